Context: an optimization exercise on an open-source flow, tuned for small area, a short achievable clock period and few clock cycles. The choices shown serve that exercise and are no tape-out recipe.
Function was checked by simulation only, so behaviour that the tests miss may differ from the original.
Runs are listed by start time; runs that overlapped did not see each other's results, and the first one shown may already differ from the original design.
Not every run is shown, and edits may drop behaviour that the tests do not exercise.

**design/flow/config.mk**
```make
export PLATFORM = sky130hd
export DESIGN_NAME = decoder_unit
export DESIGN_NICKNAME = decoder_unit
export VERILOG_FILES = /design/flow/design.v
export SDC_FILE = /design/flow/constraint.sdc
export NUM_CORES = 4
export LEC_CHECK = 0
export CAP_MARGIN = 20
export CORE_MARGIN = 2
export CORE_UTILIZATION = 40
export SLEW_MARGIN = 20
```
**design/flow/constraint.sdc**
```tcl
create_clock -name core_clock -period 100.0 [get_ports {clk}]
set_input_delay 20.0000 -clock core_clock [delete_from_list [all_inputs] [get_ports {clk}]]
set_output_delay 20.0000 -clock core_clock [all_outputs]
set_load 0.01 [all_outputs]
```
**design/flow/design.v**
```verilog
module decoder (
	input wire [31:0] out,
	output wire [6:0] d0, d1, d2, d3, d4, d5, d6, d7,
	input wire reset
);
reg [31:0] b0, b1, b2, b3, b4, b5, b6, b7;
reg [6:0] r0, r1, r2, r3, r4, r5, r6, r7;
assign d0 = r0;
assign d1 = r1;
assign d2 = r2;
assign d3 = r3;
assign d4 = r4;
assign d5 = r5;
assign d6 = r6;
assign d7 = r7;
always @ (out or reset) begin
	b0 = reset ? {32{1'b1}} : (out) % 10;
	b1 = reset ? {32{1'b1}} : (out/10) % 10;
	b2 = reset ? {32{1'b1}} : (out/100) % 10;
	b3 = reset ? {32{1'b1}} : (out/1000) % 10;
	b4 = reset ? {32{1'b1}} : (out/10000) % 10;
	b5 = reset ? {32{1'b1}} : (out/100000) % 10;
	b6 = reset ? {32{1'b1}} : (out/1000000) % 10;
	b7 = reset ? {32{1'b1}} : (out/10000000) % 10;	
   case (b0[3:0])
		4'b0000: r0 = 7'b0000001;
		4'b0001: r0 = 7'b1001111;
		4'b0010: r0 = 7'b0010010;
		4'b0011: r0 = 7'b0000110;
		4'b0100: r0 = 7'b1001100;
		4'b0101: r0 = 7'b0100100;
		4'b0110: r0 = 7'b0100000;
		4'b0111: r0 = 7'b0001111;
		4'b1000: r0 = 7'b0000000;
		4'b1001: r0 = 7'b0000100;
		default: r0 = 7'b1111111;
	endcase
   case (b1[3:0])
		4'b0000: r1 = 7'b0000001;
		4'b0001: r1 = 7'b1001111;
		4'b0010: r1 = 7'b0010010;
		4'b0011: r1 = 7'b0000110;
		4'b0100: r1 = 7'b1001100;
		4'b0101: r1 = 7'b0100100;
		4'b0110: r1 = 7'b0100000;
		4'b0111: r1 = 7'b0001111;
		4'b1000: r1 = 7'b0000000;
		4'b1001: r1 = 7'b0000100;
		default: r1 = 7'b1111111;
	endcase
   case (b2[3:0])
		4'b0000: r2 = 7'b0000001;
		4'b0001: r2 = 7'b1001111;
		4'b0010: r2 = 7'b0010010;
		4'b0011: r2 = 7'b0000110;
		4'b0100: r2 = 7'b1001100;
		4'b0101: r2 = 7'b0100100;
		4'b0110: r2 = 7'b0100000;
		4'b0111: r2 = 7'b0001111;
		4'b1000: r2 = 7'b0000000;
		4'b1001: r2 = 7'b0000100;
		default: r2 = 7'b1111111;
	endcase
   case (b3[3:0])
		4'b0000: r3 = 7'b0000001;
		4'b0001: r3 = 7'b1001111;
		4'b0010: r3 = 7'b0010010;
		4'b0011: r3 = 7'b0000110;
		4'b0100: r3 = 7'b1001100;
		4'b0101: r3 = 7'b0100100;
		4'b0110: r3 = 7'b0100000;
		4'b0111: r3 = 7'b0001111;
		4'b1000: r3 = 7'b0000000;
		4'b1001: r3 = 7'b0000100;
		default: r3 = 7'b1111111;
	endcase
   case (b4[3:0])
		4'b0000: r4 = 7'b0000001;
		4'b0001: r4 = 7'b1001111;
		4'b0010: r4 = 7'b0010010;
		4'b0011: r4 = 7'b0000110;
		4'b0100: r4 = 7'b1001100;
		4'b0101: r4 = 7'b0100100;
		4'b0110: r4 = 7'b0100000;
		4'b0111: r4 = 7'b0001111;
		4'b1000: r4 = 7'b0000000;
		4'b1001: r4 = 7'b0000100;
		default: r4 = 7'b1111111;
	endcase
   case (b5[3:0])
		4'b0000: r5 = 7'b0000001;
		4'b0001: r5 = 7'b1001111;
		4'b0010: r5 = 7'b0010010;
		4'b0011: r5 = 7'b0000110;
		4'b0100: r5 = 7'b1001100;
		4'b0101: r5 = 7'b0100100;
		4'b0110: r5 = 7'b0100000;
		4'b0111: r5 = 7'b0001111;
		4'b1000: r5 = 7'b0000000;
		4'b1001: r5 = 7'b0000100;
		default: r5 = 7'b1111111;
	endcase
   case (b6[3:0])
		4'b0000: r6 = 7'b0000001;
		4'b0001: r6 = 7'b1001111;
		4'b0010: r6 = 7'b0010010;
		4'b0011: r6 = 7'b0000110;
		4'b0100: r6 = 7'b1001100;
		4'b0101: r6 = 7'b0100100;
		4'b0110: r6 = 7'b0100000;
		4'b0111: r6 = 7'b0001111;
		4'b1000: r6 = 7'b0000000;
		4'b1001: r6 = 7'b0000100;
		default: r6 = 7'b1111111;
	endcase
   case (b7[3:0])
		4'b0000: r7 = 7'b0000001;
		4'b0001: r7 = 7'b1001111;
		4'b0010: r7 = 7'b0010010;
		4'b0011: r7 = 7'b0000110;
		4'b0100: r7 = 7'b1001100;
		4'b0101: r7 = 7'b0100100;
		4'b0110: r7 = 7'b0100000;
		4'b0111: r7 = 7'b0001111;
		4'b1000: r7 = 7'b0000000;
		4'b1001: r7 = 7'b0000100;
		default: r7 = 7'b1111111;
	endcase
end
endmodule
module decoder_unit (
	input  wire        clk,
	input  wire        rst,
	input  wire        start,
	input  wire [31:0] value,
	input  wire        blank,
	output wire        done,
	output wire [6:0]  d0, d1, d2, d3, d4, d5, d6, d7
);
wire [6:0] s0, s1, s2, s3, s4, s5, s6, s7;
reg  [55:0] regSegments;
reg         regDone;
assign done = regDone;
assign {d7, d6, d5, d4, d3, d2, d1, d0} = regSegments;
decoder u_decoder (
	.out(value),
	.d0(s0), .d1(s1), .d2(s2), .d3(s3),
	.d4(s4), .d5(s5), .d6(s6), .d7(s7),
	.reset(blank)
);
always @(posedge clk) begin
	if (rst) regDone <= 1'b0;
	else     regDone <= start;
	if (start) regSegments <= {s7, s6, s5, s4, s3, s2, s1, s0};
end
endmodule
```
**design/flow/run.sh**
```bash
#!/bin/bash
# synth_recipe.tcl (not shown) runs the flow's synth.tcl, then flattens the netlist and writes it again
# the make line also repeats each setting of config.mk as NAME=value (left out here)
make -C /OpenROAD-flow-scripts/flow DESIGN_CONFIG=/design/flow/config.mk WORK_HOME=/design/flow/orfs CLKGATE_MAP_FILE= SYNTH_SCRIPT=/design/flow/synth_recipe.tcl finish
```
==> summary.txt, run 1 <==
Run status
  • Status: no timing/DRC/antenna violations

Timing
  • Fmax: around 0.014 GHz
  • Hold_ws: ~20 ns
  • Worst Tran Pin Value: 1.09 ns
  • Max_slew headroom: 25.2%
  • Tmin final: about 74 ns
  • Tcrit/Tclk final: approximately three quarters
  • Final Hold Vio Count: 0
  • Final setup vio count: 0
  • RSZ-0062 raised after global routing: false
  • TNS Setup: 0 ns
  • Slew Viols, Final: 0

Setup path
  • Data arrival, critical path: 73.63 ns
  • CP Capture Type: flip-flop
  • Start point of the critical path: value[31]
  • Critical Path RT: 100.06 ns
  • Max incr delay on CP: approximately 0.9 ns
  • CP startpoint kind: input port
  • CP Max Fanout: 40
  • Slowest library cell on the worst path: and3_1
  • Worst setup endpoint: regSegments[29]
  • Kind of critical path: in2reg

Logic synthesis
  • Area contributors post-synth: xnor2_1 10%, nor2_1 6.1%, nand2_1 5.8%, a21oi_1 5.6%, o21ai_0 4.8%
  • Number of synthesized flops with an enable pin: 56
  • Synth Instances: 8767
  • Leading area contributor after synthesis: xnor2_1
  • Fraction of registers with async set/reset: 0%
  • Post-synth top cells: 917 x nor2_1, 873 x nand2_1, 663 x xnor2_1, 633 x a21oi_1, 546 x o21ai_0
  • Cell variety after synth: about 160
  • Mapped cell area: 56500 um2
  • Top cell type's share of synthesized area: about 10%
  • Most common cell in the netlist: nor2_1
  • Sequential share of the synthesized area: 3.01%
  • Syn_nets: 8875
  • Synth Flop Type: edfxtp_1
  • YS warnings: 2
  • Flop and latch count out of synthesis: 57
  • Syn Area/Cell: 6.45 um2

Floorplanning
  • DIE AREA: approximately 140000 um2
  • IO Count: 93
  • Core area: around 140000 um2
  • Rows: approximately 140
  • Die height: 380 um
  • DIE WIDTH: 380 um
  • Initial Util: 40.4%

Global route
  • Largest net degree at the start of global routing: 63
  • Initial antenna violation count: 2
  • Vias in the first global route: ~59000
  • GRT Util Overall: roughly a quarter
  • First-pass GRT wire length: 323 mm
  • Aggregate global routing overflow: 0

Hold path
  • Hold Path Class: in2reg

Placement
  • Placed cell area: 58600 um2
  • DPL Wire Length: 157 mm
  • Gp weighted congestion: 0.994
  • IO buf count: between 90 and 100

CTS
  • Hold-fix buffers at CTS: 0
  • Post-CTS Repair Setup Buffers: 0
  • Clk buf depth: 2
  • Num CTS Buffers: 9
  • Post-CTS sizing: 0
  • TritonCTS Sinks: 57
  • H-tree Lvls: 3
  • Reg clk slew, reported paths: around 0.05 ns
  • Clock tree from TritonCTS: yes
  • Root buffer cell: clkbuf_16

Cells and area
  • Nets: around 8600
  • Layout cells sized above 1: 6.75%
  • Filler cells: around 15000
  • Design Area, Final: between 50000 and 60000 um2
  • Area grow syn2layout: 4.33%
  • Number of diodes: 0

Drt
  • Met2 wire len: about 88 mm
  • Via density per instance: 6.48
  • Detailed Route WL: 202 mm
  • Via count: 67229
  • Initial DRT Pass Iterations: 7
  • Met3 wire len: about 14 mm
  • Final antenna-violating net count: 0
  • M1 wire length: 95.3 mm
  • Routed len/inst: between 15 and 20 um
  • Remaining DRCs: 0
  • DRT iter0 DRCs: 7288
  • Top sig layer: met5

Flow run
  • Number of max-cap violations: 0
layout by cell type (no fill, tap or decap), drive strengths merged, types with 46 or more instances in the layout:
cell and count:
nor2 927, nand2 875, xnor2 668, a21oi 646, o21ai 645, nor3 383
nand3 303, inv 249, xor2 214, mux2i 183, a31oi 167, buf 149
nand4 136, and2 132, o211ai 128, a211oi 122, and3 121, or2 120
or3 119, nor4 113, nand2b 98, maj3 96, a21o 95, o31ai 94
o21a 91, clkdlybuf4s50 74, nor2b 73, ha 72, mux2 72, o22ai 70
a2111oi 65, o2111ai 57, edfxtp 56, a221oi 56, a311oi 55, a22oi 50
or4 46
area by class of cell:
cell class                      instances  area (um2)  share of cell area [%]
Multi-Input combinational cell       7931       51800                    87.9
Clock buffer                           10         229                   0.388
Clock inverter                          6        58.8                  0.0997
Timing Repair Buffer                  224        1820                    3.09
Inverter                              267        1000                    1.70
Tap cell                             1876        2350                    3.98
Sequential cell                        57        1700                    2.89
critical path: cells and delay by family:
kind / cells / cell delay [ns]
multiplexers: 6 / 1.96
XOR/XNOR: 9 / 4.75
AND/OR/NAND/NOR: 43 / 20.09
AO/OA/AOI/OAI: 56 / 22.63
buffers and inverters: 12 / 3.72
adder cells (fa/ha/maj): 1 / 0.22
how the worst min path moves through the flow:
stage,startpoint,endpoint,slack [ns],cells after the start
after floorplan,rst,regDone,20.07,1
after global placement,rst,regDone,20.54,2
after detailed placement,rst,regDone,20.55,2
after CTS,rst,regDone,20.20,2
after global routing,rst,regDone,20.22,2
final,rst,regDone,20.20,2
metal layers:
metal	vias up	GRT usage (%)
li1	32677	-
met1	31514	38.0
met2	2724	40.9
met3	310	2.04
met4	4	6.67
met5	-	0
metrics by stage:
step | utilization, % | instances | setup WS [ns]
after floorplan | - | 8767 | 43.04
after global routing | 42.1 | 10371 | 22.01
after global placement | 41.9 | 10353 | 28.43
after detailed placement | 41.9 | 10353 | 26.91
final | 42.1 | 10371 | 26.43
after CTS | 42.1 | 10369 | 27.20
kinds of logic (layout without fill, tap and decap cells):
kind of cell,count (synthesis),in the layout,synth area share (%)
AND/OR/NAND/NOR,3657,3657,32.6
AO/OA/AOI/OAI,2964,2964,36.8
XOR/XNOR,883,883,13.9
buffers and inverters,779,507,5.54
multiplexers,259,259,4.85
adder cells (fa/ha/maj),168,168,3.30
flip-flops,57,57,3.01
sequential cells by signal, summed over array words and instances, names as in the netlist:
signal / count
regSegments: 56
regDone: 1
Testbench counts, summed over its fixed seeds: cycles 32,008.
Power of run 1 is not shown: default switching activity piles up to over one toggle a cycle in this logic, so the estimate is an artifact.
--- run 2: outline of the changes from run 1 ---
design/flow/design.v: 156 -> 3028 lines; modules unchanged: 0
  conv_front: new, 1008 lines, not shown
  g_a21o_1: new, 3 lines
  g_a31o_1: new, 3 lines
  g_a31oi_1: new, 3 lines
  g_and2_1: new, 3 lines
  g_inv_1: new, 3 lines
  g_nand2_1: new, 3 lines
  g_nand2b_1: new, 3 lines
  g_nand3_1: new, 3 lines
  g_nand4_1: new, 3 lines
  g_nor2_1: new, 3 lines
  g_o211a_1: new, 3 lines
  g_o21a_1: new, 3 lines
  g_o21ai_1: new, 3 lines
  g_o21bai_1: new, 3 lines
  g_o22ai_1: new, 3 lines
  g_or2_1: new, 3 lines
  g_or3_1: new, 3 lines
  g_xnor2_1: new, 3 lines
  g_xor2_1: new, 3 lines
  conv_back: new, 1916 lines, shown in part
  g_a21oi_2: new, 3 lines
  g_a22o_1: new, 3 lines
  g_a32o_1: new, 3 lines
  g_a41o_1: new, 3 lines
  g_and3_1: new, 3 lines
  g_mux2i_1: new, 3 lines
  g_nand3b_1: new, 3 lines
  decoder_unit: edited, 26 -> 26 lines
  removed: decoder
==> module g_a21o_1 as of run 2 <==
module g_a21o_1 (input wire A1, A2, B1, output wire X);
assign X = (A1&A2) | (B1);
endmodule
==> module g_a31o_1 as of run 2 <==
module g_a31o_1 (input wire A1, A2, A3, B1, output wire X);
assign X = (A1&A2&A3) | (B1);
endmodule
==> module g_a31oi_1 as of run 2 <==
module g_a31oi_1 (input wire A1, A2, A3, B1, output wire Y);
assign Y = (~A1&~B1) | (~A2&~B1) | (~A3&~B1);
endmodule
==> module g_and2_1 as of run 2 <==
module g_and2_1 (input wire A, B, output wire X);
assign X = (A&B);
endmodule
==> module g_inv_1 as of run 2 <==
module g_inv_1 (input wire A, output wire Y);
assign Y = (~A);
endmodule
==> module g_nand2_1 as of run 2 <==
module g_nand2_1 (input wire A, B, output wire Y);
assign Y = (~A) | (~B);
endmodule
==> module g_nand2b_1 as of run 2 <==
module g_nand2b_1 (input wire A_N, B, output wire Y);
assign Y = (A_N) | (~B);
endmodule
==> module g_nand3_1 as of run 2 <==
module g_nand3_1 (input wire A, B, C, output wire Y);
assign Y = (~A) | (~B) | (~C);
endmodule
==> module g_nand4_1 as of run 2 <==
module g_nand4_1 (input wire A, B, C, D, output wire Y);
assign Y = (~A) | (~B) | (~C) | (~D);
endmodule
==> module g_nor2_1 as of run 2 <==
module g_nor2_1 (input wire A, B, output wire Y);
assign Y = (~A&~B);
endmodule
==> module g_o211a_1 as of run 2 <==
module g_o211a_1 (input wire A1, A2, B1, C1, output wire X);
assign X = (A1&B1&C1) | (A2&B1&C1);
endmodule
==> module g_o21a_1 as of run 2 <==
module g_o21a_1 (input wire A1, A2, B1, output wire X);
assign X = (A1&B1) | (A2&B1);
endmodule
==> module g_o21ai_1 as of run 2 <==
module g_o21ai_1 (input wire A1, A2, B1, output wire Y);
assign Y = (~A1&~A2) | (~B1);
endmodule
==> module g_o21bai_1 as of run 2 <==
module g_o21bai_1 (input wire A1, A2, B1_N, output wire Y);
assign Y = (~A1&~A2) | (B1_N);
endmodule
==> module g_o22ai_1 as of run 2 <==
module g_o22ai_1 (input wire A1, A2, B1, B2, output wire Y);
assign Y = (~B1&~B2) | (~A1&~A2);
endmodule
==> module g_or2_1 as of run 2 <==
module g_or2_1 (input wire A, B, output wire X);
assign X = (A) | (B);
endmodule
==> module g_or3_1 as of run 2 <==
module g_or3_1 (input wire A, B, C, output wire X);
assign X = (A) | (B) | (C);
endmodule
==> module g_xnor2_1 as of run 2 <==
module g_xnor2_1 (input wire A, B, output wire Y);
assign Y = (~A&~B) | (A&B);
endmodule
==> module g_xor2_1 as of run 2 <==
module g_xor2_1 (input wire A, B, output wire X);
assign X = (A&~B) | (~A&B);
endmodule
==> module conv_back as of run 2, first 155 of 1916 lines <==
module conv_back (input wire [23:0] st, input wire [12:0] v, input wire blank, output wire [55:0] seg);
wire n96;
wire n97;
wire n98;
wire n99;
wire n100;
wire n101;
wire n102;
wire n103;
wire n104;
wire n105;
wire n106;
wire n107;
wire n108;
wire n109;
wire n110;
wire n111;
wire n112;
wire n113;
wire n114;
wire n115;
wire n116;
wire n117;
wire n118;
wire n119;
wire n120;
wire n121;
wire n122;
wire n123;
wire n124;
wire n125;
wire n126;
wire n127;
wire n128;
wire n129;
wire n130;
wire n131;
wire n132;
wire n133;
wire n134;
wire n135;
wire n136;
wire n137;
wire n138;
wire n139;
wire n140;
wire n141;
wire n142;
wire n143;
wire n144;
wire n145;
wire n146;
wire n147;
wire n148;
wire n149;
wire n150;
wire n151;
wire n152;
wire n153;
wire n154;
wire n155;
wire n156;
wire n157;
wire n158;
wire n159;
wire n160;
wire n161;
wire n162;
wire n163;
wire n164;
wire n165;
wire n166;
wire n167;
wire n168;
wire n169;
wire n170;
wire n171;
wire n172;
wire n173;
wire n174;
wire n175;
wire n176;
wire n177;
wire n178;
wire n179;
wire n180;
wire n181;
wire n182;
wire n183;
wire n184;
wire n185;
wire n186;
wire n187;
wire n188;
wire n189;
wire n190;
wire n191;
wire n192;
wire n193;
wire n194;
wire n195;
wire n196;
wire n197;
wire n198;
wire n199;
wire n200;
wire n201;
wire n202;
wire n203;
wire n204;
wire n205;
wire n206;
wire n207;
wire n208;
wire n209;
wire n210;
wire n211;
wire n212;
wire n213;
wire n214;
wire n215;
wire n216;
wire n217;
wire n218;
wire n219;
wire n220;
wire n221;
wire n222;
wire n223;
wire n224;
wire n225;
wire n226;
wire n227;
wire n228;
wire n229;
wire n230;
wire n231;
wire n232;
wire n233;
wire n234;
wire n235;
wire n236;
wire n237;
wire n238;
wire n239;
wire n240;
wire n241;
wire n242;
wire n243;
wire n244;
wire n245;
wire n246;
wire n247;
wire n248;
wire n249;
==> module g_a21oi_2 as of run 2 <==
module g_a21oi_2 (input wire A1, A2, B1, output wire Y);
assign Y = (~A1&~B1) | (~A2&~B1);
endmodule
==> module g_a22o_1 as of run 2 <==
module g_a22o_1 (input wire A1, A2, B1, B2, output wire X);
assign X = (B1&B2) | (A1&A2);
endmodule
==> module g_a32o_1 as of run 2 <==
module g_a32o_1 (input wire A1, A2, A3, B1, B2, output wire X);
assign X = (A1&A2&A3) | (B1&B2);
endmodule
==> module g_a41o_1 as of run 2 <==
module g_a41o_1 (input wire A1, A2, A3, A4, B1, output wire X);
assign X = (A1&A2&A3&A4) | (B1);
endmodule
==> module g_and3_1 as of run 2 <==
module g_and3_1 (input wire A, B, C, output wire X);
assign X = (A&B&C);
endmodule
==> module g_mux2i_1 as of run 2 <==
module g_mux2i_1 (input wire A0, A1, S, output wire Y);
assign Y = (~A0&~S) | (~A1&S);
endmodule
==> module g_nand3b_1 as of run 2 <==
module g_nand3b_1 (input wire A_N, B, C, output wire Y);
assign Y = (A_N) | (~B) | (~C);
endmodule
==> module decoder_unit as of run 2 <==
module decoder_unit (
	input  wire        clk,
	input  wire        rst,
	input  wire        start,
	input  wire [31:0] value,
	input  wire        blank,
	output wire        done,
	output wire [6:0]  d0, d1, d2, d3, d4, d5, d6, d7
);
reg         regDone;
reg  [23:0]  st_q;
reg  [12:0] v_q;
reg         blank_q;
wire [23:0]  st;
wire [55:0] seg;
assign done = regDone;
assign {d7, d6, d5, d4, d3, d2, d1, d0} = seg;
conv_front u_front (.v(value), .st(st));
always @(posedge clk) begin
	regDone <= start & ~rst;
	st_q    <= st;
	v_q     <= value[12:0];
	blank_q <= blank;
end
conv_back u_back (.st(st_q), .v(v_q), .blank(blank_q), .seg(seg));
endmodule
--- a/design/flow/config.mk
+++ b/design/flow/config.mk
@@ -10,2 +10,3 @@
 export CORE_UTILIZATION = 40
 export SLEW_MARGIN = 20
+export SYNTH_HIERARCHICAL = 1
==> run 2 against run 1 <==
Critical path type is now reg2out. Fmax rose to 2.8 times the previous value. Global-route usage down 10 points. Via count down 87%. Still clean on timing, DRC and antenna.
==> summary.txt, run 2 <==
Run status
  • Status: no timing/DRC/antenna violations

Logic synthesis
  • Syn_nets: between 1500 and 2000
  • Most common cell in the netlist: nand2_1
  • Post-synth top cells: 496 x nand2_1, 251 x nor2_1, 246 x o21ai_1, 240 x inv_1, 64 x nand3_1
  • Fraction of registers with async set/reset: 0%
  • Leading area contributor after synthesis: nand2_1
  • Synth Instances: 1540
  • Area contributors post-synth: nand2_1 25%, o21ai_1 16%, nor2_1 13%, inv_1 12%, dfxtp_1 10%
  • Flop and latch count out of synthesis: 39
  • Mapped cell area: 7520 um2
  • Number of synthesized flops with an enable pin: 0
  • Cell variety after synth: 28
  • Synth Flop Type: dfxtp_1
  • Sequential share of the synthesized area: 10.4%
  • Top cell type's share of synthesized area: 24.8%
  • Syn Area/Cell: 4.88 um2
  • YS warnings: 7

CTS
  • Clock tree from TritonCTS: yes
  • TritonCTS Sinks: 39
  • Post-CTS sizing: 0
  • Reg clk slew, reported paths: 0.06 ns
  • H-tree Lvls: 2
  • Hold-fix buffers at CTS: 0
  • Num CTS Buffers: 5
  • Clk buf depth: 2
  • Root buffer cell: clkbuf_16
  • Post-CTS Repair Setup Buffers: 0

Floorplanning
  • Initial Util: 40.5%
  • Die height: 141 um
  • DIE WIDTH: 141 um
  • DIE AREA: between 15000 and 20000 um2
  • Core area: 18600 um2
  • Rows: 50
  • IO Count: slightly above 90

Placement
  • DPL Wire Length: between 10 and 15 mm
  • Gp weighted congestion: 0.800
  • DP Worst Slack: around 74 ns
  • IO buf count: 92

Global route
  • Initial antenna violation count: 0
  • First-pass GRT wire length: 28.3 mm
  • Largest net degree at the start of global routing: 25
  • Aggregate global routing overflow: 0
  • Vias in the first global route: 7561
  • GRT Util Overall: 15.6%

Hold path
  • Worst Hold Endpoint: v_q[9]
  • Hold Startpoint: value[9]
  • Hold Path Class: in2reg
  • Hold Path Cell Cnt: 1

Cells and area
  • Number of diodes: 0
  • Layout cells sized above 1: 0.609%
  • Final Core Density: 47.8%
  • Area grow syn2layout: 18.1%
  • Number of flip-flops in the largest register: 24
  • Commonest non-fill, non-tap cell in the layout: nand2_1
  • Most frequent cells in the layout: 496 x nand2_1, 251 x nor2_1, 246 x o21ai_1, 240 x inv_1, 92 x clkdlybuf4s50_1
  • Nets: 1676
  • Reg with most FFs: st_q
  • Biggest regs: st_q x24, v_q x13

Timing
  • Max_slew headroom: 73.2%
  • Tmin final: between 20 and 30 ns
  • TNS Setup: 0 ns
  • RSZ-0062 raised after global routing: false
  • Final setup vio count: 0
  • Final WS setup: 73.68 ns
  • Fmax: about 0.038 GHz
  • Worst Tran Pin Value: roughly 0.40 ns
  • Final Hold Vio Count: 0
  • Tcrit/Tclk final: 26.3%
  • Slew Viols, Final: 0

Drt
  • Remaining DRCs: 0
  • Initial DRT Pass Iterations: 5
  • Routed len/inst: 8.17 um
  • Via density per instance: roughly 4.8
  • Detailed Route WL: 15.3 mm
  • Final antenna-violating net count: 0
  • DRT iter0 DRCs: 273
  • Via count: 8985

Setup path
  • CP startpoint kind: flip-flop
  • Kind of critical path: reg2out
  • Data arrival, critical path: 6.32 ns
  • Max incr delay on CP: 0.49 ns
  • Slowest library cell on the worst path: clkdlybuf4s50_1
  • CP Capture Type: primary output
  • CP Max Fanout: 4
  • Critical Path RT: around 80 ns
  • Start point of the critical path: st_q[0]

Flow run
  • Number of max-cap violations: 0
[run 2: cell types whose count changed in the layout (fill, tap and decap cells not counted), moves of 145 or more]
cell,change
a31oi_1,-145
mux2i_1,-181
nor3_1,-368
xor2_1,-205
nand2_1,-377
nor2_1,-664
o21ai_0,-542
nand3_1,-237
o21ai_1,+149
a21oi_1,-630
xnor2_1,-659
[run 2: critical path: cells and delay by family, from the launching register on]
kind	cells	cell delay, ns
AOI/OAI and AO/OA	14	2.10
buffers and inverters	7	0.90
DFF	1	0.33
and+or+nand+nor	20	2.68
[run 2: logic make-up after synthesis]
kind of cell,share of synthesized area [%]
xor gates and xnor gates,1.16
DFF,10.4
buffers and inverters,12.0
and+or+nand+nor,48.2
AOI/OAI and AO/OA,28.1
muxes,0.133
[run 2: metrics by stage]
step           hold slack (ns)  std cells  instance area [um2]
2_1_floorplan            20.03       1540                 7520
3_3_place_gp             20.45       1867                 8740
3_5_place_dp             20.45       1867                 8740
4_1_cts                  20.14       1875                 8880
5_1_grt                  20.14       1875                 8880
6_report                 20.15       1875                 8880
[run 2: worst max path at each step]
stage | end | slack (ns) | depth (start not counted)
after floorplan | st_q[14] | 74.74 | 49
after global placement | st_q[14] | 73.84 | 48
after detailed placement | st_q[14] | 73.63 | 50
after CTS | d7[1] | 73.67 | 50
after global routing | d7[1] | 72.87 | 51
final | d5[2] | 73.68 | 41
[run 2: metal layers]
| layer | track usage, % | routed length (um) | up-vias |
|---|---|---|---|
| li1 | - | - | 5198 |
| met1 | 19.3 | 7900 | 3680 |
| met5 | 0 | 0 | - |
| met3 | 1.70 | 415 | 7 |
| met4 | 2.63 | 108 | 0 |
| met2 | 29.3 | 6900 | 100 |
[run 2: per-module statistics from Yosys, one instance, submodules excluded, a selection]
module | area, um2 | cells inside | times used | flops+latches
decoder_unit | 795 | 40 | 1 | 39
g_a22o_1 | 8.76 | 1 | 1 | 0
g_a31o_1 | 8.76 | 1 | 30 | 0
g_a31oi_1 | 6.26 | 1 | 18 | 0
g_and3_1 | 6.26 | 1 | 1 | 0
g_mux2i_1 | 10.0 | 1 | 1 | 0
g_nand2_1 | 3.75 | 1 | 496 | 0
g_nand2b_1 | 6.26 | 1 | 32 | 0
g_nand4_1 | 6.26 | 1 | 21 | 0
g_o211a_1 | 10.0 | 1 | 1 | 0
g_o21a_1 | 7.51 | 1 | 19 | 0
g_o22ai_1 | 6.26 | 1 | 7 | 0
[run 2: final cells by class]
type                       instances  area [um2]
timing repair buffer              93         928
fill                            2078        9700
sequential                        39         781
clock inverter                     2        12.5
clock buffer                       6         129
tap                              234         293
multi-input combinational       1261        5840
inverter                         240         901
Testbench counts for the RTL of run 2, summed over its fixed seeds: cycles 32,008.
Power of run 2 is left out for the same reason.
==> run 3, diff against run 2 <==
==> design/flow/flow/run.sh (new file) <==
#!/bin/bash
# Layout flow: the standard ORFS flow, with the port buffers that
# buffer_ports inserts made sky130_fd_sc_hd__buf_1 instead of the default.
export BUFFER_PORTS_ARGS="-buffer_cell sky130_fd_sc_hd__buf_1"
bash standard.sh finish > standard.log 2>&1
==> design/flow/standard.sh (new file) <==
#!/bin/bash
# synth_recipe.tcl (not shown) runs the flow's synth.tcl, then flattens the netlist and writes it again
# the make line also repeats each setting of config.mk as NAME=value (left out here)
make -C /OpenROAD-flow-scripts/flow DESIGN_CONFIG=/design/flow/config.mk WORK_HOME=/design/flow/orfs CLKGATE_MAP_FILE= SYNTH_SCRIPT=/design/flow/synth_recipe.tcl "${@:-finish}"
--- a/design/flow/config.mk
+++ b/design/flow/config.mk
@@ -9,4 +9,5 @@
 export CORE_MARGIN = 2
 export CORE_UTILIZATION = 40
+export CTS_BUF_LIST = sky130_fd_sc_hd__clkbuf_8
 export SLEW_MARGIN = 20
 export SYNTH_HIERARCHICAL = 1
removed: design/flow/run.sh
==> run 3 against run 2 <==
Largest cell class unchanged. Utilization is 3.4 points lower. First-iteration DRC count is 21% lower. Die area stayed put. Sequential share of layout area is 0.67 points higher. Highest routed layer unchanged. Worst hold slack worse by 0.37 ns. Critical endpoint is now d7[1]. Synthesized area stayed put. Routed wire length is 5.0% lower. Critical path depth is 9 higher. Setup slack better by 0.37 ns. Via count is 0.88% lower. Final cell count hardly changed. Final area is 7.1% lower.
==> summary.txt, run 3 <==
Run status
  • Status: no timing/DRC/antenna violations

Logic synthesis
  • Post-synth top cells: 496 x nand2_1, 251 x nor2_1, 246 x o21ai_1, 240 x inv_1, 64 x nand3_1
  • Sequential share of the synthesized area: between 10% and 20%
  • Number of synthesized flops with an enable pin: 0
  • Syn Area/Cell: just under 5 um2
  • Most common cell in the netlist: nand2_1
  • Fraction of registers with async set/reset: 0%
  • YS warnings: 7
  • Synth Instances: 1540
  • Leading area contributor after synthesis: nand2_1
  • Area contributors post-synth: nand2_1 25%, o21ai_1 16%, nor2_1 13%, inv_1 12%, dfxtp_1 10%
  • Cell variety after synth: 28
  • Syn_nets: 1576
  • Flop and latch count out of synthesis: 39
  • Mapped cell area: about 7500 um2
  • Top cell type's share of synthesized area: 24.8%
  • Synth Flop Type: dfxtp_1

Drt
  • Via density per instance: between 4 and 5
  • Via count: 8906
  • Remaining DRCs: 0
  • Initial DRT Pass Iterations: 4
  • Detailed Route WL: 14.5 mm
  • Routed len/inst: 7.76 um
  • DRT iter0 DRCs: 216
  • Final antenna-violating net count: 0

CTS
  • Post-CTS sizing: 0
  • H-tree Lvls: 2
  • Clk buf depth: 2
  • Post-CTS Repair Setup Buffers: 0
  • Clock tree from TritonCTS: yes
  • Hold-fix buffers at CTS: 0
  • TritonCTS Sinks: 39
  • Reg clk slew, reported paths: 0.09 ns
  • Num CTS Buffers: 5
  • Root buffer cell: clkbuf_8

Setup path
  • Crit path max-delay family: simple AND/OR/NAND/NOR gates
  • Critical Path RT: ~80 ns
  • Slowest library cell on the worst path: dfxtp_1
  • Max incr delay on CP: between 0.3 and 0.4 ns
  • Critical path depth: 50
  • CP startpoint kind: flip-flop
  • CP Max Fanout: 4
  • CP most frequent cell: inv_1
  • Kind of critical path: reg2out
  • Start point of the critical path: st_q[0]
  • Buf/Inv on CP: 14
  • Data arrival, critical path: 5.95 ns
  • CP Capture Type: primary output
  • Worst setup endpoint: d7[1]

Floorplanning
  • IO Count: 93
  • Core area: 18600 um2
  • Die height: roughly 140 um
  • DIE WIDTH: between 100 and 150 um
  • DIE AREA: 19900 um2
  • Rows: 50
  • Initial Util: between 40% and 50%

Placement
  • Gp weighted congestion: 0.808
  • IO buf count: between 90 and 100
  • DPL Wire Length: roughly 13 mm

Global route
  • First-pass GRT wire length: 27.1 mm
  • GRT Util Overall: 14.8%
  • Vias in the first global route: 7452
  • Initial antenna violation count: 0
  • Largest net degree at the start of global routing: 33
  • Aggregate global routing overflow: 0

Timing
  • Tmin final: 25.95 ns
  • RSZ-0062 raised after global routing: false
  • Slew Viols, Final: 0
  • Fmax: 0.0385 GHz
  • Max_slew headroom: 48.8%
  • Final setup vio count: 0
  • Final Hold Vio Count: 0
  • TNS Setup: 0 ns
  • Worst Tran Pin Value: 0.767 ns
  • Tcrit/Tclk final: 25.9%

Cells and area
  • Most frequent cells in the layout: 496 x nand2_1, 251 x nor2_1, 246 x o21ai_1, 240 x inv_1, 92 x buf_1
  • Number of diodes: 0
  • Nets: 1675
  • Biggest regs: st_q x24, v_q x13
  • Layout cells sized above 1: 0.610%
  • Area grow syn2layout: 9.72%
  • Number of flip-flops in the largest register: 24
  • Reg with most FFs: st_q
  • Commonest non-fill, non-tap cell in the layout: nand2_1

Hold path
  • Hold Path Class: in2reg

Flow run
  • Number of max-cap violations: 0
## run 3: cell type report
| type | instances | area, um2 |
|---|---|---|
| clock buffer | 5 | 68.8 |
| clock inverter | 3 | 23.8 |
| fill | 2106 | 10300 |
| inverter | 240 | 901 |
| multi-input combinational | 1261 | 5840 |
| sequential | 39 | 781 |
| tap | 234 | 293 |
| timing repair buffer | 92 | 345 |
## run 3: worst min-delay path by stage
stage / from / end / slack [ns] / depth (start not counted)
after global routing: value[11] / v_q[11] / 19.76 / 1
after floorplan: blank / blank_q / 20.03 / 0
after detailed placement: value[5] / v_q[5] / 20.10 / 1
after global placement: value[3] / v_q[3] / 20.09 / 1
after CTS: value[5] / v_q[5] / 19.76 / 1
final: value[8] / v_q[8] / 19.78 / 1
## run 3: kinds of logic (layout without fill, tap and decap cells)
kind of cell / Yosys count / in the layout / synth area share, %
buffers and inverters: 240 / 340 / 12.0
DFF: 39 / 39 / 10.4
xor gates and xnor gates: 10 / 10 / 1.16
AOI/OAI and AO/OA: 360 / 360 / 28.1
and+or+nand+nor: 890 / 890 / 48.2
muxes: 1 / 1 / 0.133
## run 3: per-layer routing
metal  vias to the layer above  part of all wire [%]  GRT usage, %
li1                       5181                     -             -
met1                      3625                    51          18.0
met2                        93                    46          28.3
met3                         7                   2.2          1.32
met4                         0                  0.77          2.53
met5                         -                     0             0
## run 3: metrics by stage
step           utilization [%]  setup slack, ns  cells  hold slack, ns  cell area (um2)
4_1_cts                   44.4            73.98   1874           19.76             8250
3_3_place_gp              43.9            74.22   1866           20.09             8160
6_report                  44.4            74.05   1874           19.78             8250
5_1_grt                   44.4            73.14   1874           19.76             8250
3_5_place_dp              43.9            73.95   1866           20.10             8160
2_1_floorplan                -            74.74   1540           20.03             7520
## run 3: per-module statistics from Yosys (local to each module, per instance), excerpt
module | cells | area [um2]
g_a21oi_2 | 1 | 8.76
decoder_unit | 40 | 795
g_nand2_1 | 1 | 3.75
g_nand3_1 | 1 | 5.00
g_nor2_1 | 1 | 3.75
g_a31o_1 | 1 | 8.76
g_a32o_1 | 1 | 10.0
g_xnor2_1 | 1 | 8.76
g_a21o_1 | 1 | 7.51
Power of run 3 is left out for the same reason.
--- run 4: outline of the changes from run 3 ---
design/flow/design.v: 3028 -> 2437 lines; modules unchanged: 21
  conv_front: edited, 1008 -> 788 lines, not shown
  g_a32oi_1: new, 3 lines
  g_and4_1: new, 3 lines
  g_nor3_2: new, 3 lines
  g_o31a_1: new, 3 lines
  conv_back: edited, 1916 -> 1542 lines, shown in part
  g_a222oi_1: new, 3 lines
  g_and3b_1: new, 3 lines
  g_o32a_1: new, 3 lines
  removed: g_nand4_1, g_o211a_1, g_a22o_1, g_a32o_1, g_a41o_1, g_mux2i_1
==> module g_a32oi_1 as of run 4 <==
module g_a32oi_1 (input wire A1, A2, A3, B1, B2, output wire Y);
assign Y = (~A1&~B1) | (~A1&~B2) | (~A2&~B1) | (~A3&~B1) | (~A2&~B2) | (~A3&~B2);
endmodule
==> module g_and4_1 as of run 4 <==
module g_and4_1 (input wire A, B, C, D, output wire X);
assign X = (A&B&C&D);
endmodule
==> module g_nor3_2 as of run 4 <==
module g_nor3_2 (input wire A, B, C, output wire Y);
assign Y = (~A&~B&~C);
endmodule
==> module g_o31a_1 as of run 4 <==
module g_o31a_1 (input wire A1, A2, A3, B1, output wire X);
assign X = (A1&B1) | (A2&B1) | (A3&B1);
endmodule
==> module conv_back as of run 4, first 155 of 1542 lines <==
module conv_back (input wire [23:0] st, input wire [12:0] v, input wire blank, output wire [55:0] seg);
wire n96;
wire n97;
wire n98;
wire n99;
wire n100;
wire n101;
wire n102;
wire n103;
wire n104;
wire n105;
wire n106;
wire n107;
wire n108;
wire n109;
wire n110;
wire n111;
wire n112;
wire n113;
wire n114;
wire n115;
wire n116;
wire n117;
wire n118;
wire n119;
wire n120;
wire n121;
wire n122;
wire n123;
wire n124;
wire n125;
wire n126;
wire n127;
wire n128;
wire n129;
wire n130;
wire n131;
wire n132;
wire n133;
wire n134;
wire n135;
wire n136;
wire n137;
wire n138;
wire n139;
wire n140;
wire n141;
wire n142;
wire n143;
wire n144;
wire n145;
wire n146;
wire n147;
wire n148;
wire n149;
wire n150;
wire n151;
wire n152;
wire n153;
wire n154;
wire n155;
wire n156;
wire n157;
wire n158;
wire n159;
wire n160;
wire n161;
wire n162;
wire n163;
wire n164;
wire n165;
wire n166;
wire n167;
wire n168;
wire n169;
wire n170;
wire n171;
wire n172;
wire n173;
wire n174;
wire n175;
wire n176;
wire n177;
wire n178;
wire n179;
wire n180;
wire n181;
wire n182;
wire n183;
wire n184;
wire n185;
wire n186;
wire n187;
wire n188;
wire n189;
wire n190;
wire n191;
wire n192;
wire n193;
wire n194;
wire n195;
wire n196;
wire n197;
wire n198;
wire n199;
wire n200;
wire n201;
wire n202;
wire n203;
wire n204;
wire n205;
wire n206;
wire n207;
wire n208;
wire n209;
wire n210;
wire n211;
wire n212;
wire n213;
wire n214;
wire n215;
wire n216;
wire n217;
wire n218;
wire n219;
wire n220;
wire n221;
wire n222;
wire n223;
wire n224;
wire n225;
wire n226;
wire n227;
wire n228;
wire n229;
wire n230;
wire n231;
wire n232;
wire n233;
wire n234;
wire n235;
wire n236;
wire n237;
wire n238;
wire n239;
wire n240;
wire n241;
wire n242;
wire n243;
wire n244;
wire n245;
wire n246;
wire n247;
wire n248;
wire n249;
==> module g_a222oi_1 as of run 4 <==
module g_a222oi_1 (input wire A1, A2, B1, B2, C1, C2, output wire Y);
assign Y = (~A1&~B1&~C1) | (~A1&~B1&~C2) | (~A1&~B2&~C1) | (~A2&~B1&~C1) | (~A1&~B2&~C2) | (~A2&~B1&~C2) | (~A2&~B2&~C1) | (~A2&~B2&~C2);
endmodule
==> module g_and3b_1 as of run 4 <==
module g_and3b_1 (input wire A_N, B, C, output wire X);
assign X = (~A_N&B&C);
endmodule
==> module g_o32a_1 as of run 4 <==
module g_o32a_1 (input wire A1, A2, A3, B1, B2, output wire X);
assign X = (A1&B1) | (A1&B2) | (A2&B1) | (A3&B1) | (A2&B2) | (A3&B2);
endmodule
==> run 4 against run 3 <==
Critical path type unchanged. Global-route usage increased by 1.1 points. Synthesized cell count decreased by 19%. Still clean on timing, DRC and antenna. Routed wire length decreased by 3.3%.
==> summary.txt, run 4 <==
Run status
  • Status: no timing/DRC/antenna violations

Logic synthesis
  • Post-synth top cells: 383 x nor2_1, 267 x o21ai_1, 162 x nand2_1, 83 x inv_1, 59 x o21a_1
  • Most common cell in the netlist: nor2_1
  • Area contributors post-synth: nor2_1 21%, o21ai_1 20%, dfxtp_1 12%, nand2_1 9.1%, o21a_1 6.6%
  • Fraction of registers with async set/reset: 0%
  • Leading area contributor after synthesis: nor2_1
  • Cell variety after synth: 29
  • Synth Flop Type: dfxtp_1
  • Number of synthesized flops with an enable pin: 0
  • Flop and latch count out of synthesis: 39
  • YS warnings: 7
  • Synth Instances: 1243
  • Top cell type's share of synthesized area: between 20% and 30%
  • Sequential share of the synthesized area: about an eighth
  • Syn_nets: 1279
  • Syn Area/Cell: 5.40 um2
  • Mapped cell area: about 6700 um2

Placement
  • Gp weighted congestion: a little under 0.8
  • DPL Wire Length: between 10 and 15 mm
  • IO buf count: 92

Drt
  • DRT iter0 DRCs: ~340
  • Detailed Route WL: 14.1 mm
  • Routed len/inst: 9.00 um
  • Via density per instance: a little over 5
  • Remaining DRCs: 0
  • Final antenna-violating net count: 0
  • Via count: about 8000
  • Initial DRT Pass Iterations: 5

Cells and area
  • FF+latch area: around 800 um2
  • Number of diodes: 0
  • Layout cells sized above 1: around 2.1%
  • Most frequent cells in the layout: 383 x nor2_1, 267 x o21ai_1, 162 x nand2_1, 92 x buf_1, 83 x inv_1
  • Area grow syn2layout: 10.6%
  • Number of flip-flops in the largest register: 24
  • Filler cells: about 1800
  • Multi-input gate area: 5620 um2
  • Commonest non-fill, non-tap cell in the layout: nor2_1
  • Biggest regs: st_q x24, v_q x13
  • Reg with most FFs: st_q
  • Nets: 1378

Timing
  • Slew Viols, Final: 0
  • Fmax: 0.0377 GHz
  • Tcrit/Tclk final: 26.6%
  • TNS Setup: 0 ns
  • Tmin final: 26.55 ns
  • Final Hold Vio Count: 0
  • Max_slew headroom: a little over three fifths
  • Worst Tran Pin Value: 0.563 ns
  • RSZ-0062 raised after global routing: false
  • Final setup vio count: 0

Setup path
  • Max incr delay on CP: about 0.37 ns
  • CP most frequent cell: nor2_1
  • Data arrival, critical path: 6.55 ns
  • Start point of the critical path: st_q[8]
  • CP Max Fanout: 5
  • Kind of critical path: reg2out
  • CP startpoint kind: flip-flop
  • CP Capture Type: primary output
  • Critical Path RT: 80.00 ns
  • Slowest library cell on the worst path: dfxtp_1

Floorplanning
  • Core area: 16500 um2
  • DIE WIDTH: 134 um
  • Rows: 47
  • Die height: 134 um
  • IO Count: 93
  • DIE AREA: around 18000 um2
  • Initial Util: 40.6%

CTS
  • Reg clk slew, reported paths: 0.09 ns
  • Clock tree from TritonCTS: yes
  • TritonCTS Sinks: 39
  • Clk buf depth: 2
  • Hold-fix buffers at CTS: 0
  • Root buffer cell: clkbuf_8
  • H-tree Lvls: 2
  • Post-CTS sizing: 0
  • Num CTS Buffers: 5
  • Post-CTS Repair Setup Buffers: 0

Global route
  • Aggregate global routing overflow: 0
  • Largest net degree at the start of global routing: 22
  • First-pass GRT wire length: 25.8 mm
  • Vias in the first global route: approximately 6900
  • GRT Util Overall: approximately 16%
  • Initial antenna violation count: 0

Flow run
  • Number of max-cap violations: 0

Hold path
  • Hold Startpoint: value[1]
  • Hold Path Class: in2reg
-- run 4: cell types whose count changed after synthesis, moves of 40 or more --
cell	before	now
nand3_1	64	6
nor2_1	251	383
nand2_1	496	162
o21a_1	19	59
inv_1	240	83
-- run 4: path summary, 6_finish.rpt --
check | cells after the start | to
hold / removal | 1 | v_q[1]
setup / recovery | 34 | d7[3]
-- run 4: final cells by class --
cell class              count  share of cell area, %
multi-input cells        1121                   75.7
flip-flops and latches     39                   10.5
repair buffers             92                   4.65
inverters                  83                   4.19
well taps                 220                   3.70
clock buffers               5                  0.926
clock inverters             3                  0.337
-- run 4: kinds of logic after synthesis --
kind of cell / count (synthesis) / share of synthesized area (%)
compound gates: 450 / 40.3
xor+xnor: 4 / 0.522
buf+inv: 83 / 4.64
flops: 39 / 11.6
simple gates: 667 / 42.9
-- run 4: modules after synthesis (local to each module, per instance), a selection --
module / cell area [um2] / cells inside
g_a31oi_1: 6.26 / 1
g_a21o_1: 7.51 / 1
g_a222oi_1: 10.0 / 1
g_xor2_1: 8.76 / 1
g_o22ai_1: 6.26 / 1
g_nand3b_1: 7.51 / 1
-- run 4: through the flow --
stage	area [um2]	cells	util (%)	setup WS, ns	hold WS [ns]
final	7430	1563	45.0	73.45	19.78
after global routing	7430	1563	45.0	72.64	19.76
after detailed placement	7340	1555	44.4	73.43	20.09
after global placement	7340	1555	44.4	73.73	20.09
after CTS	7430	1563	45.0	73.40	19.76
after floorplan	6720	1243	-	74.23	20.03
-- run 4: critical path: cells and delay by family, from the launching register on --
kind	cells	cell delay, ns
compound gates	9	1.79
buf+inv	2	0.20
flops	1	0.37
simple gates	23	3.91
-- run 4: routing by layer --
| layer | global-route usage, % | vias up | routed length [um] |
|---|---|---|---|
| met4 | 2.19 | 0 | 60 |
| met2 | 28.3 | 48 | 6040 |
| met1 | 21.1 | 3364 | 7730 |
| li1 | - | 4529 | - |
| met3 | 1.75 | 5 | 235 |
| met5 | 0 | - | 0 |
Testbench counts for the RTL of run 4, summed over its fixed seeds: cycles 32,008.
Power of run 4 is left out for the same reason.
==> run 5, diff against run 4 <==
--- a/design/flow/config.mk
+++ b/design/flow/config.mk
@@ -9,5 +9,7 @@
 export CORE_MARGIN = 2
 export CORE_UTILIZATION = 40
-export CTS_BUF_LIST = sky130_fd_sc_hd__clkbuf_8
+export CTS_BUF_LIST = sky130_fd_sc_hd__clkbuf_16
+export CTS_CLUSTER_DIAMETER = 500
+export CTS_CLUSTER_SIZE = 40
 export SLEW_MARGIN = 20
 export SYNTH_HIERARCHICAL = 1
==> run 5 against run 4 <==
Still clean on timing, DRC and antenna. Sequential cell count unchanged. Die area unchanged. Worst hold slack improved by 0.021 ns. Synthesized area unchanged. Routed wire length increased by 0.42%. Critical path type unchanged. Highest routed layer unchanged.
==> summary.txt, run 5 <==
Timing
  • Slew Viols, Final: 0
  • TNS Setup: 0 ns
  • Worst Tran Pin Value: 0.562 ns
  • Fmax: 0.0377 GHz
  • Tcrit/Tclk final: 26.5%
  • Final setup vio count: 0
  • Tmin final: 26.55 ns
  • RSZ-0062 raised after global routing: false
  • Max_slew headroom: 62.5%
  • Final WS setup: 73.45 ns
  • Final Hold Vio Count: 0

Logic synthesis
  • Post-synth top cells: 383 x nor2_1, 267 x o21ai_1, 162 x nand2_1, 83 x inv_1, 59 x o21a_1
  • YS warnings: 7
  • Number of synthesized flops with an enable pin: 0
  • Flop and latch count out of synthesis: 39
  • Synth Area in XOR/XNOR: less than 1%
  • Main combinational cell family by area after synthesis: simple AND/OR/NAND/NOR gates
  • Leading area contributor after synthesis: nor2_1
  • Sequential share of the synthesized area: between 10% and 20%
  • Most common cell in the netlist: nor2_1
  • Syn_nets: 1279
  • Post-Synth Adder-Cell Area: 0%
  • Mapped cell area: 6720 um2
  • Synth Instances: 1243
  • Fraction of registers with async set/reset: 0%
  • Post-synthesis mux area share: 0%
  • Synth Flop Type: dfxtp_1
  • Cell variety after synth: 29
  • Syn Area/Cell: about 5.4 um2
  • Top cell type's share of synthesized area: 21.4%
  • Complex-gate fraction of the synthesized area: 40.3%
  • Area contributors post-synth: nor2_1 21%, o21ai_1 20%, dfxtp_1 12%, nand2_1 9.1%, o21a_1 6.6%
  • Synth Area in Simple Gates: between 40% and 50%

Cells and area
  • Most frequent cells in the layout: 383 x nor2_1, 267 x o21ai_1, 162 x nand2_1, 92 x buf_1, 83 x inv_1
  • Filler cells: 1808
  • Number of flip-flops in the largest register: 24
  • Number of diodes: 0
  • Design Area, Final: 7490 um2
  • Nets: 1378
  • Reg with most FFs: st_q
  • Layout cells sized above 1: around 2.1%
  • Biggest regs: st_q x24, v_q x13
  • Commonest non-fill, non-tap cell in the layout: nor2_1
  • Area grow syn2layout: 11.5%
  • Non-Filler Instances: 1563

Global route
  • Largest net degree at the start of global routing: 22
  • GRT Util Overall: about 16%
  • Vias in the first global route: a little under 7000
  • First-pass GRT wire length: 25.9 mm
  • Initial antenna violation count: 0
  • Aggregate global routing overflow: 0

Floorplanning
  • Die height: ~130 um
  • Core area: 16500 um2
  • Rows: 47
  • IO Count: 93
  • DIE WIDTH: 134 um
  • Initial Util: 40.6%
  • DIE AREA: 17800 um2

Hold path
  • Hold Path Class: in2reg

Placement
  • DPL Wire Length: 11.7 mm
  • Dpl cells: around 1600
  • DP Worst Slack: between 70 and 80 ns
  • IO buf count: 92
  • Placed cell area: between 7000 and 8000 um2
  • Gp weighted congestion: 0.780

CTS
  • Hold-fix buffers at CTS: 0
  • Root buffer cell: clkbuf_16
  • Post-CTS sizing: 0
  • Reg clk slew, reported paths: 0.07 ns
  • Num CTS Buffers: 5
  • H-tree Lvls: 2
  • Post-CTS Repair Setup Buffers: 0
  • TritonCTS Sinks: 39
  • Clock tree from TritonCTS: yes
  • Clk buf depth: 2

Setup path
  • Kind of critical path: reg2out
  • Slowest library cell on the worst path: dfxtp_1
  • Max incr delay on CP: 0.37 ns
  • CP most frequent cell: nor2_1
  • CP Capture Type: primary output
  • Critical Path RT: roughly 80 ns
  • CP startpoint kind: flip-flop
  • CP Max Fanout: 5
  • Data arrival, critical path: 6.55 ns

Drt
  • Routed len/inst: 9.04 um
  • Remaining DRCs: 0
  • Initial DRT Pass Iterations: 5
  • Via density per instance: 5.08
  • Met3 wire len: around 220 um
  • Met2 wire len: 6.09 mm
  • Detailed Route WL: 14.1 mm
  • Top sig layer: met4
  • Final antenna-violating net count: 0
  • M1 wire length: between 7 and 8 mm
  • DRT iter0 DRCs: around 310
  • Via count: slightly below 8000

Flow run
  • Number of max-cap violations: 0

Run status
  • Status: no timing/DRC/antenna violations
[run 5: cell counts after synthesis]
Identical to the previous run, type by type.
[run 5: cells by family after synthesis]
logic type / after synthesis
xor+xnor: 4
simple gates: 667
flops: 39
buf+inv: 83
compound gates: 450
[run 5: cell type report]
cell class              count  area, um2  share of cell area [%]
repair buffers             92        345                    4.61
well taps                 220        275                    3.68
clock buffers               5        125                    1.67
multi-input cells        1121       5620                    75.1
flip-flops and latches     39        781                    10.4
clock inverters             3       25.0                   0.334
inverters                  83        312                    4.16
[run 5: worst paths after layout]
| kind | from | endpoint | slack (ns) | cells past startpoint |
|---|---|---|---|---|
| max | st_q[8] | d7[3] | 73.45 | 34 |
| min | blank | blank_q | 19.80 | 1 |
[run 5: routing by layer]
layer,GRT usage (%),up-vias
met5,0,-
met4,2.36,0
met3,1.79,5
met2,28.3,45
met1,21.2,3370
li1,-,4526
[run 5: stage by stage]
step	hold slack (ns)	util [%]
floorplan	20.03	-
global placement	20.09	44.4
detailed placement	20.09	44.4
CTS	19.79	45.3
global route	19.79	45.3
finish	19.80	45.3
[run 5: critical path: cells and delay by family (launching register included)]
family	cells	cell delay, ns
AOI/OAI and AO/OA	9	1.79
DFF	1	0.37
buffers and inverters	2	0.20
and+or+nand+nor	23	3.91
[run 5: Yosys stat by module, one instance, submodules excluded, excerpt]
module        area, um2  cells  times used  flip-flops and latches
g_a32oi_1          8.76      1           2                       0
decoder_unit        795     40           1                      39
g_nand3b_1         7.51      1           1                       0
g_and3b_1          8.76      1           7                       0
g_nand2b_1         6.26      1           4                       0
g_and4_1           8.76      1           1                       0
g_inv_1            3.75      1          83                       0
g_o21bai_1         7.51      1          23                       0
g_nor3_2           10.0      1          13                       0
g_o21ai_1          5.00      1         267                       0
g_o22ai_1          6.26      1          34                       0
g_nand2_1          3.75      1         162                       0
g_xor2_1           8.76      1           3                       0
Power of run 5 is left out for the same reason.
==> run 6: too many edits to list; what changed since run 5 <==
design/flow/design.v: 2437 -> 2402 lines; modules unchanged: 23
  conv_front: edited, 788 -> 790 lines, not shown
  g_o22a_1: new, 3 lines
  conv_back: edited, 1542 -> 1514 lines, shown in part
  g_o221a_1: new, 3 lines
  removed: g_a32oi_1, g_and4_1, g_a222oi_1, g_nand3b_1, g_xnor2_1
==> module g_o22a_1 as of run 6 <==
module g_o22a_1 (input wire A1, A2, B1, B2, output wire X);
assign X = (A1&B1) | (A2&B1) | (A1&B2) | (A2&B2);
endmodule
==> module conv_back, changes in run 6, first 57 of 1597 lines <==
@@ -728,815 +728,787 @@
 wire n822;
 wire n823;
-wire n824;
-wire n825;
-wire n826;
-wire n827;
-wire n828;
-wire n829;
-wire n830;
-wire n831;
-wire n832;
-wire n833;
-wire n834;
-wire n835;
-wire n836;
-wire n837;
-g_inv_1 u0 (.A(st[2]), .Y(n96));
-g_inv_1 u1 (.A(st[7]), .Y(n97));
-g_inv_1 u2 (.A(st[0]), .Y(n98));
-g_inv_1 u3 (.A(st[6]), .Y(n99));
-g_inv_1 u4 (.A(st[3]), .Y(n100));
-g_inv_1 u5 (.A(v[12]), .Y(n101));
-g_inv_1 u6 (.A(v[11]), .Y(n102));
-g_inv_1 u7 (.A(st[11]), .Y(n103));
-g_inv_1 u8 (.A(st[4]), .Y(n104));
-g_inv_1 u9 (.A(st[10]), .Y(n105));
-g_inv_1 u10 (.A(st[14]), .Y(n106));
-g_inv_1 u11 (.A(st[15]), .Y(n107));
-g_inv_1 u12 (.A(st[8]), .Y(n108));
+g_inv_1 u0 (.A(st[15]), .Y(n96));
+g_inv_1 u1 (.A(st[14]), .Y(n97));
+g_inv_1 u2 (.A(st[8]), .Y(n98));
+g_inv_1 u3 (.A(st[10]), .Y(n99));
+g_inv_1 u4 (.A(st[4]), .Y(n100));
+g_inv_1 u5 (.A(st[11]), .Y(n101));
+g_inv_1 u6 (.A(st[6]), .Y(n102));
+g_inv_1 u7 (.A(st[0]), .Y(n103));
+g_inv_1 u8 (.A(st[7]), .Y(n104));
+g_inv_1 u9 (.A(st[2]), .Y(n105));
+g_inv_1 u10 (.A(v[12]), .Y(n106));
+g_inv_1 u11 (.A(st[3]), .Y(n107));
+g_inv_1 u12 (.A(blank), .Y(n108));
 g_inv_1 u13 (.A(st[19]), .Y(n109));
-g_inv_1 u14 (.A(st[12]), .Y(n110));
-g_inv_1 u15 (.A(st[18]), .Y(n111));
-g_inv_1 u16 (.A(st[16]), .Y(n112));
-g_inv_1 u17 (.A(st[23]), .Y(n113));
-g_inv_1 u18 (.A(st[22]), .Y(n114));
-g_inv_1 u19 (.A(blank), .Y(n115));
-g_inv_1 u20 (.A(v[0]), .Y(n116));
-g_o22ai_1 u21 (.A1(st[11]), .A2(n104), .B1(st[4]), .B2(n105), .Y(n117));
-g_o21ai_1 u22 (.A1(n103), .A2(st[4]), .B1(st[9]), .Y(n118));
-g_inv_1 u23 (.A(n118), .Y(n119));
-g_a31oi_1 u24 (.A1(n103), .A2(st[4]), .A3(st[10]), .B1(n118), .Y(n120));
-g_and3b_1 u25 (.A_N(st[5]), .B(st[6]), .C(n98), .X(n121));
-g_nor2_1 u26 (.A(n99), .B(n121), .Y(n122));
==> module g_o221a_1 as of run 6 <==
module g_o221a_1 (input wire A1, A2, B1, B2, C1, output wire X);
assign X = (A1&B1&C1) | (A2&B1&C1) | (A1&B2&C1) | (A2&B2&C1);
endmodule
--- a/design/flow/config.mk
+++ b/design/flow/config.mk
@@ -9,7 +9,5 @@
 export CORE_MARGIN = 2
 export CORE_UTILIZATION = 40
-export CTS_BUF_LIST = sky130_fd_sc_hd__clkbuf_16
-export CTS_CLUSTER_DIAMETER = 500
-export CTS_CLUSTER_SIZE = 40
+export CTS_BUF_LIST = sky130_fd_sc_hd__clkbuf_8
 export SLEW_MARGIN = 20
 export SYNTH_HIERARCHICAL = 1
==> run 6 against run 5 <==
Final area down 1.1%. Fmax increased by 0.49%. Non-clock buffer count unchanged. Clock-buffer cell count is the same. First-iteration DRC count shrank 19%. Via count decreased by 0.60%. Setup slack improved by 0.13 ns. Sequential cell count is the same. Utilization decreased by 0.33 points. Global-route usage shrank 0.72 points. Final cell count down 0.83%. Critical path type unchanged.
==> summary.txt, run 6 <==
Run status
  • Status: no timing/DRC/antenna violations

Logic synthesis
  • Most common cell in the netlist: nor2_1
  • YS warnings: 7
  • Flop and latch count out of synthesis: 39
  • Post-synth top cells: 357 x nor2_1, 305 x o21ai_1, 163 x nand2_1, 74 x inv_1, 65 x o31a_1
  • Sequential share of the synthesized area: 11.7%
  • Leading area contributor after synthesis: o21ai_1
  • Synth Flop Type: dfxtp_1
  • Top cell type's share of synthesized area: a little under a quarter
  • Number of synthesized flops with an enable pin: 0
  • Mapped cell area: 6700 um2
  • Fraction of registers with async set/reset: 0%
  • Area contributors post-synth: o21ai_1 23%, nor2_1 20%, dfxtp_1 12%, nand2_1 9.1%, o31a_1 8.5%
  • Syn Area/Cell: between 5 and 6 um2
  • Syn_nets: 1266
  • Synth Instances: 1230
  • Cell variety after synth: 26

Setup path
  • CP most frequent cell: nor2_1
  • Start point of the critical path: st_q[0]
  • Data arrival, critical path: 6.42 ns
  • CP startpoint kind: flip-flop
  • CP Max Fanout: 6
  • Max incr delay on CP: 0.42 ns
  • Slowest library cell on the worst path: dfxtp_1
  • CP Capture Type: primary output
  • Kind of critical path: reg2out
  • Worst setup endpoint: d4[2]
  • Critical Path RT: about 80 ns

Timing
  • RSZ-0062 raised after global routing: false
  • Final setup vio count: 0
  • Slew Viols, Final: 0
  • Fmax: 0.0379 GHz
  • Tcrit/Tclk final: a little over a quarter
  • Max_slew headroom: 59.6%
  • Tmin final: 26.42 ns
  • TNS Setup: 0 ns
  • Worst Tran Pin Value: 0.605 ns
  • Final Hold Vio Count: 0

Global route
  • Vias in the first global route: 6641
  • GR Util met2: a little over a quarter
  • GRT Util Overall: around 15%
  • Met3 GRT Util: 1.79%
  • Most used routing layer: met2
  • First-pass GRT wire length: roughly 25 mm
  • Aggregate global routing overflow: 0
  • Grt met1 use: between 20% and 30%
  • Largest net degree at the start of global routing: 24
  • Initial antenna violation count: 0

CTS
  • Reg clk slew, reported paths: around 0.090 ns
  • Hold-fix buffers at CTS: 0
  • TritonCTS Sinks: 39
  • Root buffer cell: clkbuf_8
  • Post-CTS sizing: 0
  • Num CTS Buffers: 5
  • H-tree Lvls: 2
  • Clock tree from TritonCTS: yes
  • Clk buf depth: 2
  • Post-CTS Repair Setup Buffers: 0

Floorplanning
  • IO Count: a little over 90
  • Rows: 47
  • DIE WIDTH: around 130 um
  • Initial Util: 40.7%
  • Core area: 16500 um2
  • DIE AREA: 17800 um2
  • Die height: 133 um

Drt
  • Via density per instance: 5.10
  • Remaining DRCs: 0
  • Final antenna-violating net count: 0
  • Initial DRT Pass Iterations: 5
  • Routed len/inst: 8.80 um
  • Detailed Route WL: 13.6 mm
  • Via count: 7898
  • DRT iter0 DRCs: approximately 260

Placement
  • DPL Wire Length: 11.5 mm
  • IO buf count: 92
  • Gp weighted congestion: between 0.8 and 0.9

Cells and area
  • Nets: between 1000 and 1500
  • Multi-input gate area: 5640 um2
  • Biggest regs: st_q x24, v_q x13
  • Area grow syn2layout: 10.6%
  • FF+latch area: 781 um2
  • Filler cells: about 1800
  • Most frequent cells in the layout: 357 x nor2_1, 305 x o21ai_1, 163 x nand2_1, 92 x buf_1, 74 x inv_1
  • Commonest non-fill, non-tap cell in the layout: nor2_1
  • Number of diodes: 0
  • Reg with most FFs: st_q
  • Layout cells sized above 1: under 10%
  • Number of flip-flops in the largest register: 24

Flow run
  • Number of max-cap violations: 0

Hold path
  • Hold Path Class: in2reg
==> run 6: cell count changes after synthesis, sizes merged, moves of 10 or more <==
cell    before  now
nor3        13    3
nor2       383  357
or2         44   59
o22ai       34   15
o31a        37   65
o21bai      23   59
o21ai      267  305
o21a        59   33
a31oi       17    7
==> run 6: area by class of cell <==
| class | count | area share [%] |
|---|---|---|
| flip-flops and latches | 39 | 10.5 |
| clock inverters | 3 | 0.270 |
| clock buffers | 5 | 0.929 |
| repair buffers | 92 | 4.66 |
| well taps | 220 | 3.72 |
| inverters | 74 | 3.75 |
| multi-input cells | 1117 | 76.1 |
==> run 6: how the worst min path moves through the flow <==
stage,startpoint,endpoint,slack [ns],depth (start not counted)
2_1_floorplan,blank,blank_q,20.03,0
3_3_place_gp,value[6],v_q[6],20.10,1
3_5_place_dp,value[7],v_q[7],20.09,1
4_1_cts,blank,blank_q,19.77,1
5_1_grt,value[6],v_q[6],19.76,1
6_report,value[0],v_q[0],19.78,1
==> run 6: cells by family after synthesis <==
group           Yosys count  share of synthesized area [%]
simple gates            620                           38.8
compound gates          496                           45.3
buf+inv                  74                           4.15
flops                    39                           11.7
xor+xnor                  1                          0.131
==> run 6: Yosys stat by module (local to each module, per instance), a selection <==
module | area [um2] | flip-flops and latches
g_inv_1 | 3.75 | 0
g_nor3_2 | 10.0 | 0
g_and3_1 | 6.26 | 0
g_o21bai_1 | 7.51 | 0
g_or3_1 | 6.26 | 0
g_and2_1 | 6.26 | 0
decoder_unit | 795 | 39
g_nand2_1 | 3.75 | 0
g_and3b_1 | 8.76 | 0
g_a31o_1 | 8.76 | 0
g_o21a_1 | 7.51 | 0
g_nand3_1 | 5.00 | 0
==> run 6: per-layer routing <==
metal / vias up / wire, um
met4: 0 / 63
met3: 4 / 279
li1: 4531 / -
met2: 52 / 5830
met1: 3311 / 7470
met5: - / 0
==> run 6: per-stage QoR <==
step	hold slack [ns]	instance area, um2	setup slack, ns	cells	util, %
after floorplan	20.03	6700	74.18	1230	-
after global placement	20.10	7320	73.69	1542	44.4
after detailed placement	20.09	7320	73.50	1542	44.4
after CTS	19.77	7400	73.59	1550	45.0
after global routing	19.76	7400	72.76	1550	45.0
final	19.78	7400	73.58	1550	45.0
==> run 6: critical path, delay by kind of cell, from the launching register on <==
family	cells	cell delay [ns]
flops	1	0.42
simple gates	20	3.49
buf+inv	2	0.25
compound gates	11	1.97
Testbench counts for the RTL of run 6, summed over its fixed seeds: cycles 32,008.
Power of run 6 is left out for the same reason.
--- run 7: outline of the changes from run 6 ---
design/flow/design.v: 2402 -> 2338 lines; modules unchanged: 15
  conv_front: edited, 790 -> 756 lines, not shown
  g_a21boi_1: new, 3 lines
  g_a21oi_1: new, 3 lines
  g_a221o_1: new, 3 lines
  g_a221oi_1: new, 3 lines
  g_inv_2: new, 3 lines
  g_nor2b_1: new, 3 lines
  g_nor3_1: new, 3 lines
  g_nor4_1: new, 3 lines
  g_o31ai_1: new, 3 lines
  g_or2_2: new, 3 lines
  conv_back: edited, 1514 -> 1472 lines, shown in part
  g_a211oi_1: new, 3 lines
  g_a22oi_1: new, 3 lines
  g_nor3b_1: new, 3 lines
  g_o221ai_1: new, 3 lines
  removed: g_inv_1, g_o32a_1, g_or2_1, g_xor2_1, g_a21oi_2, g_a31o_1, g_and3b_1, g_nand2b_1, g_nor3_2, g_o221a_1
==> module g_a21boi_1 as of run 7 <==
module g_a21boi_1 (input wire A1, A2, B1_N, output wire Y);
assign Y = (~A1&B1_N) | (~A2&B1_N);
endmodule
==> module g_a21oi_1 as of run 7 <==
module g_a21oi_1 (input wire A1, A2, B1, output wire Y);
assign Y = (~A1&~B1) | (~A2&~B1);
endmodule
==> module g_a221o_1 as of run 7 <==
module g_a221o_1 (input wire A1, A2, B1, B2, C1, output wire X);
assign X = (B1&B2) | (A1&A2) | (C1);
endmodule
==> module g_a221oi_1 as of run 7 <==
module g_a221oi_1 (input wire A1, A2, B1, B2, C1, output wire Y);
assign Y = (~A1&~B1&~C1) | (~A1&~B2&~C1) | (~A2&~B1&~C1) | (~A2&~B2&~C1);
endmodule
==> module g_inv_2 as of run 7 <==
module g_inv_2 (input wire A, output wire Y);
assign Y = (~A);
endmodule
==> module g_nor2b_1 as of run 7 <==
module g_nor2b_1 (input wire A, B_N, output wire Y);
assign Y = (~A&B_N);
endmodule
==> module g_nor3_1 as of run 7 <==
module g_nor3_1 (input wire A, B, C, output wire Y);
assign Y = (~A&~B&~C);
endmodule
==> module g_nor4_1 as of run 7 <==
module g_nor4_1 (input wire A, B, C, D, output wire Y);
assign Y = (~A&~B&~C&~D);
endmodule
==> module g_o31ai_1 as of run 7 <==
module g_o31ai_1 (input wire A1, A2, A3, B1, output wire Y);
assign Y = (~A1&~A2&~A3) | (~B1);
endmodule
==> module g_or2_2 as of run 7 <==
module g_or2_2 (input wire A, B, output wire X);
assign X = (A) | (B);
endmodule
==> module conv_back as of run 7, first 155 of 1472 lines <==
module conv_back (input wire [23:0] st, input wire [12:0] v, input wire blank, output wire [55:0] seg);
wire n96;
wire n97;
wire n98;
wire n99;
wire n100;
wire n101;
wire n102;
wire n103;
wire n104;
wire n105;
wire n106;
wire n107;
wire n108;
wire n109;
wire n110;
wire n111;
wire n112;
wire n113;
wire n114;
wire n115;
wire n116;
wire n117;
wire n118;
wire n119;
wire n120;
wire n121;
wire n122;
wire n123;
wire n124;
wire n125;
wire n126;
wire n127;
wire n128;
wire n129;
wire n130;
wire n131;
wire n132;
wire n133;
wire n134;
wire n135;
wire n136;
wire n137;
wire n138;
wire n139;
wire n140;
wire n141;
wire n142;
wire n143;
wire n144;
wire n145;
wire n146;
wire n147;
wire n148;
wire n149;
wire n150;
wire n151;
wire n152;
wire n153;
wire n154;
wire n155;
wire n156;
wire n157;
wire n158;
wire n159;
wire n160;
wire n161;
wire n162;
wire n163;
wire n164;
wire n165;
wire n166;
wire n167;
wire n168;
wire n169;
wire n170;
wire n171;
wire n172;
wire n173;
wire n174;
wire n175;
wire n176;
wire n177;
wire n178;
wire n179;
wire n180;
wire n181;
wire n182;
wire n183;
wire n184;
wire n185;
wire n186;
wire n187;
wire n188;
wire n189;
wire n190;
wire n191;
wire n192;
wire n193;
wire n194;
wire n195;
wire n196;
wire n197;
wire n198;
wire n199;
wire n200;
wire n201;
wire n202;
wire n203;
wire n204;
wire n205;
wire n206;
wire n207;
wire n208;
wire n209;
wire n210;
wire n211;
wire n212;
wire n213;
wire n214;
wire n215;
wire n216;
wire n217;
wire n218;
wire n219;
wire n220;
wire n221;
wire n222;
wire n223;
wire n224;
wire n225;
wire n226;
wire n227;
wire n228;
wire n229;
wire n230;
wire n231;
wire n232;
wire n233;
wire n234;
wire n235;
wire n236;
wire n237;
wire n238;
wire n239;
wire n240;
wire n241;
wire n242;
wire n243;
wire n244;
wire n245;
wire n246;
wire n247;
wire n248;
wire n249;
==> module g_a211oi_1 as of run 7 <==
module g_a211oi_1 (input wire A1, A2, B1, C1, output wire Y);
assign Y = (~A1&~B1&~C1) | (~A2&~B1&~C1);
endmodule
==> module g_a22oi_1 as of run 7 <==
module g_a22oi_1 (input wire A1, A2, B1, B2, output wire Y);
assign Y = (~A1&~B1) | (~A1&~B2) | (~A2&~B1) | (~A2&~B2);
endmodule
==> module g_nor3b_1 as of run 7 <==
module g_nor3b_1 (input wire A, B, C_N, output wire Y);
assign Y = (~A&~B&C_N);
endmodule
==> module g_o221ai_1 as of run 7 <==
module g_o221ai_1 (input wire A1, A2, B1, B2, C1, output wire Y);
assign Y = (~B1&~B2) | (~A1&~A2) | (~C1);
endmodule
==> design/flow/flow/run.sh (replaced) <==
#!/bin/bash
# Layout flow: the standard ORFS flow with two changes:
#  - buffer_ports uses sky130_fd_sc_hd__buf_1 for the port buffers;
#  - after the standard synthesis, combinational cells are set back to the
#    smallest drive strength of the same cell (flow/downsize.sed), since the
#    synthesis's ABC upsizes the one-gate modules the RTL is made of.
#    Registers and all cell functions are left as synthesis made them.
set -e
export BUFFER_PORTS_ARGS="-buffer_cell sky130_fd_sc_hd__buf_1"
R=orfs/results/sky130hd/decoder_unit/base
bash standard.sh $PWD/$R/1_2_yosys.v > synth.log 2>&1
cp $R/1_2_yosys.v synth_netlist_before_downsize.v
sed -E -f flow/downsize.sed synth_netlist_before_downsize.v > $R/1_2_yosys.v
diff synth_netlist_before_downsize.v $R/1_2_yosys.v > downsize.log || true
bash standard.sh finish > standard.log 2>&1
==> design/flow/flow/downsize.sed (new file) <==
s/\bsky130_fd_sc_hd__a2111o_2\b/sky130_fd_sc_hd__a2111o_1/g
s/\bsky130_fd_sc_hd__a2111o_4\b/sky130_fd_sc_hd__a2111o_1/g
s/\bsky130_fd_sc_hd__a2111oi_1\b/sky130_fd_sc_hd__a2111oi_0/g
s/\bsky130_fd_sc_hd__a2111oi_2\b/sky130_fd_sc_hd__a2111oi_0/g
s/\bsky130_fd_sc_hd__a2111oi_4\b/sky130_fd_sc_hd__a2111oi_0/g
s/\bsky130_fd_sc_hd__a211o_2\b/sky130_fd_sc_hd__a211o_1/g
s/\bsky130_fd_sc_hd__a211o_4\b/sky130_fd_sc_hd__a211o_1/g
s/\bsky130_fd_sc_hd__a211oi_2\b/sky130_fd_sc_hd__a211oi_1/g
s/\bsky130_fd_sc_hd__a211oi_4\b/sky130_fd_sc_hd__a211oi_1/g
s/\bsky130_fd_sc_hd__a21bo_1\b/sky130_fd_sc_hd__a21bo_2/g
s/\bsky130_fd_sc_hd__a21bo_4\b/sky130_fd_sc_hd__a21bo_2/g
s/\bsky130_fd_sc_hd__a21boi_0\b/sky130_fd_sc_hd__a21boi_1/g
s/\bsky130_fd_sc_hd__a21boi_2\b/sky130_fd_sc_hd__a21boi_1/g
s/\bsky130_fd_sc_hd__a21boi_4\b/sky130_fd_sc_hd__a21boi_1/g
s/\bsky130_fd_sc_hd__a21o_2\b/sky130_fd_sc_hd__a21o_1/g
s/\bsky130_fd_sc_hd__a21o_4\b/sky130_fd_sc_hd__a21o_1/g
s/\bsky130_fd_sc_hd__a21oi_2\b/sky130_fd_sc_hd__a21oi_1/g
s/\bsky130_fd_sc_hd__a21oi_4\b/sky130_fd_sc_hd__a21oi_1/g
s/\bsky130_fd_sc_hd__a221o_2\b/sky130_fd_sc_hd__a221o_1/g
s/\bsky130_fd_sc_hd__a221o_4\b/sky130_fd_sc_hd__a221o_1/g
s/\bsky130_fd_sc_hd__a221oi_2\b/sky130_fd_sc_hd__a221oi_1/g
s/\bsky130_fd_sc_hd__a221oi_4\b/sky130_fd_sc_hd__a221oi_1/g
s/\bsky130_fd_sc_hd__a22o_2\b/sky130_fd_sc_hd__a22o_1/g
s/\bsky130_fd_sc_hd__a22o_4\b/sky130_fd_sc_hd__a22o_1/g
s/\bsky130_fd_sc_hd__a22oi_2\b/sky130_fd_sc_hd__a22oi_1/g
s/\bsky130_fd_sc_hd__a22oi_4\b/sky130_fd_sc_hd__a22oi_1/g
s/\bsky130_fd_sc_hd__a2bb2oi_2\b/sky130_fd_sc_hd__a2bb2oi_1/g
s/\bsky130_fd_sc_hd__a2bb2oi_4\b/sky130_fd_sc_hd__a2bb2oi_1/g
s/\bsky130_fd_sc_hd__a311o_2\b/sky130_fd_sc_hd__a311o_1/g
s/\bsky130_fd_sc_hd__a311o_4\b/sky130_fd_sc_hd__a311o_1/g
s/\bsky130_fd_sc_hd__a311oi_2\b/sky130_fd_sc_hd__a311oi_1/g
s/\bsky130_fd_sc_hd__a311oi_4\b/sky130_fd_sc_hd__a311oi_1/g
s/\bsky130_fd_sc_hd__a31o_1\b/sky130_fd_sc_hd__a31o_2/g
s/\bsky130_fd_sc_hd__a31o_4\b/sky130_fd_sc_hd__a31o_2/g
s/\bsky130_fd_sc_hd__a31oi_2\b/sky130_fd_sc_hd__a31oi_1/g
s/\bsky130_fd_sc_hd__a31oi_4\b/sky130_fd_sc_hd__a31oi_1/g
s/\bsky130_fd_sc_hd__a32o_2\b/sky130_fd_sc_hd__a32o_1/g
s/\bsky130_fd_sc_hd__a32o_4\b/sky130_fd_sc_hd__a32o_1/g
s/\bsky130_fd_sc_hd__a32oi_2\b/sky130_fd_sc_hd__a32oi_1/g
s/\bsky130_fd_sc_hd__a32oi_4\b/sky130_fd_sc_hd__a32oi_1/g
s/\bsky130_fd_sc_hd__a41o_2\b/sky130_fd_sc_hd__a41o_1/g
s/\bsky130_fd_sc_hd__a41o_4\b/sky130_fd_sc_hd__a41o_1/g
s/\bsky130_fd_sc_hd__a41oi_2\b/sky130_fd_sc_hd__a41oi_1/g
s/\bsky130_fd_sc_hd__a41oi_4\b/sky130_fd_sc_hd__a41oi_1/g
s/\bsky130_fd_sc_hd__and2_0\b/sky130_fd_sc_hd__and2_1/g
s/\bsky130_fd_sc_hd__and2_2\b/sky130_fd_sc_hd__and2_1/g
s/\bsky130_fd_sc_hd__and2_4\b/sky130_fd_sc_hd__and2_1/g
s/\bsky130_fd_sc_hd__and3_2\b/sky130_fd_sc_hd__and3_1/g
s/\bsky130_fd_sc_hd__and3_4\b/sky130_fd_sc_hd__and3_1/g
s/\bsky130_fd_sc_hd__and3b_2\b/sky130_fd_sc_hd__and3b_1/g
s/\bsky130_fd_sc_hd__and3b_4\b/sky130_fd_sc_hd__and3b_1/g
s/\bsky130_fd_sc_hd__and4_2\b/sky130_fd_sc_hd__and4_1/g
s/\bsky130_fd_sc_hd__and4_4\b/sky130_fd_sc_hd__and4_1/g
s/\bsky130_fd_sc_hd__and4b_2\b/sky130_fd_sc_hd__and4b_1/g
s/\bsky130_fd_sc_hd__and4b_4\b/sky130_fd_sc_hd__and4b_1/g
s/\bsky130_fd_sc_hd__and4bb_1\b/sky130_fd_sc_hd__and4bb_2/g
s/\bsky130_fd_sc_hd__and4bb_4\b/sky130_fd_sc_hd__and4bb_2/g
s/\bsky130_fd_sc_hd__inv_1\b/sky130_fd_sc_hd__inv_2/g
s/\bsky130_fd_sc_hd__inv_12\b/sky130_fd_sc_hd__inv_2/g
s/\bsky130_fd_sc_hd__inv_16\b/sky130_fd_sc_hd__inv_2/g
s/\bsky130_fd_sc_hd__inv_4\b/sky130_fd_sc_hd__inv_2/g
s/\bsky130_fd_sc_hd__inv_6\b/sky130_fd_sc_hd__inv_2/g
s/\bsky130_fd_sc_hd__inv_8\b/sky130_fd_sc_hd__inv_2/g
s/\bsky130_fd_sc_hd__maj3_2\b/sky130_fd_sc_hd__maj3_1/g
s/\bsky130_fd_sc_hd__maj3_4\b/sky130_fd_sc_hd__maj3_1/g
s/\bsky130_fd_sc_hd__mux2_1\b/sky130_fd_sc_hd__mux2_2/g
s/\bsky130_fd_sc_hd__mux2_4\b/sky130_fd_sc_hd__mux2_2/g
s/\bsky130_fd_sc_hd__mux2_8\b/sky130_fd_sc_hd__mux2_2/g
s/\bsky130_fd_sc_hd__mux2i_2\b/sky130_fd_sc_hd__mux2i_1/g
s/\bsky130_fd_sc_hd__mux2i_4\b/sky130_fd_sc_hd__mux2i_1/g
s/\bsky130_fd_sc_hd__mux4_1\b/sky130_fd_sc_hd__mux4_2/g
s/\bsky130_fd_sc_hd__mux4_4\b/sky130_fd_sc_hd__mux4_2/g
s/\bsky130_fd_sc_hd__nand2_2\b/sky130_fd_sc_hd__nand2_1/g
s/\bsky130_fd_sc_hd__nand2_4\b/sky130_fd_sc_hd__nand2_1/g
s/\bsky130_fd_sc_hd__nand2_8\b/sky130_fd_sc_hd__nand2_1/g
s/\bsky130_fd_sc_hd__nand2b_2\b/sky130_fd_sc_hd__nand2b_1/g
s/\bsky130_fd_sc_hd__nand2b_4\b/sky130_fd_sc_hd__nand2b_1/g
s/\bsky130_fd_sc_hd__nand3_2\b/sky130_fd_sc_hd__nand3_1/g
s/\bsky130_fd_sc_hd__nand3_4\b/sky130_fd_sc_hd__nand3_1/g
s/\bsky130_fd_sc_hd__nand3b_2\b/sky130_fd_sc_hd__nand3b_1/g
s/\bsky130_fd_sc_hd__nand3b_4\b/sky130_fd_sc_hd__nand3b_1/g
s/\bsky130_fd_sc_hd__nand4_2\b/sky130_fd_sc_hd__nand4_1/g
s/\bsky130_fd_sc_hd__nand4_4\b/sky130_fd_sc_hd__nand4_1/g
s/\bsky130_fd_sc_hd__nand4b_2\b/sky130_fd_sc_hd__nand4b_1/g
s/\bsky130_fd_sc_hd__nand4b_4\b/sky130_fd_sc_hd__nand4b_1/g
s/\bsky130_fd_sc_hd__nand4bb_2\b/sky130_fd_sc_hd__nand4bb_1/g
s/\bsky130_fd_sc_hd__nand4bb_4\b/sky130_fd_sc_hd__nand4bb_1/g
s/\bsky130_fd_sc_hd__nor2_2\b/sky130_fd_sc_hd__nor2_1/g
s/\bsky130_fd_sc_hd__nor2_4\b/sky130_fd_sc_hd__nor2_1/g
s/\bsky130_fd_sc_hd__nor2_8\b/sky130_fd_sc_hd__nor2_1/g
s/\bsky130_fd_sc_hd__nor2b_2\b/sky130_fd_sc_hd__nor2b_1/g
s/\bsky130_fd_sc_hd__nor2b_4\b/sky130_fd_sc_hd__nor2b_1/g
s/\bsky130_fd_sc_hd__nor3_2\b/sky130_fd_sc_hd__nor3_1/g
s/\bsky130_fd_sc_hd__nor3_4\b/sky130_fd_sc_hd__nor3_1/g
s/\bsky130_fd_sc_hd__nor3b_2\b/sky130_fd_sc_hd__nor3b_1/g
s/\bsky130_fd_sc_hd__nor3b_4\b/sky130_fd_sc_hd__nor3b_1/g
s/\bsky130_fd_sc_hd__nor4_2\b/sky130_fd_sc_hd__nor4_1/g
s/\bsky130_fd_sc_hd__nor4_4\b/sky130_fd_sc_hd__nor4_1/g
s/\bsky130_fd_sc_hd__nor4b_2\b/sky130_fd_sc_hd__nor4b_1/g
s/\bsky130_fd_sc_hd__nor4b_4\b/sky130_fd_sc_hd__nor4b_1/g
s/\bsky130_fd_sc_hd__o2111a_2\b/sky130_fd_sc_hd__o2111a_1/g
s/\bsky130_fd_sc_hd__o2111a_4\b/sky130_fd_sc_hd__o2111a_1/g
s/\bsky130_fd_sc_hd__o2111ai_2\b/sky130_fd_sc_hd__o2111ai_1/g
s/\bsky130_fd_sc_hd__o2111ai_4\b/sky130_fd_sc_hd__o2111ai_1/g
s/\bsky130_fd_sc_hd__o211a_1\b/sky130_fd_sc_hd__o211a_2/g
s/\bsky130_fd_sc_hd__o211a_4\b/sky130_fd_sc_hd__o211a_2/g
s/\bsky130_fd_sc_hd__o211ai_2\b/sky130_fd_sc_hd__o211ai_1/g
s/\bsky130_fd_sc_hd__o211ai_4\b/sky130_fd_sc_hd__o211ai_1/g
s/\bsky130_fd_sc_hd__o21a_2\b/sky130_fd_sc_hd__o21a_1/g
s/\bsky130_fd_sc_hd__o21a_4\b/sky130_fd_sc_hd__o21a_1/g
s/\bsky130_fd_sc_hd__o21ai_0\b/sky130_fd_sc_hd__o21ai_1/g
s/\bsky130_fd_sc_hd__o21ai_2\b/sky130_fd_sc_hd__o21ai_1/g
s/\bsky130_fd_sc_hd__o21ai_4\b/sky130_fd_sc_hd__o21ai_1/g
s/\bsky130_fd_sc_hd__o21ba_1\b/sky130_fd_sc_hd__o21ba_2/g
s/\bsky130_fd_sc_hd__o21ba_4\b/sky130_fd_sc_hd__o21ba_2/g
s/\bsky130_fd_sc_hd__o21bai_2\b/sky130_fd_sc_hd__o21bai_1/g
s/\bsky130_fd_sc_hd__o21bai_4\b/sky130_fd_sc_hd__o21bai_1/g
s/\bsky130_fd_sc_hd__o221a_1\b/sky130_fd_sc_hd__o221a_2/g
s/\bsky130_fd_sc_hd__o221a_4\b/sky130_fd_sc_hd__o221a_2/g
s/\bsky130_fd_sc_hd__o221ai_2\b/sky130_fd_sc_hd__o221ai_1/g
s/\bsky130_fd_sc_hd__o221ai_4\b/sky130_fd_sc_hd__o221ai_1/g
s/\bsky130_fd_sc_hd__o22a_2\b/sky130_fd_sc_hd__o22a_1/g
s/\bsky130_fd_sc_hd__o22a_4\b/sky130_fd_sc_hd__o22a_1/g
s/\bsky130_fd_sc_hd__o22ai_2\b/sky130_fd_sc_hd__o22ai_1/g
s/\bsky130_fd_sc_hd__o22ai_4\b/sky130_fd_sc_hd__o22ai_1/g
s/\bsky130_fd_sc_hd__o2bb2ai_2\b/sky130_fd_sc_hd__o2bb2ai_1/g
s/\bsky130_fd_sc_hd__o2bb2ai_4\b/sky130_fd_sc_hd__o2bb2ai_1/g
s/\bsky130_fd_sc_hd__o311a_2\b/sky130_fd_sc_hd__o311a_1/g
s/\bsky130_fd_sc_hd__o311a_4\b/sky130_fd_sc_hd__o311a_1/g
s/\bsky130_fd_sc_hd__o311ai_0\b/sky130_fd_sc_hd__o311ai_1/g
s/\bsky130_fd_sc_hd__o311ai_2\b/sky130_fd_sc_hd__o311ai_1/g
s/\bsky130_fd_sc_hd__o311ai_4\b/sky130_fd_sc_hd__o311ai_1/g
s/\bsky130_fd_sc_hd__o31a_2\b/sky130_fd_sc_hd__o31a_1/g
s/\bsky130_fd_sc_hd__o31a_4\b/sky130_fd_sc_hd__o31a_1/g
s/\bsky130_fd_sc_hd__o31ai_2\b/sky130_fd_sc_hd__o31ai_1/g
s/\bsky130_fd_sc_hd__o31ai_4\b/sky130_fd_sc_hd__o31ai_1/g
s/\bsky130_fd_sc_hd__o32a_2\b/sky130_fd_sc_hd__o32a_1/g
s/\bsky130_fd_sc_hd__o32a_4\b/sky130_fd_sc_hd__o32a_1/g
s/\bsky130_fd_sc_hd__o32ai_2\b/sky130_fd_sc_hd__o32ai_1/g
s/\bsky130_fd_sc_hd__o32ai_4\b/sky130_fd_sc_hd__o32ai_1/g
s/\bsky130_fd_sc_hd__o41a_2\b/sky130_fd_sc_hd__o41a_1/g
s/\bsky130_fd_sc_hd__o41a_4\b/sky130_fd_sc_hd__o41a_1/g
s/\bsky130_fd_sc_hd__o41ai_2\b/sky130_fd_sc_hd__o41ai_1/g
s/\bsky130_fd_sc_hd__o41ai_4\b/sky130_fd_sc_hd__o41ai_1/g
s/\bsky130_fd_sc_hd__or2_0\b/sky130_fd_sc_hd__or2_2/g
s/\bsky130_fd_sc_hd__or2_1\b/sky130_fd_sc_hd__or2_2/g
s/\bsky130_fd_sc_hd__or2_4\b/sky130_fd_sc_hd__or2_2/g
s/\bsky130_fd_sc_hd__or3_2\b/sky130_fd_sc_hd__or3_1/g
s/\bsky130_fd_sc_hd__or3_4\b/sky130_fd_sc_hd__or3_1/g
s/\bsky130_fd_sc_hd__or3b_1\b/sky130_fd_sc_hd__or3b_2/g
s/\bsky130_fd_sc_hd__or3b_4\b/sky130_fd_sc_hd__or3b_2/g
s/\bsky130_fd_sc_hd__or4_2\b/sky130_fd_sc_hd__or4_1/g
s/\bsky130_fd_sc_hd__or4_4\b/sky130_fd_sc_hd__or4_1/g
s/\bsky130_fd_sc_hd__or4b_1\b/sky130_fd_sc_hd__or4b_2/g
s/\bsky130_fd_sc_hd__or4b_4\b/sky130_fd_sc_hd__or4b_2/g
s/\bsky130_fd_sc_hd__xnor2_2\b/sky130_fd_sc_hd__xnor2_1/g
s/\bsky130_fd_sc_hd__xnor2_4\b/sky130_fd_sc_hd__xnor2_1/g
s/\bsky130_fd_sc_hd__xnor3_2\b/sky130_fd_sc_hd__xnor3_1/g
s/\bsky130_fd_sc_hd__xnor3_4\b/sky130_fd_sc_hd__xnor3_1/g
s/\bsky130_fd_sc_hd__xor2_2\b/sky130_fd_sc_hd__xor2_1/g
s/\bsky130_fd_sc_hd__xor2_4\b/sky130_fd_sc_hd__xor2_1/g
s/\bsky130_fd_sc_hd__xor3_2\b/sky130_fd_sc_hd__xor3_1/g
s/\bsky130_fd_sc_hd__xor3_4\b/sky130_fd_sc_hd__xor3_1/g
==> run 7 against run 6 <==
Still clean on timing, DRC and antenna. Sequential cell count is the same. Die area shrank 4.0%. Critical path depth is the same. Clock-buffer cell count is the same. Largest cell class unchanged. Highest routed layer unchanged.
==> summary.txt, run 7 <==
CTS
  • Hold-fix buffers at CTS: 0
  • Clock tree from TritonCTS: yes
  • TritonCTS Sinks: 39
  • Clk buf depth: 2
  • Num CTS Buffers: 5
  • Post-CTS Repair Setup Buffers: 0
  • Post-CTS sizing: 0
  • Reg clk slew, reported paths: 0.08 ns
  • Root buffer cell: clkbuf_8
  • H-tree Lvls: 2

Setup path
  • CP startpoint kind: flip-flop
  • CP most frequent cell: nor2_1
  • Critical Path RT: 80.00 ns
  • CP Capture Type: primary output
  • CP Max Fanout: 6
  • Max incr delay on CP: 0.37 ns
  • Data arrival, critical path: ~6.6 ns
  • Slowest library cell on the worst path: or3_1
  • Kind of critical path: reg2out

Hold path
  • Hold Path Class: in2reg

Drt
  • Detailed Route WL: 13.7 mm
  • Remaining DRCs: 0
  • Via count: 7842
  • Final antenna-violating net count: 0
  • Initial DRT Pass Iterations: 5
  • DRT iter0 DRCs: 305
  • Routed len/inst: 9.08 um
  • Via density per instance: 5.20

Global route
  • GRT Util Overall: 16.0%
  • Initial antenna violation count: 0
  • First-pass GRT wire length: 24.5 mm
  • Largest net degree at the start of global routing: 22
  • Aggregate global routing overflow: 0
  • Vias in the first global route: 6456

Cells and area
  • Layout cells sized above 1: 8.20%
  • Nets: approximately 1300
  • Number of diodes: 0
  • Biggest regs: st_q x24, v_q x13
  • Number of flip-flops in the largest register: 24
  • Commonest non-fill, non-tap cell in the layout: nor2_1
  • Most frequent cells in the layout: 330 x nor2_1, 267 x o21ai_1, 133 x nand2_1, 92 x buf_1, 78 x o21a_1
  • Reg with most FFs: st_q
  • Area grow syn2layout: 11.7%
  • Final Core Density: 45.5%
  • Design Area, Final: around 7200 um2

Floorplanning
  • Core area: approximately 16000 um2
  • Die height: between 100 and 150 um
  • DIE WIDTH: about 130 um
  • Initial Util: between 40% and 50%
  • DIE AREA: 17100 um2
  • Rows: 46
  • IO Count: 93

Timing
  • Tcrit/Tclk final: a little over a quarter
  • TNS Setup: 0 ns
  • Final setup vio count: 0
  • Slew Viols, Final: 0
  • Max_slew headroom: around 61%
  • Fmax: 0.0377 GHz
  • Tmin final: 26.55 ns
  • Worst Tran Pin Value: 0.585 ns
  • Hold_ws: 19.79 ns
  • Final Hold Vio Count: 0
  • RSZ-0062 raised after global routing: false

Logic synthesis
  • Synth Instances: 1192
  • YS warnings: 7
  • Syn Area/Cell: 5.39 um2
  • Mapped cell area: 6420 um2
  • Syn_nets: 1228

Flow run
  • Number of max-cap violations: 0

Placement
  • IO buf count: 92
  • Gp weighted congestion: just under 0.8
  • Placed cell area: 7040 um2
  • DPL Wire Length: around 11 mm

Run status
  • Status: no timing/DRC/antenna violations
-- run 7: final cells by class --
class,instances,area (um2)
multi-input combinational,1082,5370
tap,216,270
timing repair buffer,92,345
fill,1736,8600
inverter,71,267
clock inverter,3,67.6
clock buffer,5,68.8
sequential,39,781
-- run 7: worst paths after layout --
path	from	end	slack [ns]	depth (start not counted)
worst max-delay path	st_q[0]	d5[2]	73.45	33
worst min-delay path	value[12]	v_q[12]	19.79	1
-- run 7: metal layers --
layer	wire (um)	track usage [%]	vias to the layer above	share of wire, %
met5	0	0	-	0
met3	261	1.87	7	1.9
met2	5870	27.6	55	43
met4	87	2.57	0	0.64
li1	-	-	4469	-
met1	7480	21.8	3311	55
-- run 7: through the flow --
step	instances	worst slack, ns
after floorplan	1192	74.42
after global placement	1500	73.72
after detailed placement	1500	73.76
after CTS	1508	73.48
after global routing	1508	72.49
final	1508	73.45
-- run 7: worst max-delay path: cells and delay by family (launching register included) --
family / cells / cell delay, ns
AOI/OAI and AO/OA: 11 / 1.91
DFF: 1 / 0.36
and+or+nand+nor: 19 / 3.70
buffers and inverters: 3 / 0.26
Testbench counts for the RTL of run 7, summed over its fixed seeds: cycles 32,008.
Power of run 7 is left out for the same reason.
--- run 8: outline of the changes from run 7 ---
design/flow/design.v: 2338 -> 2348 lines; modules unchanged: 25
  conv_front: edited, 756 -> 766 lines, not shown
  conv_back: edited, 1472 -> 1472 lines, shown in part
  g_a31o_2: new, 3 lines
  g_nand2b_1: new, 3 lines
  g_o211ai_1: new, 3 lines
  g_o311ai_1: new, 3 lines
  removed: g_a221o_1, g_a211oi_1, g_nor3b_1, g_o22a_1
==> module conv_back, changes in run 8, first 43 of 1526 lines <==
@@ -707,766 +707,766 @@
 wire n801;
 wire n802;
-g_inv_2 u0 (.A(st[6]), .Y(n96));
-g_inv_2 u1 (.A(st[11]), .Y(n97));
-g_inv_2 u2 (.A(st[10]), .Y(n98));
-g_inv_2 u3 (.A(st[7]), .Y(n99));
-g_inv_2 u4 (.A(st[2]), .Y(n100));
-g_inv_2 u5 (.A(st[14]), .Y(n101));
-g_inv_2 u6 (.A(st[15]), .Y(n102));
-g_inv_2 u7 (.A(st[3]), .Y(n103));
-g_inv_2 u8 (.A(v[11]), .Y(n104));
+g_inv_2 u0 (.A(st[2]), .Y(n96));
+g_inv_2 u1 (.A(st[3]), .Y(n97));
+g_inv_2 u2 (.A(v[11]), .Y(n98));
+g_inv_2 u3 (.A(st[6]), .Y(n99));
+g_inv_2 u4 (.A(st[7]), .Y(n100));
+g_inv_2 u5 (.A(st[11]), .Y(n101));
+g_inv_2 u6 (.A(st[10]), .Y(n102));
+g_inv_2 u7 (.A(blank), .Y(n103));
+g_inv_2 u8 (.A(v[0]), .Y(n104));
 g_inv_2 u9 (.A(st[19]), .Y(n105));
 g_inv_2 u10 (.A(st[18]), .Y(n106));
-g_inv_2 u11 (.A(blank), .Y(n107));
-g_inv_2 u12 (.A(v[0]), .Y(n108));
+g_inv_2 u11 (.A(st[14]), .Y(n107));
+g_inv_2 u12 (.A(st[15]), .Y(n108));
 g_inv_2 u13 (.A(st[23]), .Y(n109));
 g_inv_2 u14 (.A(st[22]), .Y(n110));
-g_o21ai_1 u15 (.A1(v[12]), .A2(st[1]), .B1(st[2]), .Y(n111));
-g_inv_2 u16 (.A(n111), .Y(n112));
-g_o21ai_1 u17 (.A1(n99), .A2(st[0]), .B1(st[5]), .Y(n113));
-g_a31oi_1 u18 (.A1(n99), .A2(st[0]), .A3(st[6]), .B1(n113), .Y(n114));
-g_nor2_1 u19 (.A(n96), .B(st[0]), .Y(n115));
-g_a21oi_1 u20 (.A1(n99), .A2(st[0]), .B1(n115), .Y(n116));
-g_a21oi_1 u21 (.A1(n111), .A2(n114), .B1(n116), .Y(n117));
-g_and3_1 u22 (.A(n111), .B(n114), .C(n116), .X(n118));
-g_nor2_1 u23 (.A(n117), .B(n118), .Y(n119));
-g_o21ai_1 u24 (.A1(v[12]), .A2(n103), .B1(st[1]), .Y(n120));
-g_o31a_1 u25 (.A1(n100), .A2(v[12]), .A3(st[1]), .B1(n120), .X(n121));
-g_nand2_1 u26 (.A(v[12]), .B(n103), .Y(n122));
-g_a31oi_1 u27 (.A1(v[12]), .A2(n103), .A3(st[2]), .B1(n120), .Y(n123));
-g_o21ai_1 u28 (.A1(n100), .A2(v[12]), .B1(n122), .Y(n124));
==> module g_a31o_2 as of run 8 <==
module g_a31o_2 (input wire A1, A2, A3, B1, output wire X);
assign X = (A1&A2&A3) | (B1);
endmodule
==> module g_nand2b_1 as of run 8 <==
module g_nand2b_1 (input wire A_N, B, output wire Y);
assign Y = (A_N) | (~B);
endmodule
==> module g_o211ai_1 as of run 8 <==
module g_o211ai_1 (input wire A1, A2, B1, C1, output wire Y);
assign Y = (~A1&~A2) | (~B1) | (~C1);
endmodule
==> module g_o311ai_1 as of run 8 <==
module g_o311ai_1 (input wire A1, A2, A3, B1, C1, output wire Y);
assign Y = (~A1&~A2&~A3) | (~B1) | (~C1);
endmodule
==> run 8 against run 7 <==
Final area down 1.3%. Setup slack got worse by 0.062 ns. Final cell count up 0.27%. Synthesized cell count is 0.42% higher. Worst hold slack got worse by 0.012 ns. Global-route usage fell by 0.68 points. Sequential share of layout area is 0.14 points higher. Sequential cell count unchanged. Largest cell class unchanged.
==> summary.txt, run 8 <==
Drt
  • Detailed Route WL: approximately 13 mm
  • Via density per instance: slightly above 5
  • Remaining DRCs: 0
  • Via count: 7706
  • Routed len/inst: approximately 8.7 um
  • DRT iter0 DRCs: 256
  • Final antenna-violating net count: 0
  • Initial DRT Pass Iterations: 4

Cells and area
  • Nets: 1332
  • Reg with most FFs: st_q
  • Biggest regs: st_q x24, v_q x13
  • Commonest non-fill, non-tap cell in the layout: nor2_1
  • Number of diodes: 0
  • Layout cells sized above 1: 8.18%
  • Most frequent cells in the layout: 339 x nor2_1, 265 x o21ai_1, 138 x nand2_1, 92 x buf_1, 84 x o21a_1
  • Number of flip-flops in the largest register: 24
  • Area grow syn2layout: 11.0%

Global route
  • Largest net degree at the start of global routing: 26
  • First-pass GRT wire length: 23.1 mm
  • Initial antenna violation count: 0
  • Vias in the first global route: 6209
  • Aggregate global routing overflow: 0
  • GRT Util Overall: 15.3%

Placement
  • Gp weighted congestion: 0.778
  • IO buf count: 92
  • DP Worst Slack: 73.71 ns
  • DPL Wire Length: 11.1 mm

Timing
  • Slew Viols, Final: 0
  • Hold_ws: 19.77 ns
  • TNS Setup: 0 ns
  • Final setup vio count: 0
  • Final Hold Vio Count: 0
  • Worst Tran Pin Value: 0.544 ns
  • Fmax: 0.0376 GHz
  • Tcrit/Tclk final: 26.6%
  • Tmin final: 26.61 ns
  • Max_slew headroom: a little under two thirds
  • Final WS setup: between 70 and 80 ns
  • RSZ-0062 raised after global routing: false

Setup path
  • Slowest library cell on the worst path: dfxtp_1
  • CP Capture Type: primary output
  • CP Max Fanout: 5
  • Data arrival, critical path: 6.61 ns
  • CP startpoint kind: flip-flop
  • Critical Path RT: 80.00 ns
  • CP most frequent cell: nor2_1
  • Kind of critical path: reg2out
  • Max incr delay on CP: 0.40 ns

Floorplanning
  • DIE WIDTH: ~130 um
  • Die height: 130 um
  • IO Count: 93
  • Core area: 15700 um2
  • DIE AREA: 17000 um2
  • Initial Util: 40.6%
  • Rows: 46

Logic synthesis
  • Syn Area/Cell: 5.33 um2
  • Synth Instances: ~1200
  • YS warnings: 7
  • Syn_nets: around 1200
  • Mapped cell area: ~6400 um2

Hold path
  • Hold Path Class: in2reg

Flow run
  • Number of max-cap violations: 0

CTS
  • H-tree Lvls: 2
  • Hold-fix buffers at CTS: 0
  • Num CTS Buffers: 5
  • Reg clk slew, reported paths: 0.08 ns
  • Root buffer cell: clkbuf_8
  • Clock tree from TritonCTS: yes
  • TritonCTS Sinks: 39
  • Clk buf depth: 2
  • Post-CTS sizing: 0
  • Post-CTS Repair Setup Buffers: 0

Run status
  • Status: no timing/DRC/antenna violations
-- run 8: cell count changes in the layout (fill, tap and decap cells not counted), sizes merged, moves of 4 or more --
cell   delta
o21a      +6
o31a      -6
nand2     +5
a22oi     -4
o22ai     -7
o31ai     -7
nor3     +19
nor2      +9
and3      -4
-- run 8: cell type report --
cell class                 count  area, um2
sequential                    39        781
multi-input combinational   1088       5330
timing repair buffer          92        345
tap                          216        270
clock buffer                   6       82.6
clock inverter                 1       5.00
fill                        1737       8630
inverter                      70        263
-- run 8: metrics by stage --
step | util [%] | instance area [um2] | cells
6_report | 45.0 | 7080 | 1512
5_1_grt | 45.0 | 7080 | 1512
4_1_cts | 45.0 | 7080 | 1512
3_5_place_dp | 44.5 | 6990 | 1505
3_3_place_gp | 44.5 | 6990 | 1505
2_1_floorplan | - | 6370 | 1197
-- run 8: per-layer routing --
metal  wire, um  GRT usage [%]  vias up  share of wire [%]
met4         57           2.09        0               0.43
met3        291           2.91        4                2.2
met5          0              0        -                  0
li1           -              -     4451                  -
met1       7210           20.6     3205                 55
met2       5570           26.0       46                 42
-- run 8: path summary, 6_finish.rpt --
check	start	end	slack [ns]	cells past startpoint
worst max-delay path	v_q[12]	d2[5]	73.39	33
worst min-delay path	value[2]	v_q[2]	19.77	1
-- run 8: worst max-delay path: cells and delay by family, from the launching register on --
| family | cells | cell delay (ns) |
|---|---|---|
| compound gates | 10 | 1.63 |
| buf+inv | 2 | 0.21 |
| flops | 1 | 0.40 |
| simple gates | 21 | 4.07 |
Testbench counts for the RTL of run 8, summed over its fixed seeds: cycles 32,008.
Power of run 8 is left out for the same reason.

## afterwards: timing with drivers on the ports
No port has a modelled driver above. Below, the same layouts with a new extraction and two added sets of constraints.
Step 1: set_driving_cell puts a clkbuf_16 on clk and a buf_2 on each other input, an assumption about the parent block.
Step 2 moves the port delays by t, midway between the first and last clock arrival at a register: inputs arrive t later, outputs are due t later. That takes back most of the time a late clock gives input paths.
Three values: ideal ports, drivers, drivers and shift; two values: the first two.
run	t, ns	setup WS [ns]	hold slack, ns	worst slew at a driven data input, ns	pins driven straight from the clock port
run 1	0.372	26.432 / 26.455 / 26.083	20.204 / 20.187 / 20.560	0.06	1
run 2	0.324	73.679 / 73.640 / 73.586	20.146 / 20.129 / 20.453	0.03	1
run 3	0.333	74.052 / 74.017 / 73.934	19.779 / 19.767 / 20.099	0.03	1
run 4	0.339	73.447 / 73.415 / 73.418	19.775 / 19.767 / 20.106	0.04	1
run 5	0.330	73.454 / 73.415 / 73.409	19.797 / 19.782 / 20.111	0.04	1
run 6	0.328	73.584 / 73.551 / 73.475	19.780 / 19.771 / 20.099	0.03	1
run 7	0.331	73.450 / 73.414 / 73.624	19.786 / 19.775 / 20.106	0.04	1
run 8	0.340	73.388 / 73.353 / 73.676	19.774 / 19.762 / 20.102	0.04	1
After both steps setup and hold are still met in every run listed. For run 1, which loses most, drivers alone change the setup slack by +0.023 ns; drivers and shift together by -0.349 ns.
